This design comes from an exercise in tuning for small area on the open sky130 flow, not from production work. The RTL was checked by simulation tests, not by an equivalence proof against the original design. The runs stand in the order in which they began. Some may have run side by side, so a run need not build on the results above it, and the first need not be the original design. The series may have gaps, and a smaller design here may also do less where the tests do not look. Power and IR drop assume default switching activity.

==> flow/design.v <==
module ym2149_vol_table
(
	input             CLK,
	input      [11:0] ADDR,
	output reg [9:0]  DATA
);
	reg [9:0] rom [0:4095];
	initial $readmemh("ym2149_vol_table.hex", rom);
	always @(posedge CLK)
		DATA <= rom[ADDR];
endmodule
module ym2149
(
	input      [7:0] I_DA,
	output reg [7:0] O_DA,
	output           O_DA_OE_L,
	input            I_A9_L,
	input            I_A8,
	input            I_BDIR,
	input            I_BC2,
	input            I_BC1,
	input            I_SEL_L,
	output reg [9:0] O_AUDIO,
	input      [7:0] I_IOA,
	output     [7:0] O_IOA,
	output           O_IOA_OE_L,
	input      [7:0] I_IOB,
	output     [7:0] O_IOB,
	output           O_IOB_OE_L,
	input            ENA,      
	input            RESET_L,
	input            CLK
);
	reg  [3:0]  cnt_div;
	reg         noise_div;
	reg         ena_div;
	reg         ena_div_noise;
	reg  [16:0] poly17;
	reg  [7:0]  addr;
	reg         busctrl_addr;
	reg         busctrl_we;
	reg         busctrl_re;
	reg  [7:0]  regs [0:15];
	wire        env_reset;
	reg  [7:0]  ioa_inreg;
	reg  [7:0]  iob_inreg;
	reg  [4:0]  noise_gen_cnt;
	wire        noise_gen_op;
	reg  [11:0] tone_gen_cnt [1:3];
	reg  [3:1]  tone_gen_op;
	reg  [15:0] env_gen_cnt;
	reg         env_ena;
	reg         env_hold;
	reg         env_inc;
	reg  [4:0]  env_vol;
	reg  [11:0] vol_table_in;
	wire [9:0]  vol_table_out;
	integer i;
	reg cs;
	always @(*) begin
		busctrl_addr = 1'b0;
		busctrl_we = 1'b0;
		busctrl_re = 1'b0;
		cs = (I_A9_L == 1'b0) && (I_A8 == 1'b1) && (addr[7:4] == 4'b0000);
		case({I_BDIR, I_BC2, I_BC1})
			3'b001: busctrl_addr = 1'b1;
			3'b011: busctrl_re = cs;
			3'b100: busctrl_addr = 1'b1;
			3'b110: busctrl_we = cs;
			3'b111: busctrl_addr = 1'b1;
			default: ;
		endcase
	end
	assign O_DA_OE_L = ~busctrl_re;
	always @(posedge CLK) begin
		if(!RESET_L)
			addr <= 8'd0;
		else if(busctrl_addr)
			addr <= I_DA;
	end
	always @(posedge CLK) begin
		if(!RESET_L) begin
			for(i = 0; i < 16; i = i + 1)
				regs[i] <= 8'd0;
		end else if(busctrl_we)
			regs[addr[3:0]] <= I_DA;
	end
	assign env_reset = busctrl_we && (addr[3:0] == 4'hD);
	always @(*) begin
		O_DA = 8'hFF;
		if(busctrl_re) begin
			case(addr[3:0])
				4'h0: O_DA = regs[0];
				4'h1: O_DA = {4'b0000, regs[1][3:0]};
				4'h2: O_DA = regs[2];
				4'h3: O_DA = {4'b0000, regs[3][3:0]};
				4'h4: O_DA = regs[4];
				4'h5: O_DA = {4'b0000, regs[5][3:0]};
				4'h6: O_DA = {3'b000, regs[6][4:0]};
				4'h7: O_DA = regs[7];
				4'h8: O_DA = {3'b000, regs[8][4:0]};
				4'h9: O_DA = {3'b000, regs[9][4:0]};
				4'hA: O_DA = {3'b000, regs[10][4:0]};
				4'hB: O_DA = regs[11];
				4'hC: O_DA = regs[12];
				4'hD: O_DA = {4'b0000, regs[13][3:0]};
				4'hE: O_DA = (regs[7][6] == 1'b0) ? ioa_inreg : regs[14];
				4'hF: O_DA = (regs[7][7] == 1'b0) ? iob_inreg : regs[15];
			endcase
		end
	end
	always @(posedge CLK) begin
		if(!RESET_L) begin
			cnt_div <= 4'd0;
			noise_div <= 1'b0;
			ena_div <= 1'b0;
			ena_div_noise <= 1'b0;
		end else if(ENA) begin
			ena_div <= 1'b0;
			ena_div_noise <= 1'b0;
			if(cnt_div == 4'b0000) begin
				cnt_div <= {~I_SEL_L, 3'b111};
				ena_div <= 1'b1;
				noise_div <= ~noise_div;
				if(noise_div)
					ena_div_noise <= 1'b1;
			end else
				cnt_div <= cnt_div - 4'd1;
		end
	end
	wire [4:0] noise_gen_comp = (regs[6][4:0] == 5'b00000) ? 5'b00000 : (regs[6][4:0] - 5'd1);
	wire       poly17_zero = (poly17 == 17'd0);
	always @(posedge CLK) begin
		if(!RESET_L) begin
			noise_gen_cnt <= 5'd0;
			poly17 <= 17'd0;
		end else if(ENA && ena_div_noise) begin
			if(noise_gen_cnt >= noise_gen_comp) begin
				noise_gen_cnt <= 5'd0;
				poly17 <= {poly17[0] ^ poly17[2] ^ poly17_zero, poly17[16:1]};
			end else
				noise_gen_cnt <= noise_gen_cnt + 5'd1;
		end
	end
	assign noise_gen_op = poly17[0];
	reg [11:0] tone_gen_freq [1:3];
	reg [11:0] tone_gen_comp [1:3];
	always @(*) begin
		tone_gen_freq[1] = {regs[1][3:0], regs[0]};
		tone_gen_freq[2] = {regs[3][3:0], regs[2]};
		tone_gen_freq[3] = {regs[5][3:0], regs[4]};
		for(i = 1; i <= 3; i = i + 1) begin
			if(tone_gen_freq[i] == 12'h000)
				tone_gen_comp[i] = 12'h000;
			else
				tone_gen_comp[i] = tone_gen_freq[i] - 12'd1;
		end
	end
	always @(posedge CLK) begin
		if(!RESET_L) begin
			for(i = 1; i <= 3; i = i + 1)
				tone_gen_cnt[i] <= 12'h000;
			tone_gen_op <= 3'b000;
		end else if(ENA && ena_div) begin
			for(i = 1; i <= 3; i = i + 1) begin
				if(tone_gen_cnt[i] >= tone_gen_comp[i]) begin
					tone_gen_cnt[i] <= 12'h000;
					tone_gen_op[i] <= ~tone_gen_op[i];
				end else
					tone_gen_cnt[i] <= tone_gen_cnt[i] + 12'd1;
			end
		end
	end
	wire [15:0] env_gen_freq = {regs[12], regs[11]};
	wire [15:0] env_gen_comp = (env_gen_freq == 16'h0000) ? 16'h0000 : (env_gen_freq - 16'd1);
	always @(posedge CLK) begin
		if(!RESET_L) begin
			env_gen_cnt <= 16'h0000;
			env_ena <= 1'b0;
		end else if(ENA) begin
			env_ena <= 1'b0;
			if(ena_div) begin
				if(env_gen_cnt >= env_gen_comp) begin
					env_gen_cnt <= 16'h0000;
					env_ena <= 1'b1;
				end else
					env_gen_cnt <= env_gen_cnt + 16'd1;
			end
		end
	end
	wire is_bot    = (env_vol == 5'b00000);
	wire is_bot_p1 = (env_vol == 5'b00001);
	wire is_top_m1 = (env_vol == 5'b11110);
	wire is_top    = (env_vol == 5'b11111);
	always @(posedge CLK) begin
		if(!RESET_L) begin
			env_vol <= 5'b00000;
			env_inc <= 1'b0;
			env_hold <= 1'b0;
		end else if(env_reset) begin
			if(I_DA[2] == 1'b0) begin  
				env_vol <= 5'b11111;
				env_inc <= 1'b0;  
			end else begin
				env_vol <= 5'b00000;
				env_inc <= 1'b1;  
			end
			env_hold <= 1'b0;
		end else if(ENA && env_ena) begin
			if(!env_hold) begin
				if(env_inc)
					env_vol <= env_vol + 5'b00001;
				else
					env_vol <= env_vol + 5'b11111;
			end
			if(regs[13][3] == 1'b0) begin
				if(!env_inc) begin  
					if(is_bot_p1) env_hold <= 1'b1;
				end else begin
					if(is_top) env_hold <= 1'b1;
				end
			end else begin
				if(regs[13][0] == 1'b1) begin  
					if(!env_inc) begin  
						if(regs[13][1] == 1'b1) begin  
							if(is_bot) env_hold <= 1'b1;
						end else begin
							if(is_bot_p1) env_hold <= 1'b1;
						end
					end else begin
						if(regs[13][1] == 1'b1) begin  
							if(is_top) env_hold <= 1'b1;
						end else begin
							if(is_top_m1) env_hold <= 1'b1;
						end
					end
				end else if(regs[13][1] == 1'b1) begin  
					if(!env_inc) begin  
						if(is_bot_p1) env_hold <= 1'b1;
						if(is_bot) begin env_hold <= 1'b0; env_inc <= 1'b1; end
					end else begin
						if(is_top_m1) env_hold <= 1'b1;
						if(is_top) begin env_hold <= 1'b0; env_inc <= 1'b0; end
					end
				end
			end
		end
	end
	wire [2:0] chan_mixed;
	assign chan_mixed[0] = (regs[7][0] | tone_gen_op[1]) & (regs[7][3] | noise_gen_op);
	assign chan_mixed[1] = (regs[7][1] | tone_gen_op[2]) & (regs[7][4] | noise_gen_op);
	assign chan_mixed[2] = (regs[7][2] | tone_gen_op[3]) & (regs[7][5] | noise_gen_op);
	always @(posedge CLK) begin
		if(!RESET_L)
			vol_table_in <= 12'h000;
		else if(ENA) begin
			vol_table_in <= 12'h000;
			if(chan_mixed[0])
				vol_table_in[3:0] <= (regs[8][4] == 1'b0) ? regs[8][3:0] : env_vol[4:1];
			if(chan_mixed[1])
				vol_table_in[7:4] <= (regs[9][4] == 1'b0) ? regs[9][3:0] : env_vol[4:1];
			if(chan_mixed[2])
				vol_table_in[11:8] <= (regs[10][4] == 1'b0) ? regs[10][3:0] : env_vol[4:1];
		end
	end
	ym2149_vol_table u_vol_table
	(
		.CLK(CLK),
		.ADDR(vol_table_in),
		.DATA(vol_table_out)
	);
	always @(posedge CLK) begin
		if(!RESET_L)
			O_AUDIO <= 10'b0000000000;
		else
			O_AUDIO <= vol_table_out;
	end
	assign O_IOA = regs[14];
	assign O_IOA_OE_L = ~regs[7][6];
	assign O_IOB = regs[15];
	assign O_IOB_OE_L = ~regs[7][7];
	always @(posedge CLK) begin
		ioa_inreg <= I_IOA;
		iob_inreg <= I_IOB;
	end
endmodule
==> flow/ym2149_vol_table.hex <==
000
002
004
006
009
00d
014
01b
027
036
050
06d
0a5
0eb
17d
24d
002
005
007
009
00d
010
016
01d
02a
038
051
06f
0a7
0ed
17e
24d
004
007
009
00b
00e
012
018
020
02b
03a
054
071
0a9
0ef
17e
24d
006
009
00b
00d
011
014
01a
021
02e
03c
055
073
0ab
0f0
17f
24d
009
00d
00e
011
014
018
01d
024
031
03f
058
076
0ad
0f3
180
24d
00d
010
012
014
018
01b
021
028
035
042
05c
079
0b0
0f5
182
24d
014
016
018
01a
01d
021
027
02f
03a
049
062
07e
0b5
0fa
184
24d
01b
01d
020
021
024
028
02f
035
042
050
068
085
0bb
0fe
188
24d
027
02a
02b
02e
031
035
03a
042
04d
05c
073
091
0c5
108
18e
24d
036
038
03a
03c
03f
042
049
050
05c
06a
082
09d
0d2
114
19a
24d
050
051
054
055
058
05c
062
068
073
082
098
0b4
0e7
128
1ab
254
06d
06f
071
073
076
079
07e
085
091
09d
0b4
0d0
102
142
1c1
264
0a5
0a7
0a9
0ab
0ad
0b0
0b5
0bb
0c5
0d2
0e7
102
133
172
1ed
27c
0eb
0ed
0ef
0f0
0f3
0f5
0fa
0fe
108
114
128
142
172
1af
21d
2ab
17d
17e
17e
17f
180
182
184
188
18e
19a
1ab
1c1
1ed
21d
284
30a
24d
24d
24d
24d
24d
24d
24d
24d
24d
24d
254
264
27c
2ab
30a
379
002
005
006
009
00c
010
016
01d
02a
038
052
06f
0a7
0ed
17e
24e
005
007
009
00b
00f
012
018
01f
02c
03a
053
071
0a9
0ef
17f
24e
006
009
00b
00d
011
014
01b
022
02e
03d
056
073
0ab
0f0
180
24e
009
00b
00d
010
013
016
01c
023
030
03e
057
075
0ad
0f2
181
24e
00c
00f
011
013
016
01a
01f
027
033
041
05b
078
0af
0f4
181
24e
010
012
014
016
01a
01d
023
02a
037
044
05e
07b
0b2
0f7
183
24e
016
018
01b
01c
01f
023
02a
031
03d
04b
064
080
0b7
0fb
185
24e
01d
01f
022
023
027
02a
031
037
044
052
06a
087
0bd
100
189
24e
02a
02c
02e
030
033
037
03d
044
04f
05e
075
092
0c7
10a
190
24e
038
03a
03d
03e
041
044
04b
052
05e
06c
083
09f
0d4
115
19b
24e
052
053
056
057
05b
05e
064
06a
075
083
09a
0b6
0e9
12a
1ad
256
06f
071
073
075
078
07b
080
087
092
09f
0b6
0d1
104
143
1c2
265
0a7
0a9
0ab
0ad
0af
0b2
0b7
0bd
0c7
0d4
0e9
104
135
174
1ee
27d
0ed
0ef
0f0
0f2
0f4
0f7
0fb
100
10a
115
12a
143
174
1b0
21e
2ac
17e
17f
180
181
181
183
185
189
190
19b
1ad
1c2
1ee
21e
285
30b
24e
24e
24e
24e
24e
24e
24e
24e
24e
24e
256
265
27d
2ac
30b
379
004
006
008
00a
00d
011
018
01f
02b
039
053
070
0a8
0ee
17f
24f
006
009
00b
00d
011
014
01a
021
02e
03c
055
073
0ab
0f0
180
24f
008
00b
00d
00f
012
016
01c
023
02f
03e
057
074
0ac
0f2
181
24f
00a
00d
00f
011
014
018
01e
025
031
040
059
077
0ae
0f3
182
24f
00d
011
012
014
018
01b
021
028
035
043
05c
079
0b0
0f5
183
24f
011
014
016
018
01b
01f
025
02c
039
046
05f
07c
0b3
0f8
184
24f
018
01a
01c
01e
021
025
02b
032
03e
04c
065
082
0b8
0fd
186
24f
01f
021
023
025
028
02c
032
039
045
053
06c
088
0be
101
18a
24f
02b
02e
02f
031
035
039
03e
045
051
05f
077
094
0c8
10b
191
24f
039
03c
03e
040
043
046
04c
053
05f
06d
085
0a0
0d5
116
19c
24f
053
055
057
059
05c
05f
065
06c
077
085
09b
0b7
0ea
12b
1ae
256
070
073
074
077
079
07c
082
088
094
0a0
0b7
0d3
105
144
1c3
266
0a8
0ab
0ac
0ae
0b0
0b3
0b8
0be
0c8
0d5
0ea
105
136
175
1ef
27e
0ee
0f0
0f2
0f3
0f5
0f8
0fc
101
10b
116
12b
144
175
1b1
21f
2ad
17f
180
181
182
183
184
186
18a
191
19c
1ae
1c3
1ef
21f
285
30b
24e
24e
24e
24e
24e
24e
24e
24e
24e
24e
256
266
27e
2ad
30b
37a
006
009
00a
00d
010
014
01a
021
02d
03b
055
072
0aa
0f0
181
250
009
00b
00d
00f
013
016
01c
023
030
03e
057
075
0ad
0f2
182
250
00a
00d
00f
011
014
018
01f
026
031
040
059
076
0ae
0f3
183
250
00d
00f
011
014
017
01a
020
027
034
042
05b
079
0b0
0f5
183
250
010
013
014
017
01a
01e
023
02a
037
045
05e
07b
0b2
0f7
184
250
014
016
018
01a
01e
021
027
02e
03b
048
061
07e
0b5
0fa
186
250
01a
01c
01f
020
023
027
02d
034
040
04e
067
084
0ba
0fe
188
250
021
023
026
027
02a
02e
034
03b
047
055
06e
08a
0c0
103
18c
250
02d
030
031
034
037
03b
040
047
053
061
079
096
0ca
10c
192
250
03b
03e
040
042
045
048
04e
055
061
06f
087
0a2
0d7
118
19e
250
055
057
059
05b
05e
061
067
06e
079
087
09d
0b9
0ec
12c
1af
258
072
075
076
079
07b
07e
084
08a
096
0a2
0b9
0d4
106
145
1c4
267
0aa
0ad
0ae
0b0
0b2
0b5
0ba
0c0
0ca
0d7
0ec
106
137
176
1f0
27f
0f0
0f2
0f3
0f5
0f7
0fa
0fe
103
10c
118
12c
145
176
1b2
220
2ae
181
182
183
183
184
186
188
18c
192
19e
1af
1c4
1f0
220
286
30c
250
250
250
250
250
250
250
250
250
250
257
267
27f
2ae
30c
37a
009
00c
00d
010
013
017
01d
024
030
03e
058
075
0ad
0f3
183
251
00c
00e
010
012
016
019
01f
026
033
041
05a
077
0af
0f4
184
251
00d
010
012
014
017
01b
022
029
034
043
05c
079
0b1
0f6
185
251
010
012
014
017
01a
01d
023
02a
037
045
05e
07b
0b2
0f7
185
251
013
016
017
01a
01d
021
026
02d
03a
048
061
07e
0b4
0fa
186
251
017
019
01b
01d
021
024
02a
031
03e
04b
064
081
0b8
0fc
188
251
01d
01f
022
023
026
02a
030
037
043
051
06a
086
0bc
101
18a
251
024
026
029
02a
02d
031
037
03e
04a
058
070
08c
0c2
105
18e
251
030
033
034
037
03a
03e
043
04a
056
064
07b
098
0cd
10f
194
251
03e
041
043
045
048
04b
051
058
064
072
089
0a4
0d9
11a
1a0
251
058
05a
05c
05e
061
064
06a
070
07b
089
0a0
0bb
0ee
12e
1b1
259
075
077
079
07b
07e
081
086
08c
098
0a4
0bb
0d6
109
147
1c6
269
0ad
0af
0b1
0b2
0b4
0b8
0bc
0c2
0cd
0d9
0ee
109
139
178
1f2
280
0f3
0f4
0f6
0f7
0fa
0fc
101
105
10e
11a
12e
147
178
1b3
221
2af
183
184
185
185
186
188
18a
18e
194
1a0
1b1
1c6
1f1
221
287
30d
251
251
251
251
251
251
251
251
251
251
259
269
280
2af
30d
37b
00d
010
011
014
017
01b
021
028
034
042
05c
078
0b0
0f6
186
254
010
012
014
016
01a
01d
023
02a
036
044
05d
07b
0b2
0f7
187
254
011
014
016
018
01b
01f
025
02c
038
047
05f
07c
0b4
0f9
187
254
014
016
018
01b
01e
021
027
02e
03a
048
061
07f
0b5
0fa
188
254
017
01a
01b
01e
021
025
02a
031
03d
04b
064
081
0b8
0fd
189
254
01b
01d
01f
021
025
028
02e
035
041
04e
067
084
0bb
0ff
18a
254
021
023
025
027
02a
02e
034
03b
047
055
06d
089
0bf
104
18d
254
028
02a
02c
02e
031
035
03b
041
04e
05b
074
090
0c6
108
191
254
034
036
038
03a
03d
041
047
04e
059
067
07e
09b
0d0
112
197
254
042
044
047
048
04b
04e
055
05b
067
075
08c
0a8
0dc
11d
1a2
254
05c
05d
05f
061
064
067
06d
074
07e
08c
0a3
0be
0f1
131
1b3
25b
078
07b
07c
07f
081
084
089
090
09b
0a8
0be
0d9
10b
14a
1c8
26b
0b0
0b2
0b4
0b5
0b8
0bb
0bf
0c6
0d0
0dc
0f1
10b
13c
17a
1f4
282
0f6
0f7
0f9
0fa
0fd
0ff
103
108
111
11d
131
14a
17a
1b6
223
2b0
186
187
187
188
189
18a
18d
191
197
1a2
1b3
1c8
1f4
223
289
30e
253
253
253
253
253
253
253
253
253
253
25b
26b
282
2b0
30e
37c
014
016
018
01a
01d
021
027
02e
03a
048
061
07e
0b5
0fa
18a
256
016
018
01b
01c
020
023
029
030
03c
04a
063
080
0b7
0fc
18b
256
018
01b
01c
01e
021
025
02b
032
03e
04c
065
081
0b9
0fd
18b
256
01a
01c
01e
021
024
027
02d
034
040
04e
066
084
0ba
0ff
18c
256
01d
020
021
024
027
02b
030
037
043
051
069
086
0bc
101
18d
256
021
023
025
027
02b
02e
034
03b
047
054
06d
089
0c0
104
18e
256
027
029
02b
02d
030
034
03a
041
04c
05a
073
08e
0c4
108
191
256
02e
030
032
034
037
03b
041
047
053
061
079
094
0ca
10d
194
256
03a
03c
03e
040
043
047
04c
053
05f
06c
083
0a0
0d4
116
19b
256
048
04a
04c
04e
051
054
05a
061
06c
07a
091
0ac
0e0
121
1a6
256
061
063
065
066
069
06d
073
079
083
091
0a7
0c3
0f5
135
1b7
25e
07e
080
081
084
086
089
08e
094
0a0
0ac
0c3
0de
10f
14e
1cb
26d
0b5
0b7
0b9
0ba
0bc
0c0
0c4
0ca
0d4
0e0
0f5
10f
13f
17e
1f6
284
0fa
0fc
0fd
0ff
101
103
108
10c
116
121
135
14e
17d
1b8
226
2b2
18a
18b
18b
18c
18d
18e
191
194
19b
1a6
1b7
1cb
1f6
226
28b
30f
256
256
256
256
256
256
256
256
256
256
25e
26d
284
2b2
30f
37d
01b
01d
01f
021
024
028
02e
034
041
04e
067
084
0bb
100
18e
25a
01d
01f
022
023
027
02a
030
037
043
050
069
086
0bd
101
18f
25a
01f
022
023
025
028
02c
032
039
044
053
06b
087
0be
103
190
25a
021
023
025
028
02b
02e
034
03b
047
054
06d
08a
0c0
104
191
25a
024
027
028
02b
02e
031
037
03e
04a
057
070
08c
0c2
107
191
25a
028
02a
02c
02e
031
034
03b
041
04d
05a
073
08f
0c5
109
193
25a
02e
030
032
034
037
03b
041
047
053
060
079
094
0ca
10d
195
25a
034
037
039
03b
03e
041
047
04d
059
067
07f
09a
0d0
112
199
25a
041
043
044
047
04a
04d
053
059
065
072
089
0a5
0d9
11b
19f
25a
04e
050
053
054
057
05a
060
067
072
080
097
0b2
0e6
126
1aa
25a
067
069
06b
06d
070
073
079
07f
089
097
0ad
0c8
0fa
13a
1bb
262
084
086
087
08a
08c
08f
094
09a
0a5
0b2
0c8
0e3
114
152
1cf
271
0bb
0bd
0be
0c0
0c2
0c5
0ca
0d0
0d9
0e6
0fa
114
144
182
1fa
287
0ff
101
102
104
106
108
10d
112
11b
126
13a
152
181
1bc
229
2b5
18e
18f
190
191
191
193
195
199
19f
1aa
1bb
1cf
1f9
229
28d
312
25a
25a
25a
25a
25a
25a
25a
25a
25a
25a
261
270
287
2b5
312
37f
027
02a
02b
02d
030
034
03a
041
04c
05a
072
08e
0c5
109
197
261
02a
02c
02e
030
033
036
03c
043
04f
05c
074
090
0c7
10b
198
261
02b
02e
030
032
035
038
03e
045
050
05e
076
092
0c8
10c
198
261
02d
030
032
034
037
03a
040
046
052
060
078
094
0ca
10e
199
261
030
033
035
037
03a
03e
043
049
055
062
07b
096
0cc
110
19a
261
034
036
038
03a
03e
041
046
04d
059
065
07e
099
0cf
112
19b
261
03a
03c
03e
040
043
046
04c
053
05e
06b
083
09e
0d3
117
19e
261
041
043
045
046
049
04d
053
059
065
072
089
0a4
0d9
11b
1a1
261
04c
04f
050
052
055
059
05e
065
070
07d
094
0af
0e3
124
1a7
261
05a
05c
05e
060
062
065
06b
072
07d
08a
0a1
0bb
0ef
12f
1b2
261
072
074
076
078
07b
07e
083
089
094
0a1
0b6
0d1
103
142
1c2
268
08e
090
092
094
096
099
09e
0a4
0af
0bb
0d1
0eb
11c
15a
1d6
277
0c5
0c7
0c8
0ca
0cc
0cf
0d3
0d9
0e3
0ef
103
11c
14b
189
200
28d
109
10a
10c
10d
110
112
116
11b
123
12f
142
15a
189
1c3
22f
2ba
197
198
198
199
19a
19b
19e
1a1
1a7
1b2
1c2
1d6
200
22f
292
315
260
260
260
260
260
260
260
260
260
260
268
276
28c
2ba
315
382
036
038
039
03b
03e
042
048
04e
05a
067
07f
09a
0d0
114
1a1
268
038
03a
03c
03e
041
044
04a
050
05c
069
080
09c
0d2
116
1a1
268
039
03c
03e
040
043
046
04c
052
05d
06b
083
09e
0d4
117
1a2
268
03b
03e
040
042
045
048
04d
054
05f
06c
084
0a0
0d5
119
1a3
268
03e
041
043
045
048
04b
050
057
062
06f
087
0a2
0d7
11b
1a3
268
042
044
046
048
04b
04e
054
05a
066
072
08a
0a5
0da
11d
1a5
268
048
04a
04c
04d
050
054
05a
060
06b
078
090
0aa
0df
121
1a7
268
04e
050
052
054
057
05a
060
066
071
07e
095
0b0
0e4
126
1ab
268
05a
05c
05d
05f
062
066
06b
071
07c
089
09f
0bb
0ee
12e
1b0
268
067
069
06b
06c
06f
072
078
07e
089
096
0ac
0c6
0f9
139
1bb
268
07f
080
083
084
087
08a
090
095
09f
0ac
0c1
0dc
10d
14c
1cb
26f
09a
09c
09e
0a0
0a2
0a5
0aa
0b0
0bb
0c6
0dc
0f6
126
163
1de
27e
0d0
0d2
0d4
0d5
0d7
0da
0df
0e4
0ee
0f9
10d
126
154
192
207
293
114
115
117
118
11a
11c
121
125
12e
138
14c
163
191
1ca
235
2bf
1a1
1a1
1a2
1a3
1a3
1a5
1a7
1ab
1b0
1bb
1cb
1de
207
235
298
31a
268
268
268
268
268
268
268
268
268
268
26f
27d
293
2bf
31a
386
050
052
053
055
058
05b
061
067
072
07e
096
0b0
0e5
128
1b1
275
052
054
056
057
05b
05d
063
069
074
080
097
0b2
0e7
129
1b2
275
053
056
057
059
05c
05f
065
06b
075
082
099
0b4
0e8
12b
1b3
275
055
057
059
05b
05e
061
066
06c
077
084
09b
0b6
0ea
12c
1b4
275
058
05b
05c
05e
061
064
069
06f
07a
086
09d
0b8
0ec
12e
1b4
275
05b
05d
05f
061
064
067
06c
073
07e
089
0a0
0ba
0ee
130
1b6
275
061
063
065
066
069
06c
072
078
082
08f
0a5
0bf
0f3
134
1b8
275
067
069
06b
06c
06f
073
078
07e
088
095
0ab
0c5
0f8
138
1bb
275
072
074
075
077
07a
07e
082
088
093
09f
0b5
0cf
101
141
1c0
275
07e
080
082
084
086
089
08f
095
09f
0ab
0c1
0da
10c
14b
1cb
275
096
097
099
09b
09d
0a0
0a5
0ab
0b5
0c1
0d5
0ef
11f
15d
1da
27c
0b0
0b2
0b4
0b6
0b8
0ba
0bf
0c5
0cf
0da
0ef
108
136
172
1ec
28a
0e5
0e7
0e8
0ea
0ec
0ee
0f3
0f8
101
10c
11e
136
164
1a0
213
29e
127
128
12a
12b
12d
12f
133
137
140
14a
15d
172
19f
1d7
240
2c8
1b1
1b2
1b3
1b4
1b4
1b6
1b8
1bb
1c0
1cb
1da
1ec
212
240
2a1
320
274
274
274
274
274
274
274
274
274
274
27b
288
29d
2c8
320
38b
06d
06f
070
072
075
078
07d
082
08c
097
0ae
0c6
0f9
13b
1c0
27d
06f
071
073
074
077
079
07e
084
08e
099
0af
0c8
0fb
13c
1c1
27d
070
073
074
076
078
07b
080
086
08f
09b
0b1
0ca
0fd
13d
1c1
27d
072
074
076
078
07a
07d
082
087
091
09c
0b2
0cb
0fe
13f
1c2
27d
075
077
078
07a
07d
080
084
08a
094
09f
0b5
0cd
100
141
1c2
27d
078
079
07b
07d
080
082
087
08d
097
0a1
0b7
0d0
102
142
1c4
27d
07d
07e
080
082
084
087
08c
092
09b
0a6
0bc
0d4
106
146
1c6
27d
082
084
086
087
08a
08d
092
097
0a1
0ac
0c1
0d9
10b
14a
1c9
27d
08c
08e
08f
091
094
097
09b
0a1
0aa
0b5
0ca
0e3
113
151
1ce
27d
097
099
09b
09c
09f
0a1
0a6
0ac
0b5
0c1
0d5
0ed
11d
15b
1d7
27d
0ae
0af
0b1
0b2
0b5
0b7
0bc
0c1
0ca
0d5
0e7
100
12f
16b
1e5
283
0c6
0c8
0ca
0cb
0cd
0d0
0d4
0d9
0e3
0ed
100
118
145
17f
1f6
290
0f9
0fb
0fd
0fe
100
102
106
10b
113
11d
12e
145
170
1ab
21a
2a2
139
13a
13c
13d
13f
141
144
148
150
159
16b
17f
1a9
1df
245
2ca
1c0
1c1
1c1
1c2
1c2
1c4
1c6
1c9
1ce
1d7
1e5
1f6
219
245
2a2
31e
27b
27b
27b
27b
27b
27b
27b
27b
27b
27b
282
28e
2a1
2ca
31e
386
0a5
0a7
0a8
0a9
0ab
0ae
0b2
0b7
0c0
0c9
0dd
0f3
123
162
1e0
292
0a7
0a8
0aa
0ab
0ae
0b0
0b4
0b9
0c1
0cb
0de
0f5
125
163
1e1
292
0a8
0aa
0ab
0ad
0af
0b1
0b6
0ba
0c2
0cc
0e0
0f6
126
164
1e1
292
0a9
0ab
0ad
0ae
0b0
0b2
0b7
0bb
0c4
0cd
0e1
0f8
127
165
1e2
292
0ab
0ae
0af
0b0
0b2
0b5
0b9
0bd
0c6
0cf
0e3
0f9
129
167
1e2
292
0ae
0b0
0b1
0b2
0b5
0b7
0bb
0c0
0c9
0d2
0e5
0fb
12b
168
1e3
292
0b2
0b4
0b6
0b7
0b9
0bb
0c0
0c4
0cc
0d6
0e9
0ff
12e
16c
1e5
292
0b7
0b9
0ba
0bb
0bd
0c0
0c4
0c9
0d1
0db
0ee
103
132
16f
1e8
292
0c0
0c1
0c2
0c4
0c6
0c9
0cc
0d1
0d9
0e2
0f5
10b
139
175
1ec
292
0c9
0cb
0cc
0cd
0cf
0d2
0d6
0db
0e2
0ec
0ff
114
142
17d
1f4
292
0dd
0de
0e0
0e1
0e3
0e5
0e9
0ee
0f5
0ff
10e
126
152
18b
1ff
298
0f3
0f5
0f6
0f8
0f9
0fb
0ff
103
10b
114
126
13b
164
19c
20e
2a2
123
125
126
127
129
12b
12e
132
139
142
150
164
18d
1c4
22e
2b2
160
161
162
163
164
166
169
16c
173
17a
18b
19c
1c2
1f4
256
2d5
1e0
1e1
1e1
1e2
1e2
1e3
1e5
1e8
1ec
1f4
1ff
20e
22b
256
2ad
324
290
290
290
290
290
290
290
290
290
290
295
2a0
2b0
2d5
324
388
0eb
0ed
0ee
0ef
0f1
0f3
0f7
0fb
103
10b
11e
132
160
19d
217
2c2
0ed
0ee
0f0
0f1
0f3
0f5
0f8
0fd
104
10c
11f
134
162
19e
217
2c2
0ee
0f0
0f1
0f2
0f4
0f6
0fa
0fe
105
10e
120
135
163
19f
217
2c2
0ef
0f1
0f2
0f3
0f5
0f7
0fb
0ff
106
10f
121
136
164
1a0
218
2c2
0f1
0f3
0f4
0f5
0f7
0f9
0fd
101
108
111
123
137
165
1a1
218
2c2
0f3
0f5
0f6
0f7
0f9
0fb
0ff
103
10b
113
125
139
167
1a3
219
2c2
0f7
0f8
0fa
0fb
0fd
0ff
103
107
10e
116
128
13c
16a
1a6
21b
2c2
0fb
0fd
0fe
0ff
101
103
107
10b
112
11a
12c
140
16d
1a8
21d
2c2
103
104
105
106
108
10b
10e
112
119
121
133
147
173
1ae
221
2c2
10b
10c
10e
10f
111
113
116
11a
121
12a
13b
14f
17b
1b5
228
2c2
11e
11f
120
121
123
125
128
12c
133
13b
149
15f
18b
1c1
232
2c6
132
134
135
136
137
139
13c
140
147
14f
15f
173
19a
1d0
23f
2d0
160
162
163
164
165
167
16a
16d
173
17b
187
19a
1c1
1f7
25c
2de
19a
19b
19c
19d
19e
1a0
1a2
1a5
1ab
1b2
1c1
1d0
1f3
224
282
2fd
217
217
217
218
218
219
21b
21d
221
228
232
23f
259
282
2d5
348
2be
2be
2be
2be
2be
2be
2be
2be
2be
2be
2c3
2cc
2da
2fd
348
3aa
17d
17e
17e
17f
181
183
185
188
18e
194
1a4
1b5
1df
218
288
325
17e
17f
180
180
182
184
186
189
18f
195
1a4
1b6
1e0
219
288
325
17e
180
180
182
183
185
187
18a
18f
196
1a5
1b6
1e0
219
289
325
17f
180
182
183
184
185
188
18b
190
197
1a6
1b7
1e1
21a
289
325
181
182
183
184
185
187
189
18c
192
198
1a7
1b8
1e2
21b
289
325
183
184
185
185
187
188
18b
18e
194
199
1a9
1ba
1e4
21c
28a
325
185
186
187
188
189
18b
18e
191
196
19c
1ab
1bc
1e6
21e
28b
325
188
189
18a
18b
18c
18e
191
194
199
19f
1ae
1bf
1e8
220
28d
325
18e
18f
18f
190
192
194
196
199
19e
1a4
1b3
1c4
1ed
224
290
325
194
195
196
197
198
199
19c
19f
1a4
1aa
1b9
1c9
1f2
229
295
325
1a4
1a4
1a5
1a6
1a7
1a9
1ab
1ae
1b3
1b9
1c3
1d8
200
232
29c
328
1b5
1b6
1b6
1b7
1b8
1ba
1bc
1bf
1c4
1c9
1d8
1e8
20b
23d
2a5
32f
1df
1e0
1e0
1e1
1e2
1e4
1e6
1e8
1ed
1f2
1fb
20b
22e
260
2bd
339
214
214
215
216
217
218
21a
21c
220
225
232
23d
25b
287
2df
352
288
288
289
289
289
28a
28b
28d
290
295
29c
2a5
2b8
2df
32b
396
320
320
320
320
320
320
320
320
320
320
324
32b
335
352
396
3f3
24d
24d
24d
24d
24d
24d
24d
24d
24d
24d
254
25c
27c
2ab
302
379
24d
24d
24d
24d
24d
24d
24d
24d
24d
24d
254
25c
27c
2ab
302
379
24d
24d
24d
24d
24d
24d
24d
24d
24d
24d
254
25c
27c
2ab
302
379
24d
24d
24d
24d
24d
24d
24d
24d
24d
24d
254
25c
27c
2ab
302
379
24d
24d
24d
24d
24d
24d
24d
24d
24d
24d
254
25c
27c
2ab
302
379
24d
24d
24d
24d
24d
24d
24d
24d
24d
24d
254
25c
27c
2ab
302
379
24d
24d
24d
24d
24d
24d
24d
24d
24d
24d
254
25c
27c
2ab
302
379
24d
24d
24d
24d
24d
24d
24d
24d
24d
24d
254
25c
27c
2ab
302
379
24d
24d
24d
24d
24d
24d
24d
24d
24d
24d
254
25c
27c
2ab
302
379
24d
24d
24d
24d
24d
24d
24d
24d
24d
24d
254
25c
27c
2ab
302
379
254
254
254
254
254
254
254
254
254
254
254
264
284
2ab
302
379
25c
25c
25c
25c
25c
25c
25c
25c
25c
25c
264
26c
284
2ab
302
379
27c
27c
27c
27c
27c
27c
27c
27c
27c
27c
27c
284
29c
2c3
30a
379
2a3
2a3
2a3
2a3
2a3
2a3
2a3
2a3
2a3
2a3
2ab
2ab
2bb
2db
322
381
302
302
302
302
302
302
302
302
302
302
302
302
302
322
359
3b0
371
371
371
371
371
371
371
371
371
371
371
371
371
381
3b0
3ff
==> flow/run.sh <==
#!/bin/bash
# synth_recipe.tcl (not shown) runs the flow's synth.tcl, then flattens the netlist and writes it again
# the make line also repeats each setting of config.mk as NAME=value (left out here)
make -C /OpenROAD-flow-scripts/flow DESIGN_CONFIG=/design/flow/config.mk WORK_HOME=/design/flow/orfs CLKGATE_MAP_FILE= SYNTH_SCRIPT=/design/flow/synth_recipe.tcl finish
==> flow/config.mk <==
export PLATFORM = sky130hd
export DESIGN_NAME = ym2149
export DESIGN_NICKNAME = ym2149
export VERILOG_FILES = /design/flow/design.v
export SDC_FILE = /design/flow/constraint.sdc
export NUM_CORES = 4
export LEC_CHECK = 0
export CAP_MARGIN = 40
export CORE_MARGIN = 2
export CORE_UTILIZATION = 15
export PLACE_DENSITY = 0.25
export SLEW_MARGIN = 40
export SYNTH_MEMORY_MAX_BITS = 65536
==> flow/constraint.sdc <==
create_clock -name core_clock -period 20.0 [get_ports {CLK}]
set_input_delay 4.0000 -clock core_clock [delete_from_list [all_inputs] [get_ports {CLK}]]
set_output_delay 4.0000 -clock core_clock [all_outputs]
set_load 0.01 [all_outputs]
==> reports/qor.yml, run 1 <==
fin_crit_sh_pct: 54.8
io_buffers: 69
arrival_ps: 6970
hpwlAfterDp_mm: 498
nets: 5881
tritoncts: "yes"
ir_worst_vdd_uv: 61.6
finClkSkew_ps: 80.2
crit_path_top_delay_cell: "nand4b_1"
grt-ovfl-total: 0
start_util_pct: 15.1
critPathCaptureType: "primary output"
seqPwrFrac_pct: 35.9
syn2layout_area_growth_pct: 25.4
internal_power_w: 0.00103
start_kind: "input pin"
path_max_fanout: 9
leakage_nw: 16.0
rsz0062_at_grt: "false"
r2r_slack_ps: 12660
grt_pass1_vias: 57500
async_reset_ff_share_pct: 0
setup_violations: 0
critPathKind: "input pin to primary output"
hold_viol: 0
tightestPinTransition_ps: 1160
sw_frac_of_total_pct: 34.5
htreeDepth: 2
place_congestion: 1.12
cts_setup_buffers: 0
setup_tns_ps: 0
final_max_slew_viol_count: 0
dieArea_mm2: 0.264
crit_top_cell: "clkdlybuf4s50_1"
grt_use_total_pct: 48.8
synth_edf_count: 100
numClockSinks: 248
clk_latency_ps: 730
synth.most_common_cell: "a21oi_1"
syn_inst: 5705
fin_hold_ws_ps: 430
ys_ff_latch: 248
ys_seq_area_share_pct: 15.3
num_rows: 187
dpl.cell_count: 9105
cts_made_buffers: 39
dieWidth_um: 514
grt_pass1_wl_mm: 808
outcome: "timing/DRC/antenna clean"
crit_chain: "clkdlybuf4s50_1, nor4bb_1, nand4b_1, a221o_1, a221oi_1, nand3_1, clkdlybuf4s50_1"
cpPeakStageDelay_ps: 640
ys_types: 127
pwr-share-clk_pct: 47.3
post_cts_resized: 0
yosys-top-cells-count: "a21oi_1, nand2_1, nor2_1"
synth_top_area_share_pct: 7.70
core_mm2: 0.259
synth-main-ff-cell: "dfxtp_1"
grt_max_degree: 110
die_height_um: 514
synthTopCellsByArea: "edfxtp_1, dfxtp_1, a21oi_1, o21ai_0, nand2_1"
required_ps: 16000
avgSynthCellArea_um2: 6.84
period_needed_ps: 10970
wl_per_cell_um: 71.6
num_vias: 67600
path_clk_slew_ps: 50
drtIter0Drc: 13300
placed_area_mm2: 0.0469
synth_top_cell_by_area: "edfxtp_1"
ant_nets: 0
timing.final.ws_setup_ps: 9030
drv_cap: 0
cts_max_path_buffers: 3
dr.pass1.iters: 9
post-route-drc-count: 0
ctsHoldBuffers: 0
fmax_ghz: 0.0912
hold_class: "register to register"
relSlewSlack_pct: 22.5
fin_area_mm2: 0.0489
drive_gt1_share_pct: 19.4
syn_nets: 5838
switchingPower_w: 0.000540
drt_wl_total_mm: 673
power_density_mw_per_mm2: 32.0
crit_family: "simple AND/OR/NAND/NOR gates"
io_pins: 70
pre_cts_slack_ps: 9050
crit_buf_inv: 2
comb_power_share_pct: 16.7
cts-root-buf: "clkbuf_16"
antenna_found_initial: 241
syn_area_mm2: 0.0390
avgViaCountPerCell: 7.20
stdcell_count: 9397
ys.warnings.count: 5
[logic make-up after synthesis]
family	synth area share, %
DFF	15.3
xor gates and xnor gates	2.40
buffers and inverters	9.10
AOI/OAI and AO/OA	41.6
muxes	2.32
adders and majority gates	3.23
and+or+nand+nor	26.1
[metal layers]
layer	wire, um	GRT usage (%)
met5	720	2.17
met1	265000	57.7
met3	94300	28.5
met2	245000	60.8
met4	67300	42.2
[path summary, 6_finish.rpt]
kind / from / endpoint / cells after the start
min: u_vol_table.DATA[9] / O_AUDIO[9] / 1
max reg2reg: vol_table_in[1] / u_vol_table.DATA[0] / 15
min reg2reg: u_vol_table.DATA[9] / O_AUDIO[9] / 1
max: I_A8 / O_DA[5] / 7
[cells in the final DEF (no fill, tap or decap), types with 100 or more instances in the layout]
cell,Yosys,final
diode_2,0,217
a211oi_1,109,100
nand3_1,209,201
o21ai_0,442,417
nand2_1,501,465
a21oi_1,533,519
a31oi_1,137,132
nor3_1,236,217
o211ai_1,127,127
nor2_1,474,412
edfxtp_1,100,100
dfxtp_1,148,136
buf_4,51,584
[metrics by stage]
stage               utilization [%]  power [W]
finish                         18.9    0.00157
global route                   18.7    0.00161
global placement               17.8   0.000819
detailed placement             18.1   0.000817
floorplan                         -   0.000663
CTS                            18.6    0.00158
[area by class of cell]
type,count,area (um^2)
tap,3402,4260
clock inverter,24,288
fill,29700,210000
clock buffer,47,1030
timing repair buffer,687,5580
sequential,248,6000
inverter,47,198
multi-input combinational,4725,31000
antenna,217,543
[state kept, by name, summed over array words and instances, names as in the netlist, 10 cells and up]
signal            cells
O_AUDIO              10
regs                100
u_vol_table.DATA     10
vol_table_in         12
tone_gen_cnt         36
env_gen_cnt          16
poly17               17
[power by group through the flow]
stage               registers [W]  logic [W]  clock network (W)
finish                   0.000563   0.000262           0.000741
global route             0.000564   0.000259           0.000786
CTS                      0.000562   0.000246           0.000774
detailed placement       0.000573   0.000245                  0
global placement         0.000573   0.000246                  0
floorplan                0.000557   0.000106                  0
==> run 2: too many edits to list; what changed since run 1 <==
flow/design.v: 286 -> 10715 lines; modules unchanged: 0
  ym2149_vol_table: edited, 11 -> 10439 lines, shown in part
  ym2149: edited, 275 -> 276 lines
==> module ym2149_vol_table, changes in run 2, first 116 of 10440 lines <==
@@ -4,8 +4,10436 @@
 	input      [11:0] ADDR,
 	output reg [9:0]  DATA
 );
-	reg [9:0] rom [0:4095];
-	initial $readmemh("ym2149_vol_table.hex", rom);
+	wire [7:0] k;
+	wire [9:0] v;
+	wire g_n100;
+	wire g_n101;
+	wire g_n103;
+	wire g_n104;
+	wire g_n105;
+	wire g_n106;
+	wire g_n107;
+	wire g_n108;
+	wire g_n109;
+	wire g_n110;
+	wire g_n111;
+	wire g_n112;
+	wire g_n113;
+	wire g_n114;
+	wire g_n115;
+	wire g_n116;
+	wire g_n117;
+	wire g_n118;
+	wire g_n119;
+	wire g_n120;
+	wire g_n121;
+	wire g_n122;
+	wire g_n123;
+	wire g_n124;
+	wire g_n125;
+	wire g_n126;
+	wire g_n127;
+	wire g_n128;
+	wire g_n129;
+	wire g_n130;
+	wire g_n131;
+	wire g_n132;
+	wire g_n133;
+	wire g_n134;
+	wire g_n135;
+	wire g_n136;
+	wire g_n137;
+	wire g_n138;
+	wire g_n139;
+	wire g_n140;
+	wire g_n141;
+	wire g_n142;
+	wire g_n143;
+	wire g_n144;
+	wire g_n145;
+	wire g_n146;
+	wire g_n147;
+	wire g_n148;
+	wire g_n149;
+	wire g_n150;
+	wire g_n151;
+	wire g_n152;
+	wire g_n153;
+	wire g_n154;
+	wire g_n155;
+	wire g_n156;
+	wire g_n157;
+	wire g_n158;
+	wire g_n159;
+	wire g_n160;
+	wire g_n161;
+	wire g_n162;
+	wire g_n163;
+	wire g_n164;
+	wire g_n165;
+	wire g_n166;
+	wire g_n167;
+	wire g_n168;
+	wire g_n169;
+	wire g_n17;
+	wire g_n170;
+	wire g_n171;
+	wire g_n172;
+	wire g_n173;
+	wire g_n174;
+	wire g_n175;
+	wire g_n176;
+	wire g_n177;
+	wire g_n178;
+	wire g_n179;
+	wire g_n18;
+	wire g_n180;
+	wire g_n181;
+	wire g_n182;
+	wire g_n183;
+	wire g_n184;
+	wire g_n185;
+	wire g_n186;
+	wire g_n187;
+	wire g_n188;
+	wire g_n189;
+	wire g_n19;
+	wire g_n190;
+	wire g_n191;
+	wire g_n192;
+	wire g_n193;
+	wire g_n195;
+	wire g_n196;
+	wire g_n197;
+	wire g_n198;
+	wire g_n199;
+	wire g_n20;
+	wire g_n200;
+	wire g_n201;
+	wire g_n202;
+	wire g_n203;
+	wire g_n204;
+	wire g_n205;
==> module ym2149, changes in run 2 <==
@@ -117,32 +117,32 @@
 				cnt_div <= cnt_div - 4'd1;
 		end
 	end
-	wire [4:0] noise_gen_comp = (regs[6][4:0] == 5'b00000) ? 5'b00000 : (regs[6][4:0] - 5'd1);
+	wire [4:0] noise_gen_nxt = noise_gen_cnt + 5'd1;
+	wire       noise_gen_hit = (noise_gen_nxt >= regs[6][4:0]);
 	wire       poly17_zero = (poly17 == 17'd0);
 	always @(posedge CLK) begin
 		if(!RESET_L) begin
 			noise_gen_cnt <= 5'd0;
 			poly17 <= 17'd0;
 		end else if(ENA && ena_div_noise) begin
-			if(noise_gen_cnt >= noise_gen_comp) begin
+			if(noise_gen_hit) begin
 				noise_gen_cnt <= 5'd0;
 				poly17 <= {poly17[0] ^ poly17[2] ^ poly17_zero, poly17[16:1]};
 			end else
-				noise_gen_cnt <= noise_gen_cnt + 5'd1;
+				noise_gen_cnt <= noise_gen_nxt;
 		end
 	end
 	assign noise_gen_op = poly17[0];
 	reg [11:0] tone_gen_freq [1:3];
-	reg [11:0] tone_gen_comp [1:3];
+	reg [11:0] tone_gen_nxt [1:3];
+	reg [3:1]  tone_gen_hit;
 	always @(*) begin
 		tone_gen_freq[1] = {regs[1][3:0], regs[0]};
 		tone_gen_freq[2] = {regs[3][3:0], regs[2]};
 		tone_gen_freq[3] = {regs[5][3:0], regs[4]};
 		for(i = 1; i <= 3; i = i + 1) begin
-			if(tone_gen_freq[i] == 12'h000)
-				tone_gen_comp[i] = 12'h000;
-			else
-				tone_gen_comp[i] = tone_gen_freq[i] - 12'd1;
+			tone_gen_nxt[i] = tone_gen_cnt[i] + 12'd1;
+			tone_gen_hit[i] = (tone_gen_nxt[i] >= tone_gen_freq[i]);
 		end
 	end
 	always @(posedge CLK) begin
@@ -152,16 +152,17 @@
 			tone_gen_op <= 3'b000;
 		end else if(ENA && ena_div) begin
 			for(i = 1; i <= 3; i = i + 1) begin
-				if(tone_gen_cnt[i] >= tone_gen_comp[i]) begin
+				if(tone_gen_hit[i]) begin
 					tone_gen_cnt[i] <= 12'h000;
 					tone_gen_op[i] <= ~tone_gen_op[i];
 				end else
-					tone_gen_cnt[i] <= tone_gen_cnt[i] + 12'd1;
+					tone_gen_cnt[i] <= tone_gen_nxt[i];
 			end
 		end
 	end
 	wire [15:0] env_gen_freq = {regs[12], regs[11]};
-	wire [15:0] env_gen_comp = (env_gen_freq == 16'h0000) ? 16'h0000 : (env_gen_freq - 16'd1);
+	wire [15:0] env_gen_nxt = env_gen_cnt + 16'd1;
+	wire        env_gen_hit = (env_gen_nxt >= env_gen_freq);
 	always @(posedge CLK) begin
 		if(!RESET_L) begin
 			env_gen_cnt <= 16'h0000;
@@ -169,11 +170,11 @@
 		end else if(ENA) begin
 			env_ena <= 1'b0;
 			if(ena_div) begin
-				if(env_gen_cnt >= env_gen_comp) begin
+				if(env_gen_hit) begin
 					env_gen_cnt <= 16'h0000;
 					env_ena <= 1'b1;
 				end else
-					env_gen_cnt <= env_gen_cnt + 16'd1;
+					env_gen_cnt <= env_gen_nxt;
 			end
 		end
 	end
removed: flow/ym2149_vol_table.hex
==> flow/config.mk (replaced) <==
export PLATFORM = sky130hd
export DESIGN_NAME = ym2149
export DESIGN_NICKNAME = ym2149
export VERILOG_FILES = /design/flow/design.v
export SDC_FILE = /design/flow/constraint.sdc
export NUM_CORES = 4
export LEC_CHECK = 0
export CAP_MARGIN = 20
export CORE_MARGIN = 2
export CORE_UTILIZATION = 50
export CTS_BUF_LIST = sky130_fd_sc_hd__clkbuf_4 sky130_fd_sc_hd__clkbuf_8
export PLACE_DENSITY = 0.6
export SLEW_MARGIN = 20
export SYNTH_MEMORY_MAX_BITS = 65536
==> reports/qor.yml, run 2 <==
ys_seq_area_share_pct: 19.2  # +3.9 points
die_height_um: 254  # -51%
io_pins: 70  # unchanged
dpl.cell_count: 5218  # -43%
grt_max_degree: 80
ys_types: 108  # -15%
avgSynthCellArea_um2: 6.96  # +1.7%
async_reset_ff_share_pct: 0  # unchanged
synth_top_cell_by_area: "edfxtp_1"
dieWidth_um: 254  # -51%
synth.most_common_cell: "nand2_1"
cts_made_buffers: 44  # +13%
syn_inst: 4476  # -22%
synth-main-ff-cell: "dfxtp_1"
ys_ff_latch: 248  # unchanged
syn_nets: 4597  # -21%
post_cts_resized: 0  # unchanged
numClockSinks: 248  # unchanged
ys.warnings.count: 5  # unchanged
cts-root-buf: "clkbuf_8"
num_rows: 91  # -51%
htreeDepth: 2  # unchanged
start_util_pct: 50.6  # +36 points
synthTopCellsByArea: "edfxtp_1, dfxtp_1, nand2_1, a21oi_1, o22ai_1"
ctsHoldBuffers: 0  # unchanged
cts_setup_buffers: 0  # unchanged
synth_top_area_share_pct: 9.64  # +1.9 points
cts_max_path_buffers: 3  # unchanged
error: "[ERROR GRT-0116] Global routing finished with congestion. Check the congestion regions in the DRC Viewer."
haltStage: "5_1_grt"
synth_edf_count: 100  # unchanged
place_congestion: 1.51  # +35%
outcome: "stopped before the end"
io_buffers: 69  # unchanged
hpwlAfterDp_mm: 193  # -61%
syn_area_mm2: 0.0311  # -20%
yosys-top-cells-count: "nand2_1, a21oi_1, nor2_1"
run 2: metrics by stage:
stage | area [um^2] | setup WS [ps] | total power, W
floorplan | 31100 | 10500 | 0.000655
global placement | 33600 | 8980 | 0.000758
detailed placement | 33600 | 8900 | 0.000762
CTS | 34600 | 8770 | 0.00127
run 2: power groups by stage:
stage | logic [W] | clock network (W) | registers (W)
after floorplan | 0.0000996 | 0 | 0.000556
after global placement | 0.000194 | 0 | 0.000564
after detailed placement | 0.000197 | 0 | 0.000565
after CTS | 0.000199 | 0.000516 | 0.000555
run 2: logic make-up after synthesis:
logic type                 synth area share, %
AOI/OAI and AO/OA                         39.1
xor gates and xnor gates                  1.83
adders and majority gates                 3.56
buffers and inverters                     8.29
DFF                                       19.2
muxes                                     1.64
and+or+nand+nor                           26.5
run 2: worst min-delay path by stage:
stage	to	slack, ps	depth (start not counted)
detailed placement	O_AUDIO[5]	420	1
global placement	O_AUDIO[5]	410	1
CTS	O_AUDIO[5]	440	1
floorplan	O_AUDIO[0]	410	1
==> inputs of run 3 (changes only) <==
==> flow/flow/run.sh (new file) <==
#!/bin/bash
# Own layout flow: the standard layout (standard.sh) with one change. Its synthesis
# (synth_recipe.tcl, ORFS's synth.tcl) maps the logic with the area-oriented ABC script
# flow/abc.script instead of ORFS's speed script. Everything else, the registers included,
# is the standard synthesis and layout.
set -euo pipefail
W=$(pwd)
sed "s#log_cmd abc {\*}\$abc_args#log_cmd abc {*}[lreplace \$abc_args 1 1 $W/flow/abc.script]#" \
  "$FLOW_HOME/scripts/synth.tcl" > "$W/own_synth_body.tcl"
grep -q "flow/abc.script" "$W/own_synth_body.tcl"
sed "s#source \$::env(SCRIPTS_DIR)/synth.tcl#source $W/own_synth_body.tcl#" synth_recipe.tcl > "$W/own_synth.tcl"
grep -q "own_synth_body.tcl" "$W/own_synth.tcl"
bash standard.sh SYNTH_SCRIPT="$W/own_synth.tcl" finish > "$W/flow_make.log" 2>&1
==> flow/flow/abc.script (new file) <==
strash
&get -n
&dch -f
&nf -a -R 1000
&put
==> flow/standard.sh (new file) <==
#!/bin/bash
# synth_recipe.tcl (not shown) runs the flow's synth.tcl, then flattens the netlist and writes it again
# the make line also repeats each setting of config.mk as NAME=value (left out here)
make -C /OpenROAD-flow-scripts/flow DESIGN_CONFIG=/design/flow/config.mk WORK_HOME=/design/flow/orfs CLKGATE_MAP_FILE= SYNTH_SCRIPT=/design/flow/synth_recipe.tcl "${@:-finish}"
removed: flow/run.sh
==> reports/qor.yml, run 3 <==
syn_nets: 3871  # -16%
ys.warnings.count: 5  # unchanged
dieWidth_um: 233  # -8.3%
yosys-top-cells-count: "nand2_1, nor2_1, a21oi_1"
cts_max_path_buffers: 3  # unchanged
outcome: "stopped before the end"
cts_setup_buffers: 0  # unchanged
error: "[ERROR GRT-0116] Global routing finished with congestion. Check the congestion regions in the DRC Viewer."
synth_edf_count: 100  # unchanged
ys_types: 58  # -46%
post_cts_resized: 0  # unchanged
ys_ff_latch: 248  # unchanged
synthTopCellsByArea: "edfxtp_1, dfxtp_1, nand2_1, a21oi_1, nor2_1"
grt_max_degree: 98
cts_made_buffers: 44  # unchanged
synth.most_common_cell: "nand2_1"
place_congestion: 1.90  # +26%
haltStage: "5_1_grt"
async_reset_ff_share_pct: 0  # unchanged
synth-main-ff-cell: "dfxtp_1"
numClockSinks: 248  # unchanged
num_rows: 83  # -8.8%
hpwlAfterDp_mm: 142  # -26%
ys_seq_area_share_pct: 22.8  # +3.7 points
io_pins: 70  # unchanged
die_height_um: 233  # -8.3%
syn_area_mm2: 0.0261  # -16%
cts-root-buf: "clkbuf_8"
synth_top_cell_by_area: "edfxtp_1"
synth_top_area_share_pct: 11.5  # +1.9 points
htreeDepth: 2  # unchanged
ctsHoldBuffers: 0  # unchanged
io_buffers: 69  # unchanged
start_util_pct: 50.7  # +0.15 points
syn_inst: 3750  # -16%
avgSynthCellArea_um2: 6.97  # +0.10%
[run 3: cell count changes after synthesis, moves of 44 or more]
cell / before / now
buf_1: 44 / 0
clkinv_1: 3 / 91
nand2_1: 448 / 504
nor2_1: 332 / 477
clkbuf_1: 319 / 0
and2_1: 74 / 0
nand3_1: 188 / 121
inv_1: 76 / 0
and2_0: 2 / 53
buf_2: 110 / 0
[run 3: stage by stage]
stage	instance area, um^2	cells	setup WS (ps)	hold slack [ps]	utilization [%]
global placement	29900	4787	9310	414	58.1
CTS	30900	4869	9290	434	59.9
detailed placement	29900	4787	9310	421	58.1
floorplan	26100	3750	9130	413	-
[run 3: cells by family after synthesis]
kind of cell / count (synthesis) / share of synthesized area, %
compound gates: 1633 / 40.6
xor+xnor: 52 / 1.74
fa+ha+maj: 88 / 4.24
buf+inv: 91 / 1.31
flops: 248 / 22.8
mux: 33 / 1.27
simple gates: 1605 / 27.9
[run 3: worst max-delay path by stage]
stage,from,to,slack [ps],cells after the start
2_1_floorplan,vol_table_in[3],u_vol_table.DATA[2],9130,25
3_5_place_dp,I_A8,O_DA[5],9310,7
4_1_cts,I_A8,O_DA[5],9290,7
3_3_place_gp,I_A8,O_DA[6],9310,7
[run 3: power by group through the flow]
stage               sequential [W]  clock (W)  combinational (W)
floorplan                 0.000558          0          0.0000726
global placement          0.000562          0           0.000161
detailed placement        0.000562          0           0.000162
CTS                       0.000551   0.000524           0.000162
==> inputs of run 4 (changes only) <==
--- a/flow/design.v
+++ b/flow/design.v
@@ -1,8 +1,7 @@
 module ym2149_vol_table
 (
-	input             CLK,
 	input      [11:0] ADDR,
-	output reg [9:0]  DATA
+	output     [9:0]  DATA
 );
 	wire [7:0] k;
 	wire [9:0] v;
@@ -10434,8 +10433,7 @@
 	assign f_n4737 = f_n4734 & f_n4736;
 	assign f_n4738 = f_n4420 & f_n4578;
 	assign v[0] = ~f_n4737 | ~f_n4738;
-	always @(posedge CLK)
-		DATA <= v;
+	assign DATA = v;
 endmodule
 module ym2149
 (
@@ -10464,7 +10462,8 @@
 	reg         ena_div;
 	reg         ena_div_noise;
 	reg  [16:0] poly17;
-	reg  [7:0]  addr;
+	reg  [3:0]  addr;          
+	reg         addr_hi_zero;  
 	reg         busctrl_addr;
 	reg         busctrl_we;
 	reg         busctrl_re;
@@ -10481,15 +10480,17 @@
 	reg         env_hold;
 	reg         env_inc;
 	reg  [4:0]  env_vol;
-	reg  [11:0] vol_table_in;
+	wire [11:0] vol_table_in;
 	wire [9:0]  vol_table_out;
+	reg  [9:0]  vol_table_val;  
+	reg  [9:0]  vol_table_rd;   
 	integer i;
 	reg cs;
 	always @(*) begin
 		busctrl_addr = 1'b0;
 		busctrl_we = 1'b0;
 		busctrl_re = 1'b0;
-		cs = (I_A9_L == 1'b0) && (I_A8 == 1'b1) && (addr[7:4] == 4'b0000);
+		cs = (I_A9_L == 1'b0) && (I_A8 == 1'b1) && addr_hi_zero;
 		case({I_BDIR, I_BC2, I_BC1})
 			3'b001: busctrl_addr = 1'b1;
 			3'b011: busctrl_re = cs;
@@ -10501,23 +10502,26 @@
 	end
 	assign O_DA_OE_L = ~busctrl_re;
 	always @(posedge CLK) begin
-		if(!RESET_L)
-			addr <= 8'd0;
-		else if(busctrl_addr)
-			addr <= I_DA;
+		if(!RESET_L) begin
+			addr <= 4'd0;
+			addr_hi_zero <= 1'b1;
+		end else if(busctrl_addr) begin
+			addr <= I_DA[3:0];
+			addr_hi_zero <= (I_DA[7:4] == 4'b0000);
+		end
 	end
 	always @(posedge CLK) begin
 		if(!RESET_L) begin
 			for(i = 0; i < 16; i = i + 1)
 				regs[i] <= 8'd0;
 		end else if(busctrl_we)
-			regs[addr[3:0]] <= I_DA;
+			regs[addr] <= I_DA;
 	end
-	assign env_reset = busctrl_we && (addr[3:0] == 4'hD);
+	assign env_reset = busctrl_we && (addr == 4'hD);
 	always @(*) begin
 		O_DA = 8'hFF;
 		if(busctrl_re) begin
-			case(addr[3:0])
+			case(addr)
 				4'h0: O_DA = regs[0];
 				4'h1: O_DA = {4'b0000, regs[1][3:0]};
 				4'h2: O_DA = regs[2];
@@ -10679,30 +10683,27 @@
 	assign chan_mixed[0] = (regs[7][0] | tone_gen_op[1]) & (regs[7][3] | noise_gen_op);
 	assign chan_mixed[1] = (regs[7][1] | tone_gen_op[2]) & (regs[7][4] | noise_gen_op);
 	assign chan_mixed[2] = (regs[7][2] | tone_gen_op[3]) & (regs[7][5] | noise_gen_op);
-	always @(posedge CLK) begin
-		if(!RESET_L)
-			vol_table_in <= 12'h000;
-		else if(ENA) begin
-			vol_table_in <= 12'h000;
-			if(chan_mixed[0])
-				vol_table_in[3:0] <= (regs[8][4] == 1'b0) ? regs[8][3:0] : env_vol[4:1];
-			if(chan_mixed[1])
-				vol_table_in[7:4] <= (regs[9][4] == 1'b0) ? regs[9][3:0] : env_vol[4:1];
-			if(chan_mixed[2])
-				vol_table_in[11:8] <= (regs[10][4] == 1'b0) ? regs[10][3:0] : env_vol[4:1];
-		end
-	end
+	assign vol_table_in[3:0]  = chan_mixed[0] ? ((regs[8][4] == 1'b0) ? regs[8][3:0] : env_vol[4:1]) : 4'h0;
+	assign vol_table_in[7:4]  = chan_mixed[1] ? ((regs[9][4] == 1'b0) ? regs[9][3:0] : env_vol[4:1]) : 4'h0;
+	assign vol_table_in[11:8] = chan_mixed[2] ? ((regs[10][4] == 1'b0) ? regs[10][3:0] : env_vol[4:1]) : 4'h0;
 	ym2149_vol_table u_vol_table
 	(
-		.CLK(CLK),
 		.ADDR(vol_table_in),
 		.DATA(vol_table_out)
 	);
 	always @(posedge CLK) begin
 		if(!RESET_L)
+			vol_table_val <= 10'd0;
+		else if(ENA)
+			vol_table_val <= vol_table_out;
+	end
+	always @(posedge CLK)
+		vol_table_rd <= vol_table_val;
+	always @(posedge CLK) begin
+		if(!RESET_L)
 			O_AUDIO <= 10'b0000000000;
 		else
-			O_AUDIO <= vol_table_out;
+			O_AUDIO <= vol_table_rd;
 	end
 	assign O_IOA = regs[14];
 	assign O_IOA_OE_L = ~regs[7][6];
--- a/flow/config.mk
+++ b/flow/config.mk
@@ -7,8 +7,8 @@
 export LEC_CHECK = 0
 export CAP_MARGIN = 20
 export CORE_MARGIN = 2
-export CORE_UTILIZATION = 50
+export CORE_UTILIZATION = 35
 export CTS_BUF_LIST = sky130_fd_sc_hd__clkbuf_4 sky130_fd_sc_hd__clkbuf_8
-export PLACE_DENSITY = 0.6
+export PLACE_DENSITY = 0.45
 export SLEW_MARGIN = 20
 export SYNTH_MEMORY_MAX_BITS = 65536
==> reports/qor.yml, run 4 <==
cts_max_path_buffers: 3  # unchanged
synth_top_cell_by_area: "edfxtp_1"
num_rows: 99  # +19%
place_congestion: 1.47  # -23%
grt_max_degree: 112
error: "[ERROR GRT-0116] Global routing finished with congestion. Check the congestion regions in the DRC Viewer."
synth_compound_area_share_pct: 40.5  # -0.17 points
hpwlAfterDp_mm: 200  # +40%
htreeDepth: 2  # unchanged
ys_types: 60  # +3.4%
synth_edf_count: 100  # unchanged
synth_fa_ha_area_share_pct: 4.26  # +0.015 points
yosys-top-cells-count: "nand2_1, nor2_1, a21oi_1"
syn_area_mm2: 0.0260  # -0.35%
synth_top_area_share_pct: 11.5  # +0.040 points
syn_inst: 3774  # +0.64%
avgSynthCellArea_um2: 6.90  # -0.98%
synth_top_family_by_area: "compound AO/OA/AOI/OAI gates"
outcome: "stopped before the end"
ys.warnings.count: 4  # -1
start_util_pct: 35.5  # -15 points
synthTopCellsByArea: "edfxtp_1, dfxtp_1, nand2_1, a21oi_1, nor2_1"
synth_simple_gate_area_share_pct: 28.8  # +0.82 points
dieWidth_um: 277  # +19%
synth-main-ff-cell: "dfxtp_1"
cts-root-buf: "clkbuf_8"
muxShareOfSynthArea_pct: 1.09  # -0.18 points
post_cts_resized: 0  # unchanged
die_height_um: 277  # +19%
ctsHoldBuffers: 0  # unchanged
io_pins: 70  # unchanged
ys_seq_area_share_pct: 22.5  # -0.30 points
numClockSinks: 243  # -2.0%
cts_made_buffers: 42  # -4.5%
ys_ff_latch: 243  # -2.0%
synth_xor_area_share_pct: 1.68  # -0.061 points
haltStage: "5_1_grt"
io_buffers: 69  # unchanged
async_reset_ff_share_pct: 0  # unchanged
cts_setup_buffers: 0  # unchanged
synth.most_common_cell: "nand2_1"
syn_nets: 3895  # +0.62%
==> run 4: metrics by stage <==
| stage | utilization (%) | area [um^2] | worst slack, ps | instances |
|---|---|---|---|---|
| CTS | 43.3 | 31700 | 9960 | 5239 |
| detailed placement | 42.0 | 30800 | 9960 | 5161 |
| global placement | 42.0 | 30800 | 9840 | 5161 |
| floorplan | - | 26000 | 10600 | 3774 |
==> run 4: worst min-delay path by stage <==
stage                 endpoint  slack [ps]  cells past startpoint
2_1_floorplan  vol_table_rd[0]         330                      0
4_1_cts        vol_table_rd[6]         350                      0
3_3_place_gp   vol_table_rd[6]         330                      0
3_5_place_dp   vol_table_rd[6]         340                      0
==> run 4: power groups by stage <==
| stage | clock (W) | sequential (W) | combinational, W |
|---|---|---|---|
| CTS | 0.000522 | 0.000542 | 0.000294 |
| floorplan | 0 | 0.000548 | 0.000112 |
| global placement | 0 | 0.000552 | 0.000298 |
| detailed placement | 0 | 0.000553 | 0.000293 |
==> run 4: logic make-up after synthesis <==
| family | Yosys count |
|---|---|
| AOI/OAI and AO/OA | 1640 |
| xor gates and xnor gates | 50 |
| adders and majority gates | 88 |
| buffers and inverters | 82 |
| DFF | 243 |
| muxes | 28 |
| and+or+nand+nor | 1643 |
==> inputs of run 5 (changes only) <==
==> flow/design.v: back to that of run 2 <==
--- a/flow/config.mk
+++ b/flow/config.mk
@@ -7,8 +7,8 @@
 export LEC_CHECK = 0
 export CAP_MARGIN = 20
 export CORE_MARGIN = 2
-export CORE_UTILIZATION = 35
+export CORE_UTILIZATION = 40
 export CTS_BUF_LIST = sky130_fd_sc_hd__clkbuf_4 sky130_fd_sc_hd__clkbuf_8
-export PLACE_DENSITY = 0.45
+export PLACE_DENSITY = 0.5
 export SLEW_MARGIN = 20
 export SYNTH_MEMORY_MAX_BITS = 65536
==> reports/qor.yml, run 5 <==
synth_compound_area_share_pct: 40.6  # +0.17 points
syn_nets: 3871  # -0.62%
outcome: "stopped before the end"
synth_edf_count: 100  # unchanged
yosys-top-cells-count: "nand2_1, nor2_1, a21oi_1"
ys_seq_area_share_pct: 22.8  # +0.30 points
num_rows: 93  # -6.1%
synth-main-ff-cell: "dfxtp_1"
synth_top_family_by_area: "compound AO/OA/AOI/OAI gates"
ys.warnings.count: 5  # +1
start_util_pct: 40.5  # +5.0 points
avgSynthCellArea_um2: 6.97  # +0.99%
post_cts_resized: 0  # unchanged
cts-root-buf: "clkbuf_8"
ys_types: 58  # -3.3%
io_pins: 70  # unchanged
synth_top_cell_by_area: "edfxtp_1"
grt_max_degree: 98
cts_made_buffers: 45  # +7.1%
error: "[ERROR GRT-0116] Global routing finished with congestion. Check the congestion regions in the DRC Viewer."
synthTopCellsByArea: "edfxtp_1, dfxtp_1, nand2_1, a21oi_1, nor2_1"
synth_xor_area_share_pct: 1.74  # +0.061 points
synth_top_area_share_pct: 11.5  # -0.040 points
dieWidth_um: 260  # -6.2%
cts_max_path_buffers: 3  # unchanged
muxShareOfSynthArea_pct: 1.27  # +0.18 points
syn_area_mm2: 0.0261  # +0.35%
ctsHoldBuffers: 0  # unchanged
htreeDepth: 2  # unchanged
hpwlAfterDp_mm: 177  # -11%
place_congestion: 1.59  # +8.4%
cts_setup_buffers: 0  # unchanged
die_height_um: 260  # -6.2%
synth_fa_ha_area_share_pct: 4.24  # -0.015 points
ys_ff_latch: 248  # +2.1%
numClockSinks: 248  # +2.1%
dpl.cell_count: 5014  # -2.8%
syn_inst: 3750  # -0.64%
synth_simple_gate_area_share_pct: 27.9  # -0.82 points
async_reset_ff_share_pct: 0  # unchanged
synth.most_common_cell: "nand2_1"
haltStage: "5_1_grt"
io_buffers: 69  # unchanged
run 5: changes by cell type after synthesis, moves of 11 or more:
cell / before / now
o21ai_0: 334 / 299
a22oi_1: 103 / 117
nor2_1: 464 / 477
and2_0: 38 / 53
and3_1: 122 / 102
nand2_1: 530 / 504
nor4_1: 83 / 66
a211oi_1: 31 / 47
o221ai_1: 31 / 56
nor3_1: 148 / 137
o22ai_1: 273 / 243
a31oi_1: 99 / 111
run 5: stage by stage:
stage,setup slack [ps],utilization (%),cell area (um^2)
after global placement,9140,47.4,30600
after detailed placement,9130,47.5,30600
after floorplan,9130,-,26100
after CTS,9030,49.0,31600
run 5: power groups by stage:
stage	clock network [W]	registers (W)	logic [W]
detailed placement	0	0.000563	0.000171
global placement	0	0.000562	0.000171
floorplan	0	0.000558	0.0000726
CTS	0.000532	0.000552	0.000172
run 5: how the worst max path moves through the flow:
stage                          from             endpoint  depth (start not counted)
floorplan           vol_table_in[3]  u_vol_table.DATA[2]                         25
global placement               I_A8              O_DA[0]                          7
detailed placement             I_A8              O_DA[0]                          7
CTS                            I_A8              O_DA[6]                          7
run 5: cells by family after synthesis:
group	Yosys count
compound gates	1633
simple gates	1605
flops	248
buf+inv	91
fa+ha+maj	88
xor+xnor	52
mux	33
==> inputs of run 6 (changes only) <==
==> flow/design.v: back to that of run 4 <==
--- a/flow/config.mk
+++ b/flow/config.mk
@@ -7,8 +7,8 @@
 export LEC_CHECK = 0
 export CAP_MARGIN = 20
 export CORE_MARGIN = 2
-export CORE_UTILIZATION = 40
+export CORE_UTILIZATION = 30
 export CTS_BUF_LIST = sky130_fd_sc_hd__clkbuf_4 sky130_fd_sc_hd__clkbuf_8
-export PLACE_DENSITY = 0.5
+export PLACE_DENSITY = 0.34
 export SLEW_MARGIN = 20
 export SYNTH_MEMORY_MAX_BITS = 65536
==> reports/qor.yml, run 6 <==
place_congestion: 1.40  # -12%
die_height_um: 299  # +15%
syn_inst: 3774  # +0.64%
yosys-top-cells-count: "nand2_1, nor2_1, a21oi_1"
synth_edf_count: 100  # unchanged
io_buffers: 69  # unchanged
start_util_pct: 30.1  # -10 points
cts_made_buffers: 45  # unchanged
syn_area_mm2: 0.0260  # -0.35%
ys_types: 60  # +3.4%
avgSynthCellArea_um2: 6.90  # -0.98%
ys.warnings.count: 4  # -1
outcome: "stopped before the end"
grt_max_degree: 112
synth.most_common_cell: "nand2_1"
io_pins: 70  # unchanged
hpwlAfterDp_mm: 213  # +20%
htreeDepth: 2  # unchanged
error: "[ERROR GRT-0116] Global routing finished with congestion. Check the congestion regions in the DRC Viewer."
dpl.cell_count: 5356  # +6.8%
ctsHoldBuffers: 0  # unchanged
synth-main-ff-cell: "dfxtp_1"
synth_top_cell_by_area: "edfxtp_1"
synth_top_family_by_area: "compound AO/OA/AOI/OAI gates"
haltStage: "5_1_grt"
ys_ff_latch: 243  # -2.0%
num_rows: 108  # +16%
muxShareOfSynthArea_pct: 1.09  # -0.18 points
async_reset_ff_share_pct: 0  # unchanged
synth_fa_ha_area_share_pct: 4.26  # +0.015 points
cts_max_path_buffers: 3  # unchanged
synth_compound_area_share_pct: 40.5  # -0.17 points
syn_nets: 3895  # +0.62%
synth_top_area_share_pct: 11.5  # +0.040 points
cts_setup_buffers: 0  # unchanged
dieWidth_um: 299  # +15%
post_cts_resized: 0  # unchanged
numClockSinks: 243  # -2.0%
cts-root-buf: "clkbuf_8"
synthTopCellsByArea: "edfxtp_1, dfxtp_1, nand2_1, a21oi_1, nor2_1"
ys_seq_area_share_pct: 22.5  # -0.30 points
synth_xor_area_share_pct: 1.68  # -0.061 points
synth_simple_gate_area_share_pct: 28.8  # +0.82 points
[run 6: cell count changes after synthesis, moves of 17 or more]
cell,delta
and3_1,+20
nand2_1,+26
nor4_1,+17
o21ai_0,+35
o221ai_1,-25
o22ai_1,+30
[run 6: stage by stage]
stage / worst slack, ps / power (W) / hold slack [ps] / instance area, um^2 / util (%)
detailed placement: 9920 / 0.000854 / 341 / 31100 / 36.0
global placement: 9810 / 0.000855 / 335 / 31100 / 36.0
CTS: 9910 / 0.00139 / 347 / 32100 / 37.2
floorplan: 10600 / 0.000660 / 326 / 26000 / -
[run 6: cells by family after synthesis]
logic type	after synthesis
flops	243
simple gates	1643
buf+inv	82
compound gates	1640
fa+ha+maj	88
mux	28
xor+xnor	50
[run 6: power groups by stage]
stage               logic (W)  registers, W  clock network (W)
CTS                  0.000302      0.000542           0.000548
global placement     0.000304      0.000552                  0
floorplan            0.000112      0.000548                  0
detailed placement   0.000301      0.000553                  0
[run 6: worst min path at each step]
stage / from / end / cells past startpoint
2_1_floorplan: vol_table_val[0] / vol_table_rd[0] / 0
3_3_place_gp: vol_table_val[0] / vol_table_rd[0] / 0
3_5_place_dp: vol_table_val[5] / vol_table_rd[5] / 0
4_1_cts: vol_table_val[3] / vol_table_rd[3] / 0
==> run 7: too many edits to list; what changed since run 6 <==
flow/design.v: 10716 -> 8592 lines; modules unchanged: 1
  ym2149_vol_table: edited, 10437 -> 8313 lines, shown in part
==> module ym2149_vol_table, changes in run 7, first 116 of 10770 lines <==
@@ -7,6 +7,7 @@
 	wire [9:0] v;
 	wire g_n100;
 	wire g_n101;
+	wire g_n102;
 	wire g_n103;
 	wire g_n104;
 	wire g_n105;
@@ -18,7 +19,6 @@
 	wire g_n111;
 	wire g_n112;
 	wire g_n113;
-	wire g_n114;
 	wire g_n115;
 	wire g_n116;
 	wire g_n117;
@@ -44,7 +44,6 @@
 	wire g_n137;
 	wire g_n138;
 	wire g_n139;
-	wire g_n140;
 	wire g_n141;
 	wire g_n142;
 	wire g_n143;
@@ -101,6 +100,7 @@
 	wire g_n191;
 	wire g_n192;
 	wire g_n193;
+	wire g_n194;
 	wire g_n195;
 	wire g_n196;
 	wire g_n197;
@@ -110,7 +110,6 @@
 	wire g_n200;
 	wire g_n201;
 	wire g_n202;
-	wire g_n203;
 	wire g_n204;
 	wire g_n205;
 	wire g_n206;
@@ -137,12 +136,10 @@
 	wire g_n225;
 	wire g_n226;
 	wire g_n227;
-	wire g_n228;
 	wire g_n229;
 	wire g_n23;
 	wire g_n230;
 	wire g_n231;
-	wire g_n232;
 	wire g_n233;
 	wire g_n234;
 	wire g_n235;
@@ -197,6 +194,7 @@
 	wire g_n28;
 	wire g_n280;
 	wire g_n281;
+	wire g_n282;
 	wire g_n283;
 	wire g_n284;
 	wire g_n285;
@@ -204,6 +202,7 @@
 	wire g_n287;
 	wire g_n288;
 	wire g_n289;
+	wire g_n29;
 	wire g_n290;
 	wire g_n291;
 	wire g_n292;
@@ -218,7 +217,6 @@
 	wire g_n300;
 	wire g_n301;
 	wire g_n302;
-	wire g_n303;
 	wire g_n304;
 	wire g_n305;
 	wire g_n306;
@@ -232,7 +230,6 @@
 	wire g_n313;
 	wire g_n314;
 	wire g_n315;
-	wire g_n316;
 	wire g_n317;
 	wire g_n318;
 	wire g_n319;
@@ -263,199 +260,24 @@
 	wire g_n341;
 	wire g_n342;
 	wire g_n343;
-	wire g_n344;
-	wire g_n345;
-	wire g_n346;
-	wire g_n347;
-	wire g_n348;
-	wire g_n349;
 	wire g_n35;
-	wire g_n350;
-	wire g_n351;
-	wire g_n352;
-	wire g_n353;
-	wire g_n354;
-	wire g_n355;
-	wire g_n356;
-	wire g_n357;
-	wire g_n358;
-	wire g_n359;
 	wire g_n36;
-	wire g_n360;
-	wire g_n361;
-	wire g_n362;
-	wire g_n363;
-	wire g_n364;
-	wire g_n365;
-	wire g_n366;
-	wire g_n367;
-	wire g_n368;
==> flow/flow/run.sh (replaced) <==
#!/bin/bash
# Own layout flow: the standard layout (standard.sh) with one change. Its synthesis
# (synth_recipe.tcl, ORFS's synth.tcl) maps the logic with the area-oriented ABC script
# flow/abc.script instead of ORFS's speed script, and keeps ABC from using the two cells
# with the smallest output load limits (a2111oi_0, o311ai_0), which the routed layout's
# wires can overload. Everything else, the registers included, is the standard synthesis
# and layout.
set -euo pipefail
W=$(pwd)
X="-dont_use sky130_fd_sc_hd__a2111oi_0 -dont_use sky130_fd_sc_hd__o311ai_0"
sed "s#log_cmd abc {\*}\$abc_args#log_cmd abc {*}[lreplace \$abc_args 1 1 $W/flow/abc.script] $X#" \
  "$FLOW_HOME/scripts/synth.tcl" > "$W/own_synth_body.tcl"
grep -q "flow/abc.script" "$W/own_synth_body.tcl"
sed "s#source \$::env(SCRIPTS_DIR)/synth.tcl#source $W/own_synth_body.tcl#" synth_recipe.tcl > "$W/own_synth.tcl"
grep -q "own_synth_body.tcl" "$W/own_synth.tcl"
bash standard.sh SYNTH_SCRIPT="$W/own_synth.tcl" finish > "$W/flow_make.log" 2>&1
==> flow/config.mk (replaced) <==
export PLATFORM = sky130hd
export DESIGN_NAME = ym2149
export DESIGN_NICKNAME = ym2149
export VERILOG_FILES = /design/flow/design.v
export SDC_FILE = /design/flow/constraint.sdc
export NUM_CORES = 4
export LEC_CHECK = 0
export CAP_MARGIN = 25
export CELL_PAD_IN_SITES_DETAIL_PLACEMENT = 1
export CELL_PAD_IN_SITES_GLOBAL_PLACEMENT = 2
export CORE_MARGIN = 2
export CORE_UTILIZATION = 20
export CTS_BUF_LIST = sky130_fd_sc_hd__clkbuf_4 sky130_fd_sc_hd__clkbuf_8
export GPL_TIMING_DRIVEN = 0
export PLACE_DENSITY = 0.25
export SLEW_MARGIN = 20
export SYNTH_MEMORY_MAX_BITS = 65536
==> reports/qor.yml, run 7 <==
required_ps: 20450
power_density_mw_per_mm2: 50.3
ys.warnings.count: 4  # unchanged
min_to: "vol_table_rd[6]"
cts_setup_buffers: 0  # unchanged
ys_ff_latch: 243  # unchanged
cts-root-buf: "clkbuf_8"
grt_pass1_wl_mm: 412
drt_wl_total_mm: 326
final_max_slew_viol_count: 0
fin_crit_sh_pct: 91.5
setup_tns_ps: 0
htreeDepth: 2  # unchanged
hpwlAfterDp_mm: 243  # +14%
grt_pass1_vias: 38000
muxShareOfSynthArea_pct: 1.05  # -0.040 points
ant_nets: 0
rsz0062_at_grt: "false"
yosys-top-cells-count: "nand2_1, nor2_1, o21ai_0"
crit_top_cell: "nor2_1"
synth-main-ff-cell: "dfxtp_1"
synth_xor_area_share_pct: 1.88  # +0.20 points
rr_worst_depth: 49
start_util_pct: 20.2  # -9.9 points
crit_path_top_delay_cell: "o31ai_1"
syn_inst: 3562  # -5.6%
r2r-end: "vol_table_val[5]"
fill_cells: 14900
tritoncts: "yes"
pre_cts_slack_ps: 2870  # -7050 ps
multiInputGateArea_mm2: 0.0196
ctsHoldBuffers: 0  # unchanged
timing.final.ws_setup_ps: 1690
numClockSinks: 243  # unchanged
synth_top_family_by_area: "compound AO/OA/AOI/OAI gates"
grt_use_total_pct: 49.2
fin_area_mm2: 0.0328
drtIter0Drc: 6808
ys_types: 71  # +18%
setup_violations: 0
antenna_found_initial: 84
drv_cap: 0
fmax_ghz: 0.0546
final_cell_mix: "nand2_1, nor2_1, o21ai_0"
start_kind: "register"
syn_area_mm2: 0.0251  # -3.5%
wl_per_cell_um: 58.0
io_pins: 70  # unchanged
r2r_start: "poly17[0]"
io_buffers: 69  # unchanged
outcome: "timing/DRC/antenna clean"
cp-startpoint: "poly17[0]"
dieWidth_um: 358  # +20%
post-route-drc-count: 0
nets: 4061
grt-ovfl-total: 0
post_cts_resized: 0  # unchanged
die_height_um: 358  # +20%
critPathKind: "register to register"
layout_commonest_cell: "nand2_1"
avgViaCountPerCell: 7.33
cpPeakStageDelay_ps: 900
synth_fa_ha_area_share_pct: 8.34  # +4.1 points
ys_seq_area_share_pct: 23.4  # +0.83 points
tightestPinTransition_ps: 1370
synth_top_area_share_pct: 12.0  # +0.42 points
r2r_slack_ps: 1690
largest_register_ffs: 100
cts_max_path_buffers: 3  # unchanged
core_mm2: 0.124
synth.most_common_cell: "nand2_1"
drive_gt1_share_pct: 11.0
top_regs: "regs (100), tone_gen_cnt (36), poly17 (17)"
synth_simple_gate_area_share_pct: 30.7  # +1.9 points
relSlewSlack_pct: 7.68
dr.pass1.iters: 7
leakage_nw: 11.6
finClkSkew_ps: 61.9
hold_viol: 0
critPathCaptureType: "register"
synth_compound_area_share_pct: 32.9  # -7.5 points
dieArea_mm2: 0.128
cts_made_buffers: 45  # unchanged
place_congestion: 1.12  # -20%
avgSynthCellArea_um2: 7.05  # +2.2%
num_rows: 129  # +19%
async_reset_ff_share_pct: 0  # unchanged
period_needed_ps: 18310
whs_path_depth: 0
synthTopCellsByArea: "edfxtp_1, dfxtp_1, ha_1, nand2_1, nor2_1"
hold_class: "register to register"
syn2layout_area_growth_pct: 30.6
ir_worst_vdd_uv: 38.6
synth_top_cell_by_area: "edfxtp_1"
path_clk_slew_ps: 60
placed_area_mm2: 0.0314  # +1.0%
clk_latency_ps: 650
arrival_ps: 18760
num_vias: 41100
regMostFlops: "regs"
regArea_mm2: 0.00587
synth_edf_count: 100  # unchanged
grt_max_degree: 77
syn_nets: 3761  # -3.4%
path_max_fanout: 34
hold_start: "vol_table_val[6]"
## run 7: final cells by class
class,count,area share (%)
repair buffers,253,11.1
inverters,115,1.50
multi-input cells,3204,59.7
flip-flops and latches,243,17.9
diodes,77,0.588
clock inverters,13,0.404
well taps,1637,6.25
clock buffers,67,2.49
## run 7: cells by family after synthesis
| family | after synthesis |
|---|---|
| compound gates | 1277 |
| xor+xnor | 54 |
| fa+ha+maj | 167 |
| buf+inv | 115 |
| flops | 243 |
| mux | 26 |
| simple gates | 1680 |
## run 7: how the worst max path moves through the flow
| stage | to | slack (ps) | depth (start not counted) |
|---|---|---|---|
| final | vol_table_val[5] | 1690 | 49 |
| after global routing | vol_table_val[6] | 2100 | 49 |
| after CTS | vol_table_val[5] | 2780 | 49 |
| after detailed placement | vol_table_val[5] | 2870 | 49 |
| after global placement | vol_table_val[5] | -33060 | 37 |
| after floorplan | vol_table_val[7] | 1600 | 45 |
## run 7: stage by stage
step	std cells	hold WS, ps	power [W]	util (%)
floorplan	3562	326	0.000715	-
global placement	5268	338	0.00102	22.4
detailed placement	5434	332	0.00107	25.3
CTS	5514	339	0.00159	26.1
global route	5540	356	0.00165	26.3
finish	5609	349	0.00165	26.4
## run 7: where the power goes
group	switching, W	internal (W)
combinational	0.000452	0.000127
sequential	0.0000154	0.000530
clock	0.000235	0.000289
total	0.000702	0.000947
## run 7: critical path, delay by kind of cell (launching register included)
family | cells | cell delay [ps]
AND/OR/NAND/NOR | 20 | 6900
AO/OA/AOI/OAI | 18 | 6490
buffers and inverters | 9 | 2730
adder cells (fa/ha/maj) | 2 | 1070
flip-flops | 1 | 660
## run 7: metal layers
layer  wire (um)  global-route usage (%)  vias up
met2      125000                    66.1     4268
li1            -                       -    14600
met4       35700                    45.0       32
met5         406                    1.37        -
met3       46000                    27.6     1568
met1      118000                    54.4    20700
==> inputs of run 8 (changes only) <==
--- a/flow/config.mk
+++ b/flow/config.mk
@@ -5,7 +5,7 @@
 export SDC_FILE = /design/flow/constraint.sdc
 export NUM_CORES = 4
 export LEC_CHECK = 0
-export CAP_MARGIN = 25
+export CAP_MARGIN = 35
 export CELL_PAD_IN_SITES_DETAIL_PLACEMENT = 1
 export CELL_PAD_IN_SITES_GLOBAL_PLACEMENT = 2
 export CORE_MARGIN = 2
==> reports/qor.yml, run 8 <==
outcome: "timing/DRC/antenna clean"
crit_path_top_delay_cell: "or3_1"
crit_top_cell: "nor2_1"
ir_worst_vdd_uv: 37.4  # -2.9%
fin_crit_sh_pct: 90.9  # -0.68 points
io_buffers: 69  # unchanged
ant_nets: 0  # unchanged
io_pins: 70  # unchanged
layout_commonest_cell: "nand2_1"
drt_wl_total_mm: 326  # about the same
start_kind: "register"
ys_ff_latch: 243  # unchanged
pre_cts_slack_ps: 3050  # +184 ps
hold_viol: 0  # unchanged
cts_made_buffers: 45  # unchanged
crit_family: "simple AND/OR/NAND/NOR gates"
drtIter0Drc: 7028  # +3.2%
dpl.cell_count: 5481  # +0.86%
post-route-drc-count: 0  # unchanged
top_regs: "regs (100), tone_gen_cnt (36), poly17 (17)"
numClockSinks: 243  # unchanged
syn_nets: 3761  # unchanged
place_congestion: 1.12  # unchanged
path_max_fanout: 34  # unchanged
antenna_found_initial: 65  # -23%
num_rows: 129  # unchanged
avgSynthCellArea_um2: 7.05  # unchanged
clk_latency_ps: 650  # about the same
grt-ovfl-total: 0  # unchanged
die_height_um: 358  # unchanged
drv_cap: 0  # unchanged
grt_pass1_wl_mm: 413  # +0.30%
synth_top_cell_by_area: "edfxtp_1"
core_mm2: 0.124  # unchanged
grt_use_total_pct: 49.3  # +0.12 points
cts_setup_buffers: 0  # unchanged
ys_types: 71  # unchanged
wl_per_cell_um: 57.5  # -0.90%
period_needed_ps: 18170  # -136 ps
routed.top_layer: "met5"
critPathCaptureType: "register"
largest_register_ffs: 100  # unchanged
setup_violations: 0  # unchanged
stdcell_count: 5665  # +1.0%
avgViaCountPerCell: 7.29  # -0.53%
leakage_nw: 12.0  # +3.4%
tritoncts: "yes"
start_util_pct: 20.2  # unchanged
cpPeakStageDelay_ps: 1070  # +170 ps
finClkSkew_ps: 61.3  # -0.552 ps
tightestPinTransition_ps: 1200  # -171 ps
syn_area_mm2: 0.0251  # unchanged
dieArea_mm2: 0.128  # unchanged
required_ps: 20450  # about the same
path_clk_slew_ps: 60  # about the same
arrival_ps: 18620  # -140 ps
regMostFlops: "regs"
fmax_ghz: 0.0550  # +0.75%
syn_inst: 3562  # unchanged
wl_met3_mm: 45.1  # -2.0%
yosys-top-cells-count: "nand2_1, nor2_1, o21ai_0"
ys_seq_area_share_pct: 23.4  # unchanged
syn2layout_area_growth_pct: 33.3
synth_edf_count: 100  # unchanged
synth-main-ff-cell: "dfxtp_1"
htreeDepth: 2  # unchanged
synth_top_area_share_pct: 12.0  # unchanged
drive_gt1_share_pct: 12.1  # +1.2 points
synthTopCellsByArea: "edfxtp_1, dfxtp_1, ha_1, nand2_1, nor2_1"
nets: 4120  # +1.5%
timing.final.ws_setup_ps: 1830  # +136 ps
ys.warnings.count: 4  # unchanged
final_cell_mix: "nand2_1, nor2_1, o21ai_0"
wl_met1_mm: 119  # +0.55%
hpwlAfterDp_mm: 245  # +0.99%
ctsHoldBuffers: 0  # unchanged
critPathKind: "register to register"
dieWidth_um: 358  # unchanged
met2_wirelength_mm: 126  # +0.38%
num_vias: 41300  # +0.47%
rsz0062_at_grt: "false"
synth.most_common_cell: "nand2_1"
cts_max_path_buffers: 3  # unchanged
hold_class: "register to register"
async_reset_ff_share_pct: 0  # unchanged
cts-root-buf: "clkbuf_8"
final_max_slew_viol_count: 0  # unchanged
post_cts_resized: 0  # unchanged
relSlewSlack_pct: 20.1  # +12 points
dr.pass1.iters: 10  # +3
crit_buf_inv: 9  # unchanged
grt_pass1_vias: 38200  # +0.62%
power_density_mw_per_mm2: 49.8  # -0.88%
grt_max_degree: 77  # unchanged
run 8: cell types whose count changed in the layout (fill, tap and decap cells not counted), sizes merged:
cell,before,now
buf,185,239
clkbuf,68,75
clkdlybuf4s15,0,1
clkdlybuf4s18,0,1
clkinvlp,0,3
diode,77,70
inv,4,1
run 8: final timing paths:
path                          from  depth (start not counted)          endpoint  slack [ps]
setup / recovery         poly17[0]                         47  vol_table_val[1]        1830
hold reg to reg   vol_table_val[8]                          0   vol_table_rd[8]         350
setup reg to reg         poly17[0]                         47  vol_table_val[1]        1830
hold / removal    vol_table_val[8]                          0   vol_table_rd[8]         350
run 8: cell families (layout without fill, tap and decap cells):
family / count (synthesis) / count (layout) / synth area share (%)
muxes: 26 / 26 / 1.05
AOI/OAI and AO/OA: 1277 / 1277 / 32.9
xor gates and xnor gates: 54 / 54 / 1.88
and+or+nand+nor: 1680 / 1680 / 30.7
adders and majority gates: 167 / 167 / 8.34
buffers and inverters: 115 / 511 / 1.72
DFF: 243 / 243 / 23.4
other: 0 / 70 / 0
run 8: metrics by stage:
stage / hold slack, ps / cell area [um^2] / utilization [%] / power (W) / setup TNS, ps
after floorplan: 326 / 25100 / - / 0.000715 / 0
after global placement: 338 / 27900 / 22.4 / 0.00102 / -325320
after detailed placement: 338 / 31900 / 25.7 / 0.00108 / 0
after CTS: 351 / 32900 / 26.5 / 0.00162 / 0
after global routing: 355 / 33300 / 26.8 / 0.00167 / 0
final: 350 / 33500 / 27.0 / 0.00167 / 0
run 8: metal layers:
layer / track usage [%] / vias to the layer above
li1: - / 14700
met4: 45.5 / 26
met2: 65.9 / 4204
met3: 27.5 / 1488
met1: 54.7 / 20900
met5: 2.37 / -
run 8: final cells by class:
cell class	instances	area [um^2]
diodes	70	175
clock buffers	71	865
clock inverters	13	135
fillers	14900	90700
inverters	115	492
multi-input cells	3204	19500
flip-flops and latches	243	5870
well taps	1637	2050
repair buffers	312	4340
run 8: where the power goes:
group	internal, W	switching, W	total, W
combinational	0.000136	0.000453	0.000589
sequential	0.000530	0.0000156	0.000546
clock	0.000303	0.000229	0.000532
total	0.000969	0.000698	0.00167
==> run 9: too many edits to list; what changed since run 8 <==
flow/design.v: 8592 -> 8478 lines; modules unchanged: 1
  ym2149_vol_table: edited, 8313 -> 8199 lines, shown in part
==> module ym2149_vol_table, changes in run 9, first 116 of 8568 lines <==
@@ -19,6 +19,7 @@
 	wire g_n111;
 	wire g_n112;
 	wire g_n113;
+	wire g_n114;
 	wire g_n115;
 	wire g_n116;
 	wire g_n117;
@@ -44,6 +45,7 @@
 	wire g_n137;
 	wire g_n138;
 	wire g_n139;
+	wire g_n140;
 	wire g_n141;
 	wire g_n142;
 	wire g_n143;
@@ -55,7 +57,6 @@
 	wire g_n149;
 	wire g_n150;
 	wire g_n151;
-	wire g_n152;
 	wire g_n153;
 	wire g_n154;
 	wire g_n155;
@@ -103,13 +104,13 @@
 	wire g_n194;
 	wire g_n195;
 	wire g_n196;
-	wire g_n197;
 	wire g_n198;
 	wire g_n199;
 	wire g_n20;
 	wire g_n200;
 	wire g_n201;
 	wire g_n202;
+	wire g_n203;
 	wire g_n204;
 	wire g_n205;
 	wire g_n206;
@@ -119,10 +120,8 @@
 	wire g_n21;
 	wire g_n210;
 	wire g_n211;
-	wire g_n212;
 	wire g_n213;
 	wire g_n214;
-	wire g_n215;
 	wire g_n216;
 	wire g_n217;
 	wire g_n218;
@@ -136,10 +135,12 @@
 	wire g_n225;
 	wire g_n226;
 	wire g_n227;
+	wire g_n228;
 	wire g_n229;
 	wire g_n23;
 	wire g_n230;
 	wire g_n231;
+	wire g_n232;
 	wire g_n233;
 	wire g_n234;
 	wire g_n235;
@@ -207,7 +208,6 @@
 	wire g_n291;
 	wire g_n292;
 	wire g_n293;
-	wire g_n294;
 	wire g_n295;
 	wire g_n296;
 	wire g_n297;
@@ -215,8 +215,8 @@
 	wire g_n299;
 	wire g_n30;
 	wire g_n300;
-	wire g_n301;
 	wire g_n302;
+	wire g_n303;
 	wire g_n304;
 	wire g_n305;
 	wire g_n306;
@@ -230,6 +230,7 @@
 	wire g_n313;
 	wire g_n314;
 	wire g_n315;
+	wire g_n316;
 	wire g_n317;
 	wire g_n318;
 	wire g_n319;
@@ -249,17 +250,7 @@
 	wire g_n331;
 	wire g_n332;
 	wire g_n333;
-	wire g_n334;
-	wire g_n335;
-	wire g_n336;
-	wire g_n337;
-	wire g_n338;
-	wire g_n339;
 	wire g_n34;
-	wire g_n340;
-	wire g_n341;
-	wire g_n342;
-	wire g_n343;
 	wire g_n35;
 	wire g_n36;
 	wire g_n37;
@@ -303,7 +294,6 @@
 	wire g_n75;
 	wire g_n76;
 	wire g_n77;
-	wire g_n78;
 	wire g_n79;
 	wire g_n80;
 	wire g_n81;
@@ -373,7 +363,6 @@
--- a/flow/config.mk
+++ b/flow/config.mk
@@ -5,7 +5,7 @@
 export SDC_FILE = /design/flow/constraint.sdc
 export NUM_CORES = 4
 export LEC_CHECK = 0
-export CAP_MARGIN = 35
+export CAP_MARGIN = 30
 export CELL_PAD_IN_SITES_DETAIL_PLACEMENT = 1
 export CELL_PAD_IN_SITES_GLOBAL_PLACEMENT = 2
 export CORE_MARGIN = 2
==> reports/qor.yml, run 9 <==
hold_class: "register to register"
htreeDepth: 2  # unchanged
ir_worst_vdd_uv: 40.0  # +6.9%
path_max_fanout: 29  # -15%
yosys-top-cells-count: "nand2_1, nor2_1, a21oi_1"
ys.warnings.count: 4  # unchanged
final_cell_mix: "nand2_1, nor2_1, a21oi_1"
synth_top_area_share_pct: 11.9  # -0.083 points
largest_register_ffs: 100  # unchanged
final_max_slew_viol_count: 0  # unchanged
cts_made_buffers: 50  # +11%
tritoncts: "yes"
async_reset_ff_share_pct: 0  # unchanged
switchingPower_w: 0.000602  # -14%
grt_pass1_vias: 36800  # -3.7%
finClkSkew_ps: 50.2  # -11.1 ps
drt_wl_total_mm: 299  # -8.3%
synth_edf_count: 100  # unchanged
relSlewSlack_pct: 17.0  # -3.1 points
syn_area_mm2: 0.0253  # +0.70%
wl_per_cell_um: 53.8  # -6.4%
sw_frac_of_total_pct: 38.6  # -3.3 points
comb_power_share_pct: 28.1  # -7.2 points
fmax_ghz: 0.0557  # +1.2%
dieArea_mm2: 0.129  # +0.69%
fin_area_mm2: 0.0329  # -1.7%
synth_fa_ha_area_share_pct: 8.94  # +0.60 points
synth_top_family_by_area: "compound AO/OA/AOI/OAI gates"
io_buffers: 69  # unchanged
synth-main-ff-cell: "dfxtp_1"
synth_simple_gate_area_share_pct: 31.2  # +0.49 points
placed_area_mm2: 0.0315  # -1.4%
avgViaCountPerCell: 7.13  # -2.2%
grt_pass1_wl_mm: 382  # -7.5%
post_cts_resized: 0  # unchanged
nets: 4029  # -2.2%
layout_commonest_cell: "nand2_1"
leakage_nw: 11.7  # -2.9%
start_util_pct: 20.1  # -0.093 points
dr.pass1.iters: 6  # -4
cts-root-buf: "clkbuf_8"
muxShareOfSynthArea_pct: 1.46  # +0.41 points
arrival_ps: 18600  # -20 ps
synth_top_cell_by_area: "edfxtp_1"
clk_latency_ps: 700  # +50 ps
cts_setup_buffers: 0  # unchanged
start_kind: "register"
avgSynthCellArea_um2: 7.19  # +2.0%
setup_violations: 0  # unchanged
syn_nets: 3728  # -0.88%
syn2layout_area_growth_pct: 30.1
drv_cap: 0  # unchanged
regMostFlops: "regs"
period_needed_ps: 17960  # -208 ps
cpPeakStageDelay_ps: 810  # -260 ps
io_pins: 70  # unchanged
top_regs: "regs (100), tone_gen_cnt (36), poly17 (17)"
critPathKind: "register to register"
tightestPinTransition_ps: 1240  # +42.0 ps
fin_hold_ws_ps: 348  # -2.81 ps
ys_seq_area_share_pct: 23.2  # -0.16 points
pwr-share-clk_pct: 37.1  # +5.2 points
num_vias: 39500  # -4.2%
die_height_um: 360  # +0.35%
syn_inst: 3515  # -1.3%
cts_max_path_buffers: 3  # unchanged
hold_viol: 0  # unchanged
internal_power_w: 0.000959  # -1.0%
post-route-drc-count: 0  # unchanged
synth_compound_area_share_pct: 31.5  # -1.4 points
outcome: "timing/DRC/antenna clean"
place_congestion: 1.13  # +0.50%
fill_cells: 15100  # +1.1%
grt-ovfl-total: 0  # unchanged
core_mm2: 0.126  # +1.2%
required_ps: 20630  # +180 ps
hpwlAfterDp_mm: 219  # -10%
crit_top_cell: "nor2_1"
synth_xor_area_share_pct: 1.97  # +0.091 points
power_density_mw_per_mm2: 47.5  # -4.7%
numClockSinks: 243  # unchanged
ctsHoldBuffers: 0  # unchanged
drive_gt1_share_pct: 11.0  # -1.1 points
critPathCaptureType: "register"
ant_nets: 0  # unchanged
drtIter0Drc: 6977  # -0.73%
grt_use_total_pct: 44.3  # -5.1 points
antenna_found_initial: 56  # -14%
grt_max_degree: 84  # +9.1%
crit_path_top_delay_cell: "clkinv_1"
num_rows: 130  # +0.78%
fin_crit_sh_pct: 89.8  # -1.0 points
ys_types: 69  # -2.8%
ys_ff_latch: 243  # unchanged
path_clk_slew_ps: 50  # about the same
rsz0062_at_grt: "false"
synthTopCellsByArea: "edfxtp_1, dfxtp_1, ha_1, nand2_1, a21oi_1"
seqPwrFrac_pct: 34.7  # +2.0 points
synth.most_common_cell: "nand2_1"
dieWidth_um: 360  # +0.35%
finalPower_w: 0.00156  # -6.3%
[run 9: changes by cell type after synthesis, moves of 14 or more]
cell      previous run  this run
nor3_1             124        99
nor2b_1             23        73
nand2_1            545       526
o22ai_1             55        39
and3_1             111       138
a22oi_1             47        64
a31oi_1            114        91
ha_1               165       179
a221oi_1            32        17
mux2_1               3        24
nor2_1             446       377
o21ai_0            323       292
[run 9: area by class of cell]
cell class | instances | area, um^2 | share of cell area, %
flip-flops and latches | 243 | 5870 | 17.8
well taps | 1650 | 2060 | 6.28
clock buffers | 74 | 918 | 2.79
multi-input cells | 3156 | 19700 | 59.9
inverters | 116 | 492 | 1.49
repair buffers | 249 | 3580 | 10.9
diodes | 43 | 108 | 0.327
clock inverters | 18 | 168 | 0.510
[run 9: logic make-up (layout without fill, tap and decap cells)]
family	after synthesis	after routing
xor gates and xnor gates	57	57
AOI/OAI and AO/OA	1221	1221
and+or+nand+nor	1664	1664
other	0	43
adders and majority gates	180	180
buffers and inverters	116	457
DFF	243	243
muxes	34	34
[run 9: worst max-delay path: cells and delay by family (launching register included)]
| kind | cells | cell delay [ps] |
|---|---|---|
| and+or+nand+nor | 24 | 6550 |
| AOI/OAI and AO/OA | 19 | 5840 |
| buffers and inverters | 7 | 3370 |
| adders and majority gates | 2 | 1270 |
| DFF | 1 | 700 |
| muxes | 1 | 90 |
[run 9: power by group through the flow]
stage / clock network (W) / logic (W) / registers [W]
6_report: 0.000580 / 0.000439 / 0.000543
5_1_grt: 0.000627 / 0.000421 / 0.000544
4_1_cts: 0.000607 / 0.000393 / 0.000543
3_5_place_dp: 0 / 0.000392 / 0.000553
3_3_place_gp: 0 / 0.000356 / 0.000552
2_1_floorplan: 0 / 0.000138 / 0.000548
[run 9: worst paths after layout]
| path | start | endpoint | slack, ps | depth (start not counted) |
|---|---|---|---|---|
| min | vol_table_val[4] | vol_table_rd[4] | 350 | 0 |
| min reg2reg | vol_table_val[4] | vol_table_rd[4] | 350 | 0 |
| max reg2reg | poly17[0] | vol_table_val[7] | 2040 | 53 |
| max | poly17[0] | vol_table_val[7] | 2040 | 53 |
[run 9: per-stage QoR]
stage                     util (%)  instances  setup TNS, ps  worst slack, ps
after floorplan                  -       3515              0             3770
after global placement        22.3       5234        -181520           -19130
after detailed placement      25.1       5399              0             2800
after CTS                     25.9       5491              0             2730
after global routing          26.1       5509              0             2200
final                         26.2       5549              0             2040
[run 9: routing by layer]
layer | GRT usage [%] | up-vias | part of all wire [%] | wire length, um
li1 | - | 14300 | - | -
met1 | 54.4 | 20100 | 40 | 119000
met2 | 56.1 | 3868 | 36 | 107000
met3 | 27.0 | 1217 | 16 | 47100
met4 | 29.7 | 28 | 8.5 | 25500
met5 | 0.259 | - | 0.096 | 287
==> inputs of run 10 (changes only) <==
--- a/flow/config.mk
+++ b/flow/config.mk
@@ -5,7 +5,7 @@
 export SDC_FILE = /design/flow/constraint.sdc
 export NUM_CORES = 4
 export LEC_CHECK = 0
-export CAP_MARGIN = 30
+export CAP_MARGIN = 25
 export CELL_PAD_IN_SITES_DETAIL_PLACEMENT = 1
 export CELL_PAD_IN_SITES_GLOBAL_PLACEMENT = 2
 export CORE_MARGIN = 2
==> reports/qor.yml, run 10 <==
avgViaCountPerCell: 7.17  # +0.66%
setup_violations: 0  # unchanged
syn_nets: 3728  # unchanged
yosys-top-cells-count: "nand2_1, nor2_1, a21oi_1"
required_ps: 20610  # -20 ps
final_cell_mix: "nand2_1, nor2_1, a21oi_1"
ir_worst_vdd_uv: 38.5  # -3.7%
largest_register_ffs: 100  # unchanged
ys_types: 69  # unchanged
r2r_start: "poly17[0]"
cpPeakStageDelay_ps: 810  # about the same
rsz0062_at_grt: "false"
dr.pass1.iters: 7  # +1
r2r_slack_ps: 2060  # +20 ps
dieArea_mm2: 0.129  # unchanged
place_congestion: 1.13  # unchanged
critPathCaptureType: "register"
arrival_ps: 18550  # -50 ps
timing.final.ws_setup_ps: 2060  # +20.5 ps
die_height_um: 360  # unchanged
regMostFlops: "regs"
critPathKind: "register to register"
fmax_ghz: 0.0557  # +0.11%
syn_inst: 3515  # unchanged
relSlewSlack_pct: 4.03  # -13 points
ctsHoldBuffers: 0  # unchanged
layout_commonest_cell: "nand2_1"
synth_edf_count: 100  # unchanged
hold_class: "register to register"
crit_top_cell: "o21ai_0"
start_util_pct: 20.1  # unchanged
nets: 3999  # -0.74%
post-route-drc-count: 0  # unchanged
post_cts_resized: 0  # unchanged
power_density_mw_per_mm2: 48.4  # +1.9%
wl_per_cell_um: 54.1  # +0.47%
grt_max_degree: 84  # unchanged
whs_path_depth: 0  # unchanged
core_mm2: 0.126  # unchanged
finClkSkew_ps: 71.7  # +21.5 ps
min_to: "vol_table_rd[4]"
ys_seq_area_share_pct: 23.2  # unchanged
io_pins: 70  # unchanged
top_regs: "regs (100), tone_gen_cnt (36), poly17 (17)"
syn2layout_area_growth_pct: 28.8
r2r-end: "vol_table_val[5]"
path_clk_slew_ps: 60  # about the same
hold_start: "vol_table_val[4]"
final_max_slew_viol_count: 0  # unchanged
setup_tns_ps: 0  # unchanged
cts-root-buf: "clkbuf_8"
drv_cap: 0  # unchanged
grt-ovfl-total: 0  # unchanged
fin_area_mm2: 0.0326  # -1.0%
drtIter0Drc: 6684  # -4.2%
ys_ff_latch: 243  # unchanged
synth-main-ff-cell: "dfxtp_1"
fin_hold_ws_ps: 353  # +4.91 ps
start_kind: "register"
hold_viol: 0  # unchanged
path_max_fanout: 29  # unchanged
num_vias: 39500  # -0.015%
grt_pass1_vias: 36800  # -0.011%
leakage_nw: 11.5  # -1.7%
grt_use_total_pct: 44.0  # -0.30 points
antenna_found_initial: 53  # -5.4%
dieWidth_um: 360  # unchanged
period_needed_ps: 17940  # -20.5 ps
cts_max_path_buffers: 3  # unchanged
crit_path_top_delay_cell: "clkinv_1"
clk_latency_ps: 720  # +20 ps
avgSynthCellArea_um2: 7.19  # unchanged
fill_cells: 15100  # +0.56%
post-route-util_pct: 25.9  # -0.27 points
cts_setup_buffers: 0  # unchanged
syn_area_mm2: 0.0253  # unchanged
drt_wl_total_mm: 298  # -0.20%
rr_worst_depth: 52  # -1.9%
io_buffers: 69  # unchanged
outcome: "timing/DRC/antenna clean"
tritoncts: "yes"
grt_pass1_wl_mm: 379  # -0.71%
async_reset_ff_share_pct: 0  # unchanged
ys.warnings.count: 4  # unchanged
synth_top_area_share_pct: 11.9  # unchanged
synth_top_cell_by_area: "edfxtp_1"
num_rows: 130  # unchanged
fin_crit_sh_pct: 89.7  # -0.10 points
pre_cts_slack_ps: 2830  # +30.6 ps
multiInputGateArea_mm2: 0.0197  # +0.11%
hpwlAfterDp_mm: 218  # -0.67%
cts_made_buffers: 50  # unchanged
numClockSinks: 243  # unchanged
placed_area_mm2: 0.0312  # -1.0%
synthTopCellsByArea: "edfxtp_1, dfxtp_1, ha_1, nand2_1, a21oi_1"
synth.most_common_cell: "nand2_1"
htreeDepth: 2  # unchanged
drive_gt1_share_pct: 10.5  # -0.51 points
ant_nets: 0  # unchanged
regArea_mm2: 0.00587  # unchanged
tightestPinTransition_ps: 1440  # +197 ps
## run 10: cell counts after synthesis
Identical to the previous run, type by type.
## run 10: cell type report
type                            instances  share of cell area (%)
Inverter                              116                    1.51
Sequential cell                       243                    18.0
Antenna cell                           38                   0.292
Multi-Input combinational cell       3156                    60.6
Clock buffer                           75                    2.86
Tap cell                             1650                    6.34
Clock inverter                         15                   0.542
Timing Repair Buffer                  219                    9.85
## run 10: stage by stage
| step | std cells | total power, W |
|---|---|---|
| final | 5512 | 0.00157 |
| after global routing | 5481 | 0.00160 |
| after CTS | 5459 | 0.00155 |
| after detailed placement | 5369 | 0.000941 |
| after global placement | 5234 | 0.000909 |
| after floorplan | 3515 | 0.000686 |
## run 10: logic make-up after synthesis
| group | count (synthesis) | share of synthesized area (%) |
|---|---|---|
| compound gates | 1221 | 31.5 |
| xor+xnor | 57 | 1.97 |
| fa+ha+maj | 180 | 8.94 |
| buf+inv | 116 | 1.72 |
| flops | 243 | 23.2 |
| mux | 34 | 1.46 |
| simple gates | 1664 | 31.2 |
## run 10: critical path, delay by kind of cell (launching register included)
kind | cells | cell delay, ps
AND/OR/NAND/NOR | 21 | 5970
adder cells (fa/ha/maj) | 2 | 1230
AO/OA/AOI/OAI | 21 | 6310
flip-flops | 1 | 720
buffers and inverters | 8 | 3510
## run 10: worst max-delay path by stage
stage	slack [ps]	from	end	cells past startpoint
after floorplan	3770	regs[9][4]	vol_table_val[7]	47
after global placement	-19130	poly17[0]	vol_table_val[0]	39
after detailed placement	2830	poly17[0]	vol_table_val[7]	52
after CTS	2790	poly17[0]	vol_table_val[7]	52
after global routing	2180	poly17[0]	vol_table_val[5]	52
final	2060	poly17[0]	vol_table_val[5]	52
## run 10: report_power, final
| group | total, W | leakage (nW) | internal, W | switching, W |
|---|---|---|---|---|
| logic | 0.000437 | 8.68 | 0.000101 | 0.000335 |
| clock network | 0.000595 | 0.587 | 0.000339 | 0.000256 |
| registers | 0.000543 | 2.20 | 0.000530 | 0.0000127 |
| total | 0.00157 | 11.5 | 0.000971 | 0.000604 |
## run 10: per-layer routing
layer | vias to the layer above | wire, um | GRT usage [%]
li1 | 14300 | - | -
met1 | 20100 | 118000 | 53.4
met2 | 3942 | 106000 | 54.8
met3 | 1216 | 48400 | 28.6
met4 | 46 | 25000 | 29.6
met5 | - | 802 | 3.81
==> inputs of run 11 (changes only) <==
--- a/flow/config.mk
+++ b/flow/config.mk
@@ -5,7 +5,7 @@
 export SDC_FILE = /design/flow/constraint.sdc
 export NUM_CORES = 4
 export LEC_CHECK = 0
-export CAP_MARGIN = 25
+export CAP_MARGIN = 20
 export CELL_PAD_IN_SITES_DETAIL_PLACEMENT = 1
 export CELL_PAD_IN_SITES_GLOBAL_PLACEMENT = 2
 export CORE_MARGIN = 2
@@ -13,5 +13,5 @@
 export CTS_BUF_LIST = sky130_fd_sc_hd__clkbuf_4 sky130_fd_sc_hd__clkbuf_8
 export GPL_TIMING_DRIVEN = 0
 export PLACE_DENSITY = 0.25
-export SLEW_MARGIN = 20
+export SLEW_MARGIN = 15
 export SYNTH_MEMORY_MAX_BITS = 65536
==> reports/qor.yml, run 11 <==
tritoncts: "yes"
synth_top_area_share_pct: 11.9  # unchanged
period_needed_ps: 19060  # +1120 ps
arrival_ps: 19710  # +1160 ps
cts_max_path_buffers: 3  # unchanged
grt_pass1_vias: 36600  # -0.44%
crit_top_cell: "o21ai_0"
avgSynthCellArea_um2: 7.19  # unchanged
synth_top_cell_by_area: "edfxtp_1"
syn_nets: 3728  # unchanged
cts_setup_buffers: 0  # unchanged
syn2layout_area_growth_pct: 27.6
r2r_slack_ps: 940  # -1120 ps
cts_made_buffers: 50  # unchanged
ant_nets: 0  # unchanged
core_mm2: 0.126  # unchanged
hpwlAfterDp_mm: 216  # -0.81%
hold_start: "vol_table_val[2]"
layout_commonest_cell: "nand2_1"
htreeDepth: 2  # unchanged
ir_worst_vdd_uv: 39.0  # +1.1%
r2r_start: "poly17[0]"
synth.most_common_cell: "nand2_1"
fin_area_mm2: 0.0323  # -0.88%
post_cts_resized: 0  # unchanged
num_vias: 39500  # -0.051%
grt_pass1_wl_mm: 380  # +0.10%
numClockSinks: 243  # unchanged
rr_worst_depth: 51  # -1.9%
tightestPinTransition_ps: 1440  # +3.99 ps
power_density_mw_per_mm2: 48.5  # +0.29%
synth-main-ff-cell: "dfxtp_1"
regArea_mm2: 0.00587  # unchanged
min_to: "vol_table_rd[2]"
rsz0062_at_grt: "false"
grt-ovfl-total: 0  # unchanged
crit_path_top_delay_cell: "clkinv_1"
yosys-top-cells-count: "nand2_1, nor2_1, a21oi_1"
regMostFlops: "regs"
dr.pass1.iters: 8  # +1
cpPeakStageDelay_ps: 910  # +100 ps
drtIter0Drc: 7043  # +5.4%
required_ps: 20640  # +30 ps
die_height_um: 360  # unchanged
io_buffers: 69  # unchanged
critPathCaptureType: "register"
critPathKind: "register to register"
final_cell_mix: "nand2_1, nor2_1, a21oi_1"
whs_path_depth: 0  # unchanged
fin_crit_sh_pct: 95.3  # +5.6 points
fmax_ghz: 0.0525  # -5.9%
async_reset_ff_share_pct: 0  # unchanged
path_clk_slew_ps: 50  # about the same
dieWidth_um: 360  # unchanged
synthTopCellsByArea: "edfxtp_1, dfxtp_1, ha_1, nand2_1, a21oi_1"
pre_cts_slack_ps: 1770  # -1050 ps
io_pins: 70  # unchanged
wl_per_cell_um: 54.2  # +0.19%
setup_violations: 0  # unchanged
num_rows: 130  # unchanged
grt_max_degree: 84  # unchanged
ctsHoldBuffers: 0  # unchanged
multiInputGateArea_mm2: 0.0196  # -0.60%
path_max_fanout: 52  # +79%
syn_area_mm2: 0.0253  # unchanged
synth_edf_count: 100  # unchanged
leakage_nw: 11.4  # -0.70%
hold_viol: 0  # unchanged
outcome: "timing/DRC/antenna clean"
ys_seq_area_share_pct: 23.2  # unchanged
cts-root-buf: "clkbuf_8"
ys_types: 69  # unchanged
largest_register_ffs: 100  # unchanged
fill_cells: 15000  # -0.71%
grt_use_total_pct: 44.1  # +0.11 points
drive_gt1_share_pct: 9.97  # -0.55 points
timing.final.ws_setup_ps: 938  # -1120 ps
syn_inst: 3515  # unchanged
hold_class: "register to register"
finClkSkew_ps: 67.6  # -4.05 ps
ys_ff_latch: 243  # unchanged
place_congestion: 1.13  # unchanged
dieArea_mm2: 0.129  # unchanged
start_kind: "register"
final_max_slew_viol_count: 0  # unchanged
placed_area_mm2: 0.0309  # -0.79%
relSlewSlack_pct: 3.51  # -0.52 points
antenna_found_initial: 56  # +5.7%
drt_wl_total_mm: 299  # +0.19%
start_util_pct: 20.1  # unchanged
top_regs: "regs (100), tone_gen_cnt (36), poly17 (17)"
clk_latency_ps: 750  # +30 ps
avgViaCountPerCell: 7.17  # about the same
ys.warnings.count: 4  # unchanged
post-route-drc-count: 0  # unchanged
nets: 3994  # -0.13%
r2r-end: "vol_table_val[7]"
drv_cap: 0  # unchanged
run 11: cell counts after synthesis:
No cell type changed its count.
run 11: logic make-up after synthesis:
family / Yosys count / synth area share (%)
and+or+nand+nor: 1664 / 31.2
AOI/OAI and AO/OA: 1221 / 31.5
DFF: 243 / 23.2
adders and majority gates: 180 / 8.94
buffers and inverters: 116 / 1.72
xor gates and xnor gates: 57 / 1.97
muxes: 34 / 1.46
run 11: worst max path at each step:
stage                                  end  slack [ps]  cells past startpoint  startpoint
after global placement    vol_table_val[0]      -19130                     39   poly17[0]
final                     vol_table_val[7]         940                     51   poly17[0]
after global routing      vol_table_val[7]        1150                     50   poly17[0]
after detailed placement  vol_table_val[7]        1770                     52   poly17[0]
after floorplan           vol_table_val[7]        3770                     47  regs[9][4]
after CTS                 vol_table_val[7]        1720                     52   poly17[0]
run 11: layer usage:
metal | track usage, % | part of all wire, % | vias up
met3 | 26.0 | 15 | 1225
met5 | 0.962 | 0.21 | -
met2 | 55.8 | 36 | 3852
li1 | - | - | 14300
met1 | 54.7 | 40 | 20100
met4 | 29.8 | 8.3 | 54
run 11: critical path, delay by kind of cell (launching register included):
kind	cells	cell delay [ps]
AO/OA/AOI/OAI	21	7180
adder cells (fa/ha/maj)	2	1230
buffers and inverters	5	3780
multiplexers	1	90
flip-flops	1	700
AND/OR/NAND/NOR	22	5830
run 11: layout make-up:
cell class | instances | area share (%)
well taps | 1650 | 6.40
clock inverters | 15 | 0.485
clock buffers | 79 | 2.92
repair buffers | 214 | 9.44
multi-input cells | 3156 | 60.8
flip-flops and latches | 243 | 18.2
inverters | 116 | 1.52
diodes | 39 | 0.302
run 11: where the power goes:
part	leakage, nW	total [W]	switching (W)	internal [W]
logic	8.60	0.000432	0.000332	0.0000996
clock network	0.588	0.000591	0.000261	0.000329
registers	2.20	0.000543	0.0000125	0.000530
run 11: through the flow:
stage          TNS, ps  instances  power (W)  hold slack [ps]  util, %
5_1_grt              0       5476    0.00159              358     25.6
3_3_place_gp   -181520       5234   0.000909              336     22.3
2_1_floorplan        0       3515   0.000686              324        -
3_5_place_dp         0       5367   0.000938              334     24.6
4_1_cts              0       5461    0.00155              350     25.5
6_report             0       5512    0.00157              349     25.7

afterwards: timing with drivers on the ports:
No port has a modelled driver above. Below, the same layouts with a new extraction and two added sets of constraints. Step 1: set_driving_cell puts a clkbuf_16 on CLK and a buf_2 on each other input, an assumption about the parent block. Step 2, shift: input delay + t, output delay - t, t = (earliest + latest rising clock arrival at the registers) / 2. This alone moves slack from input paths to output paths. a / b / c = ideal / step 1 / step 2; a / b = the first two.
run	shift t [ns]	slack for setup (ns)	hold slack, ns	latest minus earliest clock arrival (ns)
run 1	0.785	9.031 / 9.003 / 9.003	0.430 / 0.430 / 0.430	0.081 / 0.081
run 7	0.696	1.692 / 1.692 / 1.692	0.349 / 0.349 / 0.349	0.062 / 0.062
run 8	0.681	1.829 / 1.829 / 1.829	0.350 / 0.350 / 0.350	0.061 / 0.062
run 9	0.734	2.037 / 2.037 / 2.037	0.348 / 0.348 / 0.348	0.051 / 0.050
run 10	0.762	2.057 / 2.057 / 2.057	0.353 / 0.353 / 0.353	0.079 / 0.079
run 11	0.770	0.938 / 0.938 / 0.938	0.349 / 0.349 / 0.349	0.068 / 0.068
After both steps setup and hold are still met in every run listed. For run 1, which loses most, drivers alone change the setup slack by -0.028 ns; drivers and shift together by -0.028 ns.
